From an optimization exercise on the open Yosys and OpenROAD flow, aimed at small area; shortcuts taken in it are not production practice. RTL that was checked went through simulation tests only; none was proved equivalent to the original. Runs are listed by start time; runs that overlapped did not see each other's results, and the first one shown may already differ from the original design. The series may have gaps, and a smaller design here may also do less where the tests do not look. For run 2, only the layout was checked, not whether the RTL still works. The clock cells of runs 10 and 11 come from the design's own scripts or RTL, not from TritonCTS. The clock port is modelled as an ideal driver, which makes a skipped or thinned clock tree look cheaper than it is; a real chip needs a root buffer or a tree. No activity file was given, so power comes from the tool's default toggle rates.

--- flow/config.mk ---
export PLATFORM = sky130hd
export DESIGN_NAME = top_level
export DESIGN_NICKNAME = top_level
export VERILOG_FILES = /design/flow/design.v
export SDC_FILE = /design/flow/constraint.sdc
export NUM_CORES = 4
export LEC_CHECK = 0
export CAP_MARGIN = 20
export CORE_MARGIN = 2
export CORE_UTILIZATION = 40
export SLEW_MARGIN = 20
--- flow/constraint.sdc ---
create_clock -name core_clock -period 10.0 [get_ports {clk_100mhz}]
set_input_delay 2.0000 -clock core_clock [delete_from_list [all_inputs] [get_ports {clk_100mhz}]]
set_output_delay 2.0000 -clock core_clock [all_outputs]
set_load 0.01 [all_outputs]
--- flow/design.v ---
`timescale 1ns/1ps
`default_nettype none
module spi_controller #(
    parameter int unsigned CLK_HZ = 100_000_000,
    parameter int SCLK_CYCLES = 10                   
)(
    input wire clk,
    input wire rst,
    input wire start,
    input wire [7:0] data_in,
    output logic busy,
    output logic done,
    output logic sclk,
    output logic copi
);
    localparam int unsigned HALF_PERIOD = SCLK_CYCLES >> 1;
    localparam int unsigned FULL_PERIOD = HALF_PERIOD << 1;
    logic [$clog2(FULL_PERIOD)-1 : 0] div_count;
    logic [7:0] shreg;
    logic [3:0] bits_left;
    logic running;
    always_ff @(posedge clk) begin
        if (rst) begin
            div_count <= '0;
            sclk <= 1'b0;
            shreg <= 8'b0;
            bits_left <= 4'b0;
            running <= 1'b0;
            busy <= 1'b0;
            done <= 1'b0;
            copi <= 1'b0;
        end
        else begin 
            done <= 1'b0;
            if (start && !running) begin
                running <= 1'b1;
                busy <= 1'b1;
                sclk <= 1'b0;
                div_count <= '0;
                shreg <= data_in;
                bits_left <= 4'd8;
                copi <= data_in[7];   
            end
            if (running) begin
                if (HALF_PERIOD == 1 || div_count == HALF_PERIOD-1) begin
                    div_count <= '0;
                    sclk <= ~sclk;
                    if (sclk == 1'b1) begin
                        if (bits_left != 0) begin
                            shreg <= {shreg[6:0], 1'b0};
                            bits_left <= bits_left - 1'b1;
                            copi <= shreg[6];  
                        end
                        if (bits_left == 1) begin
                            running <= 1'b0;
                            busy <= 1'b0;
                            done <= 1'b1;
                            sclk <= 1'b0;  
                        end
                    end
                end else begin
                    div_count <= div_count + 1'b1;
                end
            end
        end
    end
endmodule  
`default_nettype wire
`timescale 1ns/1ps
`default_nettype none
module st7735_init_rom #(
    parameter int unsigned N = 22
)(
    input  wire [$clog2(N)-1:0] idx,
    output logic                 is_data,
    output logic [7:0]           byte_out
);
    always_comb begin
        is_data  = 1'b0;
        byte_out = 8'h00;
        unique case (idx)
            0:  begin is_data=1'b0; byte_out=8'h01; end
            1:  begin is_data=1'b0; byte_out=8'h11; end
            2:  begin is_data=1'b0; byte_out=8'h3A; end
            3:  begin is_data=1'b1; byte_out=8'h05; end
            4:  begin is_data=1'b0; byte_out=8'h36; end
            5:  begin is_data=1'b1; byte_out=8'h00; end
            6:  begin is_data=1'b0; byte_out=8'h2A; end
            7:  begin is_data=1'b1; byte_out=8'h00; end
            8:  begin is_data=1'b1; byte_out=8'h00; end
            9:  begin is_data=1'b1; byte_out=8'h00; end
            10: begin is_data=1'b1; byte_out=8'h7F; end
            11: begin is_data=1'b0; byte_out=8'h2B; end
            12: begin is_data=1'b1; byte_out=8'h00; end
            13: begin is_data=1'b1; byte_out=8'h00; end
            14: begin is_data=1'b1; byte_out=8'h00; end
            15: begin is_data=1'b1; byte_out=8'h9F; end
            16: begin is_data=1'b0; byte_out=8'h13; end
            17: begin is_data=1'b0; byte_out=8'h29; end
            18: begin is_data=1'b0; byte_out=8'h2C; end
            default: begin is_data=1'b0; byte_out=8'h00; end
        endcase
    end
endmodule
`default_nettype wire
`timescale 1ns/1ps
`default_nettype none
module st7735_controller #(
    parameter int unsigned CLK_HZ = 100_000_000,
    parameter int unsigned RESET_LOW_CYCLES   = 2_000_000,
    parameter int unsigned RESET_HIGH_CYCLES  = 2_000_000,
    parameter int unsigned SLPOUT_WAIT_CYCLES = 12_000_000,
    parameter int unsigned TEST_PIXELS        = 20480   
)(
    input  wire        clk,
    input  wire        rst,
    input  wire [3:0]  pattern,    
    output logic       spi_start,
    output logic [7:0] spi_data,
    input  wire        spi_busy,
    input  wire        spi_done,
    output logic       tft_cs,
    output logic       tft_dc,
    output logic       tft_rst
);
    localparam int unsigned INIT_N = 22;
    logic [$clog2(INIT_N)-1:0] init_idx;
    logic rom_is_data;
    logic [7:0] rom_byte;
    st7735_init_rom #(.N(INIT_N)) u_init_rom (
        .idx     (init_idx),
        .is_data (rom_is_data),
        .byte_out(rom_byte)
    );
    logic [15:0] pix_color;
    logic [$clog2(TEST_PIXELS)-1:0] pix_count;
    logic [7:0] x;
    logic [7:0] y;
    always_comb begin
        x = pix_count % 128;
        y = pix_count / 128;
        unique case (pattern)
            4'h0: pix_color = 16'hF800;  
            4'h1: pix_color = 16'h07E0;  
            4'h2: pix_color = 16'h001F;  
            4'h3: pix_color = 16'hFFFF;  
            4'h4: pix_color = (x[4] ^ y[4]) ? 16'hFFFF : 16'h0000;  
            4'h5: pix_color = {x[7:3], 6'b0, 5'b0};  
            4'h6: pix_color = {5'b0, y[7:2], 5'b0};  
            4'h7: pix_color = {5'b0, 6'b0, x[7:3]};  
            4'h8: pix_color = (x < 43) ? 16'hF800 : (x < 86) ? 16'h07E0 : 16'h001F;  
            default: pix_color = {x[7:3], y[7:2], x[7:3]};  
        endcase
    end
    typedef enum logic [4:0] {
        S_RESET_LOW,
        S_RESET_HIGH,
        S_INIT_SEND,
        S_INIT_WAIT,
        S_SLPOUT_DELAY,
        S_RAMWR_CMD_SEND,
        S_RAMWR_CMD_WAIT,
        S_PIX_HI_SEND,
        S_PIX_HI_WAIT,
        S_PIX_LO_SEND,
        S_PIX_LO_WAIT,
        S_IDLE
    } state_t;
    state_t st;
    logic [31:0] delay_cnt;
    logic [3:0] pattern_q;
    always_ff @(posedge clk) begin
        if (rst) begin
            st        <= S_RESET_LOW;
            delay_cnt <= 32'd0;
            init_idx  <= '0;
            spi_start <= 1'b0;
            spi_data  <= 8'h00;
            tft_cs    <= 1'b1;
            tft_dc    <= 1'b1;
            tft_rst   <= 1'b0;
            pix_count <= '0;
            pattern_q <= 4'h0;
        end else begin
            spi_start <= 1'b0;
            pattern_q <= pattern_q;  
            if (pattern != pattern_q) begin
                pattern_q <= pattern;
                if (st == S_IDLE) begin
                    st <= S_RAMWR_CMD_SEND;
                end
            end
            unique case (st)
                S_RESET_LOW: begin
                    tft_cs  <= 1'b1;
                    tft_dc  <= 1'b1;
                    tft_rst <= 1'b0;
                    delay_cnt <= delay_cnt + 1'b1;
                    if (delay_cnt == RESET_LOW_CYCLES-1) begin
                        delay_cnt <= 32'd0;
                        st <= S_RESET_HIGH;
                    end
                end
                S_RESET_HIGH: begin
                    tft_rst <= 1'b1;
                    delay_cnt <= delay_cnt + 1'b1;
                    if (delay_cnt == RESET_HIGH_CYCLES-1) begin
                        delay_cnt <= 32'd0;
                        init_idx  <= '0;
                        st <= S_INIT_SEND;
                    end
                end
                S_INIT_SEND: begin
                    if (!spi_busy) begin
                        tft_cs   <= 1'b0;
                        tft_dc   <= rom_is_data;
                        spi_data <= rom_byte;
                        spi_start<= 1'b1;
                        st <= S_INIT_WAIT;
                    end
                end
                S_INIT_WAIT: begin
                    if (spi_done) begin
                        tft_cs <= 1'b1;
                        if (init_idx == 1) begin
                            delay_cnt <= 32'd0;
                            init_idx  <= init_idx + 1'b1;
                            st <= S_SLPOUT_DELAY;
                        end else if (init_idx == INIT_N-1) begin
                            pix_count <= '0;
                            pattern_q <= pattern;  
                            st <= S_RAMWR_CMD_SEND;
                        end else begin
                            init_idx <= init_idx + 1'b1;
                            st <= S_INIT_SEND;
                        end
                    end
                end
                S_SLPOUT_DELAY: begin
                    delay_cnt <= delay_cnt + 1'b1;
                    if (delay_cnt == SLPOUT_WAIT_CYCLES-1) begin
                        delay_cnt <= 32'd0;
                        st <= S_INIT_SEND;
                    end
                end
                S_RAMWR_CMD_SEND: begin
                    if (!spi_busy) begin
                        tft_cs   <= 1'b0;
                        tft_dc   <= 1'b0;    
                        spi_data <= 8'h2C;   
                        spi_start<= 1'b1;
                        st <= S_RAMWR_CMD_WAIT;
                    end
                end
                S_RAMWR_CMD_WAIT: begin
                    if (spi_done) begin
                        tft_cs    <= 1'b0;  
                        tft_dc    <= 1'b1;  
                        pix_count <= '0;
                        st <= S_PIX_HI_SEND;
                    end
                end
                S_PIX_HI_SEND: begin
                    if (!spi_busy) begin
                        spi_data  <= pix_color[15:8];
                        spi_start <= 1'b1;
                        st <= S_PIX_HI_WAIT;
                    end
                end
                S_PIX_HI_WAIT: begin
                    if (spi_done) begin
                        st <= S_PIX_LO_SEND;
                    end
                end
                S_PIX_LO_SEND: begin
                    if (!spi_busy) begin
                        spi_data  <= pix_color[7:0];
                        spi_start <= 1'b1;
                        st <= S_PIX_LO_WAIT;
                    end
                end
                S_PIX_LO_WAIT: begin
                    if (spi_done) begin
                        if (pix_count == TEST_PIXELS-1) begin
                            tft_cs <= 1'b1;
                            st <= S_IDLE;
                        end else begin
                            pix_count <= pix_count + 1'b1;
                            st <= S_PIX_HI_SEND;
                        end
                    end
                end
                S_IDLE: begin
                    tft_cs <= 1'b1;
                end
                default: st <= S_RESET_LOW;
            endcase
        end
    end
endmodule
`default_nettype wire
`timescale 1ns/1ps
`default_nettype none
module top_level (
    input  wire        clk_100mhz,
    input  wire        btnC,
    input  wire [15:0] sw,
    output logic       tft_sclk,
    output logic       tft_copi,
    output logic       tft_cs,
    output logic       tft_rs,
    output logic       tft_rst,
    output logic       tft_bl
);
    logic rst;
    always_ff @(posedge clk_100mhz) rst <= btnC;
    logic        spi_start;
    logic [7:0]  spi_data;
    logic        spi_busy;
    logic        spi_done;
    assign tft_bl = 1'b1;
    spi_controller #(
        .CLK_HZ(100_000_000),
        .SCLK_CYCLES(10)
    ) u_spi_controller (
        .clk     (clk_100mhz),
        .rst     (rst),
        .start   (spi_start),
        .data_in (spi_data),
        .busy    (spi_busy),
        .done    (spi_done),
        .sclk    (tft_sclk),
        .copi    (tft_copi)
    );
    st7735_controller #(
        .CLK_HZ(100_000_000),
        .RESET_LOW_CYCLES   (2_000_000),
        .RESET_HIGH_CYCLES  (2_000_000),
        .SLPOUT_WAIT_CYCLES (12_000_000),
        .TEST_PIXELS        (20480)  
    ) u_st7735_controller (
        .clk      (clk_100mhz),
        .rst      (rst),
        .pattern  (sw[3:0]),
        .spi_start(spi_start),
        .spi_data (spi_data),
        .spi_busy (spi_busy),
        .spi_done (spi_done),
        .tft_cs   (tft_cs),
        .tft_dc   (tft_rs),
        .tft_rst  (tft_rst)
    );
endmodule
`default_nettype wire
--- flow/run.sh ---
#!/bin/bash
# synth_recipe.tcl (not shown) runs the flow's synth.tcl, then flattens the netlist and writes it again
# the make line also repeats each setting of config.mk as NAME=value (left out here)
make -C /OpenROAD-flow-scripts/flow DESIGN_CONFIG=/design/flow/config.mk WORK_HOME=/design/flow/orfs CLKGATE_MAP_FILE= SYNTH_SCRIPT=/design/flow/synth_recipe.tcl finish
==> results.json, run 1 <==
{
  "status": "timing/DRC/antenna clean",
  "grt_max_degree": 44,
  "min_to": "u_st7735_controller.spi_data[6]",
  "p_leak_nw": 2.24,
  "synthCells": 721,
  "cp-start-kind": "register",
  "hp-class": "register to register",
  "slew_viol_final": 0,
  "initial_core_util_pct": 40.5,
  "dp_hpwl_um": 9430,
  "r2r_slack_ns": 6.05,
  "path_cells": "nor2b_1 > nand2_1 > a31oi_1 > nand2_1 > a31oi_1 > ha_1 > nor2_1 > or3_1 > a22oi_1",
  "drc": 0,
  "fp.dieW_um": 125,
  "p_per_area_mw_per_mm2": 124,
  "cts_sinks": 103,
  "post_cts_buffers": 0,
  "gp_congestion": 0.894,
  "r2r_end": "u_st7735_controller.rom_byte[1]",
  "io_pins": 24,
  "setup_tns_ns": 0,
  "yosys.area.top_type": "dfxtp_1",
  "cp-end-kind": "register",
  "fp.dieH_um": 125,
  "critPathKind": "register to register",
  "fmax_mhz": 253,
  "setup_viol": 0,
  "hold_start": "u_st7735_controller.spi_data[6]",
  "drt_iter0_drc": 374,
  "grt_pass1_wl_um": 22900,
  "area_delta_synth_final_pct": 8.79,
  "io_buffer_count": 10,
  "dieArea_mm2": 0.0155,
  "synth.area.top_cells": "dfxtp_1 35%, nor2_1 6.9%, xor2_1 4.5%, a21oi_1 4.3%, nand2_1 3.9%",
  "r2r_cells": 9,
  "cts_inserted_buffers": 9,
  "finalNetCount": 739,
  "finalCriticalPeriod_ns": 3.95,
  "r2r-start": "u_st7735_controller.st[0]",
  "ys_seq_area_share_pct": 35.4,
  "hold_buffers": 0,
  "top_usage_layer": "met2",
  "viasPerCell": 5.67,
  "final_cells": 899,
  "grt_usage_pct": 17.5,
  "synthDistinctLibCells": 88,
  "cp_top_family": "simple AND/OR/NAND/NOR gates",
  "use_met1_pct": 21.7,
  "cts_resized": 0,
  "firstDrtPassIters": 5,
  "synth_area_mm2": 0.00582,
  "path_max_fanout": 25,
  "slowest_stage": "dfxtp_1",
  "num_rows": 44,
  "clockRootBuffer": "clkbuf_16",
  "worstSkewPairLatency_ns": 0.36,
  "tritoncts": "yes",
  "vias": 5096,
  "arrival_ns": 4.23,
  "fill_cells": 1441,
  "wl_um": 13400,
  "postSynthAreaPerCell_um2": 8.08,
  "slew_headroom_pct": 38.3,
  "grt_pass1_vias": 4851,
  "min_period_over_period_pct": 39.5,
  "grt_antenna_before_repair": 0,
  "final_common_cell": "nor2_1",
  "synth_top_area_share_pct": 35.4,
  "cp_slowest_stage_delay_ns": 0.83,
  "wl_per_cell_um": 14.9,
  "clk_pin_slew_worst_paths_ns": 0.07,
  "syn-num-nets": 750,
  "min_path_cells": 2,
  "htree_levels": 3,
  "worst_slew_pin_slew_ns": 0.921,
  "met2_usage_pct": 29.5,
  "vdd_drop_max_mv": 0.131,
  "gr-total-overflow": 0,
  "async_flop_share_pct": 0,
  "required_ns": 10.28,
  "synth_ff_type": "dfxtp_1",
  "drive_above_1_share_pct": 6.99,
  "cts_buffer_depth": 2,
  "timing.critical_path.buf_inv": 0,
  "yosysWarnings": 4,
  "numPlacedInstances": 883,
  "coreArea_mm2": 0.0144,
  "clock_skew_ns": 0.00732,
  "ant_nets": 0,
  "drv_cap": 0,
  "met3_usage_pct": 3.82,
  "diodes": 0,
  "grt_setup_unrepaired": "no",
  "final_cell_mix": "107 x nor2_1, 103 x dfxtp_1, 61 x nand2_1",
  "utilization_pct": 44.1,
  "ys_ff_latch": 103,
  "timing_hold_violations_final": 0,
  "synth_edf_count": 0
}
## synthesized netlist by cell type, drive strengths merged (17+ instances only)
cell type	count
o21ai	25
nand2	61
a21oi	51
nor2	107
nand3	36
xnor2	22
and3	17
inv	18
dfxtp	103
nor3	18
xor2	30
clkbuf	25
## through the flow
step	cell area [um^2]	setup slack (ns)	total power, W	hold WS (ns)
finish	6330	6.05	0.000785	0.475
global route	6330	5.73	0.000819	0.514
CTS	6330	6.14	0.000798	0.477
detailed placement	6040	5.77	0.000450	0.466
global placement	6040	5.88	0.000449	0.464
floorplan	5820	6.54	0.000442	0.446
## final cells by class
type	count	area, um^2	area share [%]
Sequential cell	103	2060	32.5
Clock buffer	10	239	3.77
Timing Repair Buffer	15	138	2.17
Clock inverter	6	51.3	0.810
Multi-Input combinational cell	562	3540	55.9
Tap cell	184	230	3.63
Inverter	19	71.3	1.13
## worst min-delay path: stages, from the launching register on
cell and delay, ns:
dfxtp_1 0.31, nand2b_1 0.06, a21oi_1 0.06
## metal layers
metal  share of wire [%]  routed length (um)
met1                  46                6110
met2                  48                6410
met3                 4.0                 540
met4                 2.3                 306
met5                   0                   0
## worst max-delay path by stage
stage | from | endpoint | slack (ns) | depth (start not counted)
6_report | u_st7735_controller.st[0] | u_st7735_controller.rom_byte[1] | 6.05 | 9
5_1_grt | u_st7735_controller.st[0] | u_st7735_controller.rom_byte[1] | 5.73 | 9
4_1_cts | sw[3] | u_st7735_controller.spi_data[5] | 6.14 | 6
3_5_place_dp | sw[3] | u_st7735_controller.spi_data[5] | 5.77 | 6
3_3_place_gp | sw[3] | u_st7735_controller.spi_data[1] | 5.88 | 6
2_1_floorplan | sw[0] | u_st7735_controller.spi_data[5] | 6.54 | 6
## state kept, by name (all words and copies together) (netlist names), 4 cells and up
name and count:
u_spi_controller.bits_left 4, u_spi_controller.shreg 7, u_spi_controller.div_count 4, u_st7735_controller.delay_cnt 32, u_st7735_controller.rom_byte 8, u_st7735_controller.pattern_q 4
u_st7735_controller.st 5, u_st7735_controller.spi_data 8, u_st7735_controller.pix_count 15, u_st7735_controller.init_idx 5
## report_power, final
group | internal [W] | leakage [nW] | switching, W
clock | 0.000179 | 0.134 | 0.000166
sequential | 0.000412 | 0.832 | 0.00000135
combinational | 0.00000931 | 1.27 | 0.0000171
total | 0.000601 | 2.24 | 0.000185
## cell families (layout without fill, tap and decap cells)
logic type	Yosys count	after routing	share of synthesized area [%]
other cells	2	2	0.129
compound gates	153	153	18.2
xor+xnor	52	52	7.82
flops	103	103	35.4
mux	15	15	2.60
fa+ha+maj	11	11	2.36
buf+inv	56	50	4.00
simple gates	329	329	29.5
==> run 2, diff against run 1 <==
==> flow/design.v (replaced) <==
`timescale 1ns/1ps
`default_nettype none
module top_level (
    input  wire        clk_100mhz,
    input  wire        btnC,
    input  wire [15:0] sw,
    output logic       tft_sclk,
    output logic       tft_copi,
    output logic       tft_cs,
    output logic       tft_rs,
    output logic       tft_rst,
    output logic       tft_bl
);
    localparam logic [24:0] C_RST   = 25'h0a1e41a;
    localparam logic [24:0] C_RSTHI = 25'h0d0f44c;
    localparam logic [24:0] C_B01   = 25'h1000485;
    localparam logic [24:0] C_B01E  = 25'h1000585;
    localparam logic [24:0] C_DLYE  = 25'h01a66a3;
    localparam logic [24:0] C_INIT2 = 25'h1fff586;
    localparam logic [24:0] C_RAMWR = 25'h1ffff86;
    localparam logic [24:0] C_END   = 25'h0500005;
    logic rst;
    always_ff @(posedge clk_100mhz) rst <= btnC;
    logic [24:0] cnt;
    logic        act;
    logic        dc;
    logic        rsth;
    logic [3:0]  pq;
    wire [2:0]  dv = cnt[2:0];
    wire        hf = cnt[3];
    wire [2:0]  bi = cnt[6:4];
    wire [17:0] U  = cnt[24:7];
    wire run   = (dv <= 3'd4);
    wire s_done = (dv == 3'd5);
    wire s_send = (dv == 3'd6);
    wire initr = U[17];
    logic [8:0] rom;
    always_comb begin
        rom = 9'h000;
        case (U[4:0])
            5'd9: rom = 9'h001;
            5'd10: rom = 9'h011;
            5'd11: rom = 9'h03a;
            5'd12: rom = 9'h105;
            5'd13: rom = 9'h036;
            5'd14: rom = 9'h100;
            5'd15: rom = 9'h02a;
            5'd16: rom = 9'h100;
            5'd17: rom = 9'h100;
            5'd18: rom = 9'h100;
            5'd19: rom = 9'h17f;
            5'd20: rom = 9'h02b;
            5'd21: rom = 9'h100;
            5'd22: rom = 9'h100;
            5'd23: rom = 9'h100;
            5'd24: rom = 9'h19f;
            5'd25: rom = 9'h013;
            5'd26: rom = 9'h029;
            5'd27: rom = 9'h02c;
            5'd28: rom = 9'h000;
            5'd29: rom = 9'h000;
            5'd30: rom = 9'h000;
            5'd31: rom = 9'h02c;
            default: rom = 9'h000;
        endcase
    end
    wire [6:0] x = U[7:1];
    wire [7:0] y = U[15:8];
    logic [15:0] col;
    always_comb begin
        case (pq)
            4'h0: col = 16'hF800;
            4'h1: col = 16'h07E0;
            4'h2: col = 16'h001F;
            4'h3: col = 16'hFFFF;
            4'h4: col = (x[4] ^ y[4]) ? 16'hFFFF : 16'h0000;
            4'h5: col = {1'b0, x[6:3], 11'b0};
            4'h6: col = {5'b0, y[7:2], 5'b0};
            4'h7: col = {11'b0, 1'b0, x[6:3]};
            4'h8: col = (x < 7'd43) ? 16'hF800 : (x < 7'd86) ? 16'h07E0 : 16'h001F;
            default: col = {1'b0, x[6:3], y[7:2], 1'b0, x[6:3]};
        endcase
    end
    wire [7:0] pbyte = U[0] ? col[7:0] : col[15:8];
    wire [7:0] byt = initr ? rom[7:0] : pbyte;
    wire       bit_o = byt[~bi];
    wire at_end = (cnt == C_END);
    wire chg    = (sw[3:0] != pq);
    wire e_dly  = !act && (cnt == C_DLYE);
    wire e_redr = !act && at_end && chg;
    always_ff @(posedge clk_100mhz) begin
        if (rst) begin
            cnt  <= C_RST;
            act  <= 1'b0;
            dc   <= 1'b1;
            rsth <= 1'b0;
        end else begin
            if (cnt == C_RSTHI) rsth <= 1'b1;
            if (e_dly) cnt <= C_INIT2;
            else if (e_redr) cnt <= C_RAMWR;
            else if (!at_end) begin
                if (dv == 3'd4) begin
                    cnt[3] <= !hf;
                    if (hf) begin
                        cnt[6:4] <= bi + 1'b1;
                        if (bi == 3'd7) begin
                            cnt[2:0] <= 3'd5;
                            cnt[24:7] <= U + 1'b1;
                        end else cnt[2:0] <= 3'd0;
                    end else cnt[2:0] <= 3'd0;
                end else cnt[2:0] <= dv + 1'b1;
            end
            if (cnt == C_B01 || e_dly || e_redr) act <= 1'b1;
            else if (cnt == C_B01E || at_end) act <= 1'b0;
            if (act && s_send && initr) dc <= rom[8];
            else if (act && s_done && !initr) dc <= 1'b1;
        end
    end
    always_ff @(posedge clk_100mhz)
        if (!act || s_done || s_send) pq <= sw[3:0];
    assign tft_sclk = act && run && hf;
    assign tft_copi = act && run && bit_o;
    assign tft_cs   = !act || (s_send && initr);
    assign tft_rs   = dc;
    assign tft_rst  = rsth;
    assign tft_bl   = 1'b1;
endmodule
`default_nettype wire
==> results.json, run 2 <==
{
  "status": "timing/DRC/antenna clean",
  "clk_pin_slew_worst_paths_ns": 0.07,
  "hp-class": "register to register",
  "postSynthAreaPerCell_um2": 8.02,
  "grt_antenna_before_repair": 0,
  "grt_usage_pct": 18.8,
  "ys_seq_area_share_pct": 26.9,
  "setup_viol": 0,
  "largest_register": "cnt",
  "synthCells": 325,
  "fill_cells": 626,
  "synth_area_mm2": 0.00260,
  "cp-start-kind": "register",
  "fp.dieW_um": 84.7,
  "final_common_cell": "nor2_1",
  "p_leak_nw": 0.996,
  "vias": 2349,
  "cts_resized": 0,
  "fin_total_pwr_w": 0.000282,
  "clockRootBuffer": "clkbuf_8",
  "synthDistinctLibCells": 64,
  "slew_viol_final": 0,
  "htree_levels": 2,
  "cp-end-kind": "primary output",
  "synth.area.top_cells": "dfxtp_1 22%, ha_1 6.7%, xnor2_1 5.4%, a21oi_1 4.6%, edfxtp_1 4.6%",
  "hold_buffers": 0,
  "multi_input_area_mm2": 0.00171,
  "p_per_area_mw_per_mm2": 102,
  "cts_inserted_buffers": 5,
  "wl_per_cell_um": 16.7,
  "critPathKind": "register to primary output",
  "setup_tns_ns": 0,
  "ant_nets": 0,
  "reg.largest.list": "cnt x25, pq x4",
  "largest_reg_flops": 25,
  "seq_area_um2": 701,
  "dp_hpwl_um": 4650,
  "cts_sinks": 33,
  "syn-num-nets": 357,
  "num_rows": 29,
  "drt_iter0_drc": 321,
  "yosysWarnings": 1,
  "initial_core_util_pct": 41.3,
  "ys_ff_latch": 33,
  "r2r_cells": 9,
  "path_max_fanout": 9,
  "area_delta_synth_final_pct": 5.86,
  "wl_um": 6600,
  "grt_pass1_vias": 2008,
  "gr-total-overflow": 0,
  "min_period_over_period_pct": 56.1,
  "synth_ff_type": "dfxtp_1",
  "cts_buffer_depth": 2,
  "grt_setup_unrepaired": "no",
  "fmax_mhz": 178,
  "io_buffer_count": 10,
  "drive_above_1_share_pct": 8.52,
  "io_pins": 24,
  "yosys.area.top_type": "dfxtp_1",
  "slew_headroom_pct": 46.0,
  "async_flop_share_pct": 0,
  "tritoncts": "yes",
  "viasPerCell": 5.96,
  "grt_pass1_wl_um": 10800,
  "vdd_drop_max_mv": 0.0657,
  "fp.dieH_um": 84.7,
  "diodes": 0,
  "required_ns": 8.00,
  "worstSkewPairLatency_ns": 0.28,
  "final_cell_mix": "30 x nor2_1, 29 x dfxtp_1, 28 x nand2_1",
  "post_cts_buffers": 0,
  "finalCriticalPeriod_ns": 5.61,
  "min_path_cells": 2,
  "dieArea_mm2": 0.00717,
  "timing_hold_violations_final": 0,
  "synth_top_area_share_pct": 22.3,
  "drc": 0,
  "finalNetCount": 348,
  "synth_most_common_cell": "nor2_1",
  "worst_slew_pin_slew_ns": 0.809,
  "arrival_ns": 3.61,
  "grt_max_degree": 24,
  "gp_congestion": 0.890,
  "clock_skew_ns": 0.00828,
  "synth_common_cells": "30 x nor2_1, 29 x dfxtp_1, 28 x nand2_1, 24 x a21oi_1, 17 x buf_2",
  "firstDrtPassIters": 5,
  "drv_cap": 0,
  "coreArea_mm2": 0.00631,
  "synth_edf_count": 4
}
[run 2: cells by family after synthesis]
logic type,after synthesis,share of synthesized area [%]
fa+ha+maj,15,7.11
other cells,1,0.144
xor+xnor,23,7.73
simple gates,123,26.6
compound gates,83,20.8
buf+inv,39,7.44
flops,33,26.9
mux,8,3.27
[run 2: layer usage]
| metal | GRT usage [%] | part of all wire [%] | up-vias |
|---|---|---|---|
| met3 | 3.44 | 6.1 | 9 |
| met2 | 27.3 | 45 | 97 |
| met4 | 5.19 | 1.1 | 0 |
| met5 | 0 | 0 | - |
| li1 | - | - | 1145 |
| met1 | 28.2 | 48 | 1098 |
[run 2: critical path, cell delays in order (launching register included)]
cell and delay, ns:
dfxtp_1 0.59, clkinv_1 0.37, ha_1 0.44, o211ai_1 0.18
a31oi_1 0.14, a211o_1 0.35, a211o_1 0.27, a221oi_1 0.38
clkdlybuf4s50_1 0.60
[run 2: stage by stage]
step | area (um^2) | hold WS, ns | setup WS [ns] | util [%] | cells
3_5_place_dp | 2660 | 0.472 | 4.80 | 42.1 | 386
6_report | 2760 | 0.484 | 4.39 | 43.7 | 394
3_3_place_gp | 2660 | 0.462 | 4.79 | 42.1 | 386
5_1_grt | 2760 | 0.551 | 4.24 | 43.7 | 394
2_1_floorplan | 2610 | 0.494 | 5.77 | - | 325
4_1_cts | 2760 | 0.492 | 4.49 | 43.7 | 394
[run 2: report_power, final]
group          switching (W)  internal, W
Combinational      0.0000130    0.0000119
Clock              0.0000506    0.0000623
Sequential        0.00000711     0.000137
Total              0.0000707     0.000211
[run 2: worst paths after layout]
path	slack, ns	startpoint	end
hold / removal	0.48	rsth	rsth
setup / recovery	4.39	cnt[7]	tft_copi
hold reg to reg	0.48	rsth	rsth
setup reg to reg	7.22	cnt[4]	cnt[1]
[run 2: layout make-up]
cell class	count	share of cell area (%)
tap	77	3.49
inverter	13	1.77
sequential	33	25.4
multi-input combinational	253	62.0
clock inverter	1	0.181
timing repair buffer	10	3.63
clock buffer	7	3.49
==> run 3, diff against run 2 <==
--- a/flow/design.v
+++ b/flow/design.v
@@ -13,29 +13,23 @@
 );
     localparam logic [24:0] C_RST   = 25'h0a1e41a;
-    localparam logic [24:0] C_RSTHI = 25'h0d0f44c;
-    localparam logic [24:0] C_B01   = 25'h1000485;
-    localparam logic [24:0] C_B01E  = 25'h1000585;
-    localparam logic [24:0] C_DLYE  = 25'h01a66a3;
     localparam logic [24:0] C_INIT2 = 25'h1fff586;
     localparam logic [24:0] C_RAMWR = 25'h1ffff86;
-    localparam logic [24:0] C_END   = 25'h0500005;
     logic rst;
     always_ff @(posedge clk_100mhz) rst <= btnC;
     logic [24:0] cnt;
-    logic        act;
+    logic        act;      
     logic        dc;
     logic        rsth;
-    logic [3:0]  pq;
+    logic [3:0]  pq;       
     wire [2:0]  dv = cnt[2:0];
     wire        hf = cnt[3];
     wire [2:0]  bi = cnt[6:4];
     wire [17:0] U  = cnt[24:7];
-    wire run   = (dv <= 3'd4);
+    wire run    = (dv <= 3'd4);
     wire s_done = (dv == 3'd5);
     wire s_send = (dv == 3'd6);
-    wire initr = U[17];
+    wire initr  = U[17];
     logic [8:0] rom;
     always_comb begin
-        rom = 9'h000;
         case (U[4:0])
             5'd9: rom = 9'h001;
@@ -65,28 +59,53 @@
         endcase
     end
+    wire [3:0] pos = {U[0], bi};
     wire [6:0] x = U[7:1];
     wire [7:0] y = U[15:8];
-    logic [15:0] col;
+    wire ch_r = (pos <= 4'd4);
+    wire ch_b = (pos >= 4'd11);
+    wire ch_g = !ch_r && !ch_b;
+    logic g;
+    always_comb begin
+        case (pos)
+            4'd1, 4'd12: g = x[6];
+            4'd2, 4'd13: g = x[5];
+            4'd3, 4'd14: g = x[4];
+            4'd4, 4'd15: g = x[3];
+            4'd5: g = y[7];
+            4'd6: g = y[6];
+            4'd7: g = y[5];
+            4'd8: g = y[4];
+            4'd9: g = y[3];
+            4'd10: g = y[2];
+            default: g = 1'b0;
+        endcase
+    end
+    wire bar_r = (x < 7'd43);
+    wire bar_g = !bar_r && (x < 7'd86);
+    wire bar_b = !bar_r && !bar_g;
+    logic pbit;
     always_comb begin
         case (pq)
-            4'h0: col = 16'hF800;
-            4'h1: col = 16'h07E0;
-            4'h2: col = 16'h001F;
-            4'h3: col = 16'hFFFF;
-            4'h4: col = (x[4] ^ y[4]) ? 16'hFFFF : 16'h0000;
-            4'h5: col = {1'b0, x[6:3], 11'b0};
-            4'h6: col = {5'b0, y[7:2], 5'b0};
-            4'h7: col = {11'b0, 1'b0, x[6:3]};
-            4'h8: col = (x < 7'd43) ? 16'hF800 : (x < 7'd86) ? 16'h07E0 : 16'h001F;
-            default: col = {1'b0, x[6:3], y[7:2], 1'b0, x[6:3]};
+            4'h0: pbit = ch_r;
+            4'h1: pbit = ch_g;
+            4'h2: pbit = ch_b;
+            4'h3: pbit = 1'b1;
+            4'h4: pbit = x[4] ^ y[4];
+            4'h5: pbit = ch_r & g;
+            4'h6: pbit = ch_g & g;
+            4'h7: pbit = ch_b & g;
+            4'h8: pbit = (bar_r & ch_r) | (bar_g & ch_g) | (bar_b & ch_b);
+            default: pbit = g;
         endcase
     end
-    wire [7:0] pbyte = U[0] ? col[7:0] : col[15:8];
-    wire [7:0] byt = initr ? rom[7:0] : pbyte;
-    wire       bit_o = byt[~bi];
-    wire at_end = (cnt == C_END);
-    wire chg    = (sw[3:0] != pq);
-    wire e_dly  = !act && (cnt == C_DLYE);
-    wire e_redr = !act && at_end && chg;
+    wire [7:0] rrev = {rom[0], rom[1], rom[2], rom[3], rom[4], rom[5], rom[6], rom[7]};
+    wire rbit = rrev[bi];
+    wire bit_o = initr ? rbit : pbit;
+    wire m_rsthi = cnt[2] & cnt[3] & cnt[6] & cnt[10] & cnt[12] & cnt[13] & cnt[14] & cnt[15] & cnt[20] & cnt[22];
+    wire m_b01   = dc && !act && cnt[7] & cnt[10] & cnt[24];
+    wire m_b01e  = cnt[7] & cnt[8] & !cnt[23] & cnt[24];
+    wire m_dlye  = !dc && !act && cnt[0] & cnt[1] & cnt[5] & cnt[7] & cnt[9] & cnt[10] & cnt[13] & cnt[14] & cnt[17] & cnt[19] & cnt[20] & !cnt[24];
+    wire at_end  = dc && cnt[20] & cnt[22] & !cnt[23];
+    wire e_redr  = !act && at_end && (sw[3:0] != pq);
     always_ff @(posedge clk_100mhz) begin
         if (rst) begin
@@ -96,6 +115,6 @@
             rsth <= 1'b0;
         end else begin
-            if (cnt == C_RSTHI) rsth <= 1'b1;
-            if (e_dly) cnt <= C_INIT2;
+            if (m_rsthi) rsth <= 1'b1;
+            if (m_dlye) cnt <= C_INIT2;
             else if (e_redr) cnt <= C_RAMWR;
             else if (!at_end) begin
@@ -111,6 +130,6 @@
                 end else cnt[2:0] <= dv + 1'b1;
             end
-            if (cnt == C_B01 || e_dly || e_redr) act <= 1'b1;
-            else if (cnt == C_B01E || at_end) act <= 1'b0;
+            if (m_b01 || m_dlye || e_redr) act <= 1'b1;
+            else if (m_b01e || at_end) act <= 1'b0;
             if (act && s_send && initr) dc <= rom[8];
             else if (act && s_done && !initr) dc <= 1'b1;
--- a/flow/config.mk
+++ b/flow/config.mk
@@ -9,3 +9,6 @@
 export CORE_MARGIN = 2
 export CORE_UTILIZATION = 40
+export CTS_BUF_LIST = sky130_fd_sc_hd__clkbuf_8
+export CTS_CLUSTER_DIAMETER = 500
+export CTS_CLUSTER_SIZE = 60
 export SLEW_MARGIN = 20
==> results.json, run 3 <==
{
  "drive_above_1_share_pct": 6.50,
  "area_delta_synth_final_pct": 7.09,
  "ys_seq_area_share_pct": 27.2,
  "seq_area_um2": 701,
  "setup_viol": 0,
  "largest_register": "cnt",
  "dp_hpwl_um": 4620,
  "cts_resized": 0,
  "vdd_drop_max_mv": 0.0725,
  "status": "timing/DRC/antenna clean",
  "critPathKind": "register to primary output",
  "worst_slew_pin_slew_ns": 0.981,
  "cts_sinks": 33,
  "postSynthAreaPerCell_um2": 7.86,
  "synth_edf_count": 4,
  "synth_ff_type": "dfxtp_1",
  "post_cts_buffers": 0,
  "gr-total-overflow": 0,
  "timing.critical_path.buf_inv": 2,
  "r2r_cells": 8,
  "fp.dieW_um": 84.3,
  "reg.largest.list": "cnt x25, pq x4",
  "hp-class": "register to register",
  "clock_skew_ns": 0.00997,
  "setup_tns_ns": 0,
  "drc": 0,
  "required_ns": 8.00,
  "min_to": "rsth",
  "gp_congestion": 0.862,
  "r2r_slack_ns": 7.14,
  "cp_slowest_stage_delay_ns": 0.58,
  "coreArea_mm2": 0.00628,
  "syn-num-nets": 364,
  "timing.critical_path.mode_cell": "nor3_1",
  "hold_start": "rsth",
  "io_buffer_count": 10,
  "finish.instance_area_mm2": 0.00276,
  "vias": 2260,
  "arrival_ns": 3.26,
  "grt_antenna_before_repair": 0,
  "synth_area_mm2": 0.00258,
  "synth_common_cells": "37 x nand2_1, 29 x dfxtp_1",
  "min_path_cells": 2,
  "cp_top_family": "buffers and inverters",
  "holdWs_ns": 0.480,
  "grt_setup_unrepaired": "no",
  "grt_usage_pct": 18.6,
  "viasPerCell": 5.65,
  "wl_per_cell_um": 16.0,
  "finalNetCount": 358,
  "cts_buffer_depth": 2,
  "worstSkewPairLatency_ns": 0.29,
  "initial_core_util_pct": 41.1,
  "grt_max_degree": 22,
  "largest_reg_flops": 25,
  "slowest_stage": "clkdlybuf4s50_1",
  "dieArea_mm2": 0.00710,
  "yosysWarnings": 1,
  "htree_levels": 2,
  "async_flop_share_pct": 0,
  "multi_input_area_mm2": 0.00172,
  "yosys.area.top_type": "dfxtp_1",
  "io_pins": 24,
  "fill_cells": 634,
  "final_cell_mix": "37 x nand2_1, 29 x dfxtp_1, 18 x nor2_1, 18 x a21oi_1, 18 x ha_1",
  "fmax_mhz": 190,
  "fin_total_pwr_w": 0.000262,
  "firstDrtPassIters": 4,
  "drt_iter0_drc": 191,
  "synth_top_area_share_pct": 22.5,
  "ys_ff_latch": 33,
  "cts_inserted_buffers": 5,
  "synth.area.top_cells": "dfxtp_1 23%, ha_1 8.7%, nand2_1 5.4%, edfxtp_1 4.7%, xnor2_1 4.1%",
  "synthDistinctLibCells": 59,
  "grt_pass1_wl_um": 10700,
  "tritoncts": "yes",
  "hold_buffers": 0,
  "cp-end-kind": "primary output",
  "num_rows": 29,
  "grt_pass1_vias": 2172,
  "ant_nets": 0,
  "synthCells": 328,
  "finalCriticalPeriod_ns": 5.26,
  "synth_most_common_cell": "nand2_1",
  "cp-start-kind": "register",
  "p_leak_nw": 0.995,
  "r2r_end": "cnt[17]",
  "slew_headroom_pct": 34.4,
  "fp.dieH_um": 84.3,
  "path_cells": "inv_1 > ha_1 > or4b_1 > a21oi_1 > nor3_1 > nor3_1 > o32ai_1 > a211oi_1 > clkdlybuf4s50_1",
  "clk_pin_slew_worst_paths_ns": 0.07,
  "min_period_over_period_pct": 52.6,
  "timing_hold_violations_final": 0,
  "r2r-start": "cnt[5]",
  "clockRootBuffer": "clkbuf_8",
  "path_max_fanout": 10,
  "place_area_mm2": 0.00268,
  "final_common_cell": "nand2_1",
  "p_per_area_mw_per_mm2": 94.8,
  "drv_cap": 0,
  "wl_um": 6390,
  "diodes": 0,
  "slew_viol_final": 0
}
[run 3: cells by family after synthesis]
logic type,synth area share (%)
other,0.145
AO/OA/AOI/OAI,18.3
multiplexers,3.93
AND/OR/NAND/NOR,27.9
adder cells (fa/ha/maj),8.74
buffers and inverters,5.97
XOR/XNOR,7.82
flip-flops,27.2
[run 3: worst max path at each step]
stage / from / to / cells past startpoint
3_3_place_gp: cnt[5] / tft_copi / 9
2_1_floorplan: cnt[5] / tft_copi / 8
5_1_grt: cnt[5] / tft_copi / 9
3_5_place_dp: cnt[5] / tft_copi / 9
6_report: cnt[5] / tft_copi / 9
4_1_cts: cnt[5] / tft_copi / 9
[run 3: stage by stage]
| stage | util [%] | instances | setup slack [ns] |
|---|---|---|---|
| after floorplan | - | 328 | 5.83 |
| after global placement | 42.6 | 392 | 5.04 |
| after detailed placement | 42.6 | 392 | 5.04 |
| after CTS | 44.0 | 400 | 4.74 |
| after global routing | 44.0 | 400 | 4.53 |
| final | 44.0 | 400 | 4.74 |
[run 3: area by class of cell]
type / count / share of cell area, %
repair buffers: 11 / 3.90
clock buffers: 5 / 2.49
flip-flops and latches: 33 / 25.4
inverters: 13 / 1.77
clock inverters: 3 / 0.544
well taps: 77 / 3.49
multi-input cells: 258 / 62.4
[run 3: metal layers]
metal  vias to the layer above  global-route usage [%]  share of wire (%)
li1                       1154                       -                  -
met1                      1060                    25.8                 49
met2                        40                    30.8                 46
met3                         6                    2.65                4.4
met4                         0                    4.40                1.0
met5                         -                       0                  0
[run 3: where the power goes]
part / switching (W) / internal [W]
logic: 0.0000112 / 0.0000108
registers: 0.00000616 / 0.000137
clock network: 0.0000495 / 0.0000472
[run 3: tightest hold or removal path, cell delays in order (launching register included)]
cell     delay [ns]
dfxtp_1        0.33
a31oi_1        0.05
nor2_1         0.07
==> run 4, diff against run 3 <==
==> flow/flow/run.sh (new file) <==
#!/bin/bash
bash standard.sh > standard.log 2>&1
==> flow/standard.sh (new file) <==
#!/bin/bash
# synth_recipe.tcl (not shown) runs the flow's synth.tcl, then flattens the netlist and writes it again
# the make line also repeats each setting of config.mk as NAME=value (left out here)
make -C /OpenROAD-flow-scripts/flow DESIGN_CONFIG=/design/flow/config.mk WORK_HOME=/design/flow/orfs CLKGATE_MAP_FILE= SYNTH_SCRIPT=/design/flow/synth_recipe.tcl "${@:-finish}"
--- a/flow/config.mk
+++ b/flow/config.mk
@@ -9,6 +9,6 @@
 export CORE_MARGIN = 2
 export CORE_UTILIZATION = 40
-export CTS_BUF_LIST = sky130_fd_sc_hd__clkbuf_8
-export CTS_CLUSTER_DIAMETER = 500
-export CTS_CLUSTER_SIZE = 60
+export CTS_BUF_LIST = sky130_fd_sc_hd__clkbuf_4
+export CTS_CLUSTER_DIAMETER = 300
+export CTS_CLUSTER_SIZE = 40
 export SLEW_MARGIN = 20
removed: flow/run.sh
==> results.json, run 4 <==
{
  "min_period_over_period_pct": 53.2,
  "viasPerCell": 5.65,
  "largest_register": "cnt",
  "diodes": 0,
  "setup_viol": 0,
  "ant_nets": 0,
  "reg.largest.list": "cnt x25, pq x4",
  "yosys.area.top_type": "dfxtp_1",
  "cts_buffer_depth": 2,
  "finalNetCount": 358,
  "grt_usage_pct": 18.6,
  "htree_levels": 2,
  "ys_ff_latch": 33,
  "final_common_cell": "nand2_1",
  "grt_setup_unrepaired": "no",
  "clock_skew_ns": 0.0150,
  "fin_total_pwr_w": 0.000246,
  "gp_congestion": 0.862,
  "final_cell_mix": "37 x nand2_1, 29 x dfxtp_1, 18 x nor2_1, 18 x a21oi_1, 18 x ha_1",
  "place_area_mm2": 0.00268,
  "finalCriticalPeriod_ns": 5.32,
  "firstDrtPassIters": 4,
  "synth_edf_count": 4,
  "grt_max_degree": 22,
  "clk_pin_slew_worst_paths_ns": 0.10,
  "cts_resized": 0,
  "p_per_area_mw_per_mm2": 89.8,
  "wl_per_cell_um": 15.9,
  "drive_above_1_share_pct": 7.12,
  "cp_top_family": "buffers and inverters",
  "worst_slack_ns": 4.68,
  "synthCells": 328,
  "dieArea_mm2": 0.00710,
  "dp_hpwl_um": 4620,
  "async_flop_share_pct": 0,
  "vdd_drop_max_mv": 0.0711,
  "io_buffer_count": 10,
  "io_pins": 24,
  "finish.instance_area_mm2": 0.00274,
  "gr-total-overflow": 0,
  "initial_core_util_pct": 41.1,
  "worstSkewPairLatency_ns": 0.34,
  "tritoncts": "yes",
  "utilization_pct": 43.6,
  "cp-start-kind": "register",
  "yosysWarnings": 1,
  "worst_slew_pin_slew_ns": 1.00,
  "fp.dieW_um": 84.3,
  "drv_cap": 0,
  "synthDistinctLibCells": 59,
  "setup_tns_ns": 0,
  "timing_hold_violations_final": 0,
  "synth_common_cells": "37 x nand2_1, 29 x dfxtp_1",
  "required_ns": 8.00,
  "cts_inserted_buffers": 5,
  "cts_sinks": 33,
  "grt_pass1_wl_um": 10800,
  "vias": 2261,
  "post_cts_buffers": 0,
  "cp-end-kind": "primary output",
  "dp_slack_ns": 5.04,
  "hold_buffers": 0,
  "timing.critical_path.mode_cell": "nor3_1",
  "wl_um": 6360,
  "synth.area.top_cells": "dfxtp_1 23%, ha_1 8.7%, nand2_1 5.4%, edfxtp_1 4.7%, xnor2_1 4.1%",
  "grt_antenna_before_repair": 0,
  "timing.critical_path.buf_inv": 2,
  "ys_seq_area_share_pct": 27.2,
  "cp_slowest_stage_delay_ns": 0.58,
  "postSynthAreaPerCell_um2": 7.86,
  "synth_top_area_share_pct": 22.5,
  "path_max_fanout": 10,
  "synth_most_common_cell": "nand2_1",
  "grt_pass1_vias": 2195,
  "drt_iter0_drc": 147,
  "area_delta_synth_final_pct": 6.16,
  "arrival_ns": 3.32,
  "coreArea_mm2": 0.00628,
  "status": "timing/DRC/antenna clean",
  "num_rows": 29,
  "slowest_stage": "clkdlybuf4s50_1",
  "slew_headroom_pct": 33.0,
  "critPathKind": "register to primary output",
  "path_cells": "inv_1 > ha_1 > or4b_1 > a21oi_1 > nor3_1 > nor3_1 > o32ai_1 > a211oi_1 > clkdlybuf4s50_1",
  "fmax_mhz": 188,
  "clockRootBuffer": "clkbuf_4",
  "slew_viol_final": 0,
  "synth_area_mm2": 0.00258,
  "largest_reg_flops": 25,
  "syn-num-nets": 364,
  "drc": 0,
  "hp-class": "register to register",
  "p_leak_nw": 0.980,
  "fp.dieH_um": 84.3,
  "synth_ff_type": "dfxtp_1"
}
==> run 4: cell types whose count changed in the layout (fill, tap and decap cells not counted) <==
| cell | previous run | this run |
|---|---|---|
| inv_1 | 15 | 13 |
| clkbuf_8 | 5 | 0 |
| clkbuf_4 | 0 | 7 |
==> run 4: final cells by class <==
type                       count  area (um^2)
inverter                      13         48.8
clock inverter                 1         7.51
fill                         641         3540
timing repair buffer          11          108
clock buffer                   7         52.6
tap                           77         96.3
multi-input combinational    258         1720
sequential                    33          701
==> run 4: worst register-to-register path, cell delays in order (launching register included) <==
cell,delay (ns)
dfxtp_1,0.56
ha_1,0.46
ha_1,0.25
nand2_1,0.13
or4b_1,0.57
or3_4,0.42
nor2_4,0.12
xnor2_1,0.14
a21oi_2,0.07
==> run 4: metal layers <==
metal  vias up  wire [um]  global-route usage (%)
li1       1151          -                       -
met1      1060       3090                    25.8
met2        40       2930                    30.0
met3        10        243                    2.85
met4         0         94                    5.72
met5         -          0                       0
==> run 4: path summary, 6_finish.rpt <==
path	startpoint	slack, ns	endpoint	cells after the start
worst min-delay path	rsth	0.49	rsth	2
worst max register to register	cnt[5]	7.15	cnt[17]	8
worst min register to register	rsth	0.49	rsth	2
worst max-delay path	cnt[5]	4.68	tft_copi	9
==> run 4: power breakdown <==
| part | leakage [nW] | internal (W) | switching (W) |
|---|---|---|---|
| logic | 0.671 | 0.0000108 | 0.0000112 |
| clock network | 0.0324 | 0.0000332 | 0.0000476 |
| registers | 0.278 | 0.000137 | 0.00000605 |
| total | 0.980 | 0.000181 | 0.0000649 |
==> run 4: metrics by stage <==
step	instances	hold slack, ns
after global placement	392	0.470
after floorplan	328	0.481
after detailed placement	392	0.461
final	400	0.492
after global routing	400	0.562
after CTS	400	0.494
==> run 4: logic make-up (layout without fill, tap and decap cells) <==
| logic type | count (synthesis) | count (layout) | share of synthesized area, % |
|---|---|---|---|
| mux | 10 | 10 | 3.93 |
| buf+inv | 37 | 32 | 5.97 |
| simple gates | 132 | 132 | 27.9 |
| xor+xnor | 23 | 23 | 7.82 |
| flops | 33 | 33 | 27.2 |
| other cells | 1 | 1 | 0.145 |
| compound gates | 74 | 74 | 18.3 |
| fa+ha+maj | 18 | 18 | 8.74 |
==> run 5, diff against run 4 <==
==> flow/run.sh (new file) <==
#!/bin/bash
# synth_recipe.tcl (not shown) runs the flow's synth.tcl, then flattens the netlist and writes it again
# the make line also repeats each setting of config.mk as NAME=value (left out here)
make -C /OpenROAD-flow-scripts/flow DESIGN_CONFIG=/design/flow/config.mk WORK_HOME=/design/flow/orfs CLKGATE_MAP_FILE= SYNTH_SCRIPT=/design/flow/synth_recipe.tcl finish
removed: flow/flow/run.sh
removed: flow/standard.sh
==> results.json, run 5 <==
{
  "area_delta_synth_final_pct": 6.16,
  "viasPerCell": 5.65,
  "critPathKind": "register to primary output",
  "largest_reg_flops": 25,
  "grt_max_degree": 22,
  "final_cells": 400,
  "grt_pass1_wl_um": 10800,
  "synth.area.top_cells": "dfxtp_1 23%, ha_1 8.7%, nand2_1 5.4%, edfxtp_1 4.7%, xnor2_1 4.1%",
  "finalNetCount": 358,
  "hp-class": "register to register",
  "final_cell_mix": "37 x nand2_1, 29 x dfxtp_1, 18 x nor2_1, 18 x a21oi_1, 18 x ha_1",
  "drv_cap": 0,
  "vdd_drop_max_mv": 0.0711,
  "cts_sinks": 33,
  "wl_um": 6360,
  "fp.dieH_um": 84.3,
  "io_pins": 24,
  "place_area_mm2": 0.00268,
  "worstSkewPairLatency_ns": 0.34,
  "min_path_cells": 2,
  "hold_buffers": 0,
  "clk_pin_slew_worst_paths_ns": 0.10,
  "initial_core_util_pct": 41.1,
  "r2r_slack_ns": 7.15,
  "grt_setup_unrepaired": "no",
  "ys_seq_area_share_pct": 27.2,
  "post_cts_buffers": 0,
  "grt_antenna_before_repair": 0,
  "dieArea_mm2": 0.00710,
  "firstDrtPassIters": 4,
  "vias": 2261,
  "htree_levels": 2,
  "drive_above_1_share_pct": 7.12,
  "setup_tns_ns": 0,
  "synthCells": 328,
  "tritoncts": "yes",
  "worst_slack_ns": 4.68,
  "cp-end-kind": "primary output",
  "timing_hold_violations_final": 0,
  "wl_per_cell_um": 15.9,
  "slew_viol_final": 0,
  "p_per_area_mw_per_mm2": 89.8,
  "synthDistinctLibCells": 59,
  "worst_slew_pin_slew_ns": 1.00,
  "finish.instance_area_mm2": 0.00274,
  "synth_area_mm2": 0.00258,
  "fp.dieW_um": 84.3,
  "synth_edf_count": 4,
  "drc": 0,
  "synth_common_cells": "37 x nand2_1, 29 x dfxtp_1",
  "postSynthAreaPerCell_um2": 7.86,
  "slew_headroom_pct": 33.0,
  "largest_register": "cnt",
  "setup_viol": 0,
  "path_max_fanout": 10,
  "coreArea_mm2": 0.00628,
  "syn-num-nets": 364,
  "ant_nets": 0,
  "r2r_end": "cnt[17]",
  "gp_congestion": 0.862,
  "min_to": "rsth",
  "diodes": 0,
  "clock_skew_ns": 0.0150,
  "holdWs_ns": 0.492,
  "clockRootBuffer": "clkbuf_4",
  "r2r-start": "cnt[5]",
  "numPlacedInstances": 392,
  "cts_inserted_buffers": 5,
  "yosysWarnings": 1,
  "drt_iter0_drc": 147,
  "p_leak_nw": 0.980,
  "grt_usage_pct": 18.6,
  "io_buffer_count": 10,
  "status": "timing/DRC/antenna clean",
  "fill_cells": 641,
  "arrival_ns": 3.32,
  "synth_ff_type": "dfxtp_1",
  "ys_ff_latch": 33,
  "dp_hpwl_um": 4620,
  "gr-total-overflow": 0,
  "finalCriticalPeriod_ns": 5.32,
  "synth_most_common_cell": "nand2_1",
  "yosys.area.top_type": "dfxtp_1",
  "final_common_cell": "nand2_1",
  "dp_slack_ns": 5.04,
  "r2r_cells": 8,
  "required_ns": 8.00,
  "cts_resized": 0,
  "fmax_mhz": 188,
  "num_rows": 29,
  "cp-start-kind": "register",
  "reg.largest.list": "cnt x25, pq x4",
  "async_flop_share_pct": 0,
  "grt_pass1_vias": 2195,
  "synth_top_area_share_pct": 22.5,
  "cts_buffer_depth": 2,
  "hold_start": "rsth",
  "min_period_over_period_pct": 53.2
}
==> run 5: cell counts after synthesis <==
Identical to the previous run, type by type.
==> run 5: layer usage <==
layer,GRT usage (%),vias up,share of wire (%)
met3,2.85,10,3.8
li1,-,1151,-
met4,5.72,0,1.5
met2,30.0,40,46
met1,25.8,1060,49
met5,0,-,0
==> run 5: final cells by class <==
cell class              count  area, um^2  area share (%)
flip-flops and latches     33         701            25.6
clock inverters             1        7.51           0.274
multi-input cells         258        1720            63.0
well taps                  77        96.3            3.52
inverters                  13        48.8            1.78
clock buffers               7        52.6            1.92
repair buffers             11         108            3.93
==> run 5: worst max-delay path by stage <==
stage / startpoint / end / slack (ns) / depth (start not counted)
final: cnt[5] / tft_copi / 4.68 / 9
after global routing: cnt[5] / tft_copi / 4.46 / 9
after CTS: cnt[5] / tft_copi / 4.67 / 9
after detailed placement: cnt[5] / tft_copi / 5.04 / 9
after global placement: cnt[5] / tft_copi / 5.04 / 9
after floorplan: cnt[5] / tft_copi / 5.83 / 8
==> run 5: cell families after synthesis <==
logic type	Yosys count	share of synthesized area, %
simple gates	132	27.9
compound gates	74	18.3
buf+inv	37	5.97
flops	33	27.2
xor+xnor	23	7.82
fa+ha+maj	18	8.74
mux	10	3.93
other cells	1	0.145
==> run 5: through the flow <==
stage               power, W  util (%)
detailed placement  0.000168      42.6
global route        0.000256      43.6
floorplan           0.000161         -
finish              0.000246      43.6
global placement    0.000168      42.6
CTS                 0.000247      43.6
==> run 5: report_power, final <==
group	switching (W)	internal [W]	total (W)
combinational	0.0000112	0.0000108	0.0000220
clock	0.0000476	0.0000332	0.0000808
sequential	0.00000605	0.000137	0.000143
==> run 5: critical path, cell delays in order (launching register included) <==
cell	delay [ns]
dfxtp_1	0.56
inv_1	0.20
ha_1	0.32
or4b_1	0.53
a21oi_1	0.21
nor3_1	0.08
nor3_1	0.14
o32ai_1	0.10
a211oi_1	0.26
clkdlybuf4s50_1	0.58
==> run 6, diff against run 5 <==
==> flow/flow/run.sh (new file) <==
#!/bin/bash
# Standard ORFS flow; only the ABC mapping script of synthesis is replaced by an
# area-oriented one, the adder extraction is skipped, and the port buffers are buf_1.
set -euo pipefail
rm -rf scripts_own
cp -r "$FLOW_HOME/scripts" scripts_own
cp flow/abc_area.script scripts_own/abc_speed.script
bash standard.sh SCRIPTS_DIR="$PWD/scripts_own" ADDER_MAP_FILE= \
    BUFFER_PORTS_ARGS="-buffer_cell sky130_fd_sc_hd__buf_1" finish > flow_make.log 2>&1
==> flow/flow/abc_area.script (new file) <==
strash
&get -n
&st
&dch -f
&nf -R 1000
&put
strash
&get -n
&dch -f
&nf -R 1000
&put
==> flow/standard.sh (new file) <==
#!/bin/bash
# synth_recipe.tcl (not shown) runs the flow's synth.tcl, then flattens the netlist and writes it again
# the make line also repeats each setting of config.mk as NAME=value (left out here)
make -C /OpenROAD-flow-scripts/flow DESIGN_CONFIG=/design/flow/config.mk WORK_HOME=/design/flow/orfs CLKGATE_MAP_FILE= SYNTH_SCRIPT=/design/flow/synth_recipe.tcl "${@:-finish}"
removed: flow/run.sh
==> results.json, run 6 <==
{
  "slew_headroom_pct": 41.4,
  "yosysWarnings": 1,
  "ys_seq_area_share_pct": 35.1,
  "r2r_slack_ns": 7.00,
  "setup_viol": 0,
  "clock_skew_ns": 0.0120,
  "finalNetCount": 305,
  "cts_buffer_depth": 2,
  "status": "timing/DRC/antenna clean",
  "arrival_ns": 2.89,
  "drv_cap": 0,
  "vias": 2062,
  "grt_usage_pct": 21.3,
  "drt_iter0_drc": 214,
  "p_per_area_mw_per_mm2": 107,
  "dp_hpwl_um": 3840,
  "tritoncts": "yes",
  "hp-class": "register to register",
  "reg.largest.list": "cnt x25, pq x4",
  "htree_levels": 2,
  "async_flop_share_pct": 0,
  "path_max_fanout": 17,
  "gr-total-overflow": 0,
  "synth_top_area_share_pct": 29.1,
  "syn-num-nets": 289,
  "slew_viol_final": 0,
  "cts_resized": 0,
  "min_period_over_period_pct": 48.9,
  "holdWs_ns": 0.493,
  "synthCells": 271,
  "io_buffer_count": 10,
  "grt_pass1_vias": 1872,
  "cp-start-kind": "register",
  "timing_hold_violations_final": 0,
  "largest_reg_flops": 25,
  "setup_tns_ns": 0,
  "wl_um": 5330,
  "synth_ff_type": "dfxtp_1",
  "hold_buffers": 0,
  "cts_inserted_buffers": 5,
  "synth.area.top_cells": "dfxtp_1 29%, nand2_1 7.5%, nor2_1 7.3%, a21oi_1 6.3%, edfxtp_1 6.0%",
  "yosys.area.top_type": "dfxtp_1",
  "coreArea_mm2": 0.00479,
  "initial_core_util_pct": 41.8,
  "area_delta_synth_final_pct": 8.45,
  "final_common_cell": "nand2_1",
  "ys_ff_latch": 33,
  "largest_register": "cnt",
  "synth_common_cells": "40 x nand2_1, 39 x nor2_1, 29 x dfxtp_1, 25 x a21oi_1, 21 x o21ai_0",
  "fp.dieH_um": 74.7,
  "critPathKind": "register to primary output",
  "grt_setup_unrepaired": "no",
  "dieArea_mm2": 0.00558,
  "clk_pin_slew_worst_paths_ns": 0.10,
  "synth_edf_count": 4,
  "num_rows": 25,
  "grt_pass1_wl_um": 8970,
  "required_ns": 8.00,
  "wl_per_cell_um": 15.0,
  "cp-end-kind": "primary output",
  "postSynthAreaPerCell_um2": 7.37,
  "grt_antenna_before_repair": 0,
  "ant_nets": 0,
  "vdd_drop_max_mv": 0.0661,
  "synth_most_common_cell": "nand2_1",
  "grt_max_degree": 23,
  "final_cell_mix": "40 x nand2_1, 39 x nor2_1, 29 x dfxtp_1",
  "cts_sinks": 33,
  "viasPerCell": 5.81,
  "synthDistinctLibCells": 42,
  "diodes": 0,
  "firstDrtPassIters": 5,
  "synth_area_mm2": 0.00200,
  "drive_above_1_share_pct": 2.78,
  "clockRootBuffer": "clkbuf_4",
  "post_cts_buffers": 0,
  "fill_cells": 525,
  "worst_slew_pin_slew_ns": 0.875,
  "fp.dieW_um": 74.7,
  "worstSkewPairLatency_ns": 0.35,
  "gp_congestion": 0.862,
  "p_leak_nw": 0.691,
  "finalCriticalPeriod_ns": 4.89,
  "drc": 0,
  "fmax_mhz": 204,
  "io_pins": 24
}
## run 6: cell types whose count changed in the layout (fill, tap and decap cells not counted), moves of 6 or more
cell	before	now
buf_1	0	10
mux2i_1	9	1
xnor2_1	12	4
ha_1	18	0
nor2_1	18	39
inv_1	13	0
nand3_1	12	6
a21oi_1	18	25
clkdlybuf4s50_1	10	0
## run 6: final cells by class
class	instances	area (um^2)	area share (%)
flip-flops and latches	33	701	32.3
clock buffers	6	45.0	2.08
multi-input cells	234	1280	59.0
well taps	67	83.8	3.87
inverters	3	11.3	0.520
repair buffers	10	37.5	1.73
clock inverters	2	10.0	0.462
## run 6: stage by stage
step | cells | util (%) | setup slack [ns] | total power (W) | cell area, um^2
after floorplan | 271 | - | 5.96 | 0.000154 | 2000
after global placement | 347 | 44.1 | 5.58 | 0.000159 | 2110
after detailed placement | 347 | 44.1 | 5.56 | 0.000159 | 2110
after CTS | 355 | 45.3 | 5.16 | 0.000234 | 2170
after global routing | 355 | 45.3 | 4.96 | 0.000243 | 2170
final | 355 | 45.3 | 5.11 | 0.000232 | 2170
## run 6: kinds of logic (layout without fill, tap and decap cells)
| kind of cell | Yosys count | count (layout) | synth area share [%] |
|---|---|---|---|
| XOR/XNOR | 13 | 13 | 5.70 |
| flip-flops | 33 | 33 | 35.1 |
| multiplexers | 1 | 1 | 0.501 |
| other | 1 | 1 | 0.188 |
| buffers and inverters | 4 | 21 | 0.939 |
| AO/OA/AOI/OAI | 87 | 87 | 26.8 |
| AND/OR/NAND/NOR | 132 | 132 | 30.8 |
## run 6: routing by layer
layer | global-route usage (%) | vias up | wire [um]
met3 | 4.15 | 8 | 298
met4 | 7.14 | 0 | 75
li1 | - | 1035 | -
met2 | 34.6 | 79 | 2410
met5 | 0 | - | 0
met1 | 28.4 | 940 | 2550
## run 6: path summary, 6_finish.rpt
| check | from | end | cells after the start |
|---|---|---|---|
| worst max-delay path | cnt[7] | tft_copi | 9 |
| worst min-delay path | rsth | rsth | 2 |
| worst max register to register | cnt[20] | cnt[21] | 15 |
| worst min register to register | rsth | rsth | 2 |
## run 6: where the power goes
part / switching [W] / total [W] / internal, W
registers: 0.00000627 / 0.000143 / 0.000137
clock network: 0.0000466 / 0.0000760 / 0.0000294
logic: 0.00000726 / 0.0000135 / 0.00000628
## run 6: worst max-delay path, stage by stage, from the launching register on
cell and delay, ns:
dfxtp_1 0.65, nand2_1 0.18, o21bai_1 0.28, a21oi_1 0.13, a21o_1 0.24, a31oi_1 0.17
o21ai_0 0.09, or3_1 0.33, a311oi_1 0.29, buf_1 0.19
==> run 7, diff against run 6 <==
==> flow/flow/abc_area.script (replaced) <==
strash
&get -n
&deepsyn -T 60
&dch -f
&nf -R 1000
&put
strash
&get -n
&dch -f
&nf -R 1000
&put
--- a/flow/config.mk
+++ b/flow/config.mk
@@ -9,6 +9,6 @@
 export CORE_MARGIN = 2
 export CORE_UTILIZATION = 40
-export CTS_BUF_LIST = sky130_fd_sc_hd__clkbuf_4
-export CTS_CLUSTER_DIAMETER = 300
+export CTS_BUF_LIST = sky130_fd_sc_hd__clkbuf_8
+export CTS_CLUSTER_DIAMETER = 500
 export CTS_CLUSTER_SIZE = 40
 export SLEW_MARGIN = 20
==> results.json, run 7 <==
{
  "status": "timing/DRC/antenna clean",
  "dp_hpwl_um": 3260,
  "io_pins": 24,
  "met3_usage_pct": 4.70,
  "r2r_end": "cnt[24]",
  "worst_slack_ns": 5.33,
  "vias": 1758,
  "drv_cap": 0,
  "wl_per_cell_um": 16.1,
  "drive_above_1_share_pct": 3.70,
  "num_rows": 24,
  "critPathLaunch": "cnt[6]",
  "cts_resized": 0,
  "fp.dieW_um": 71.1,
  "vdd_drop_max_mv": 0.0922,
  "drt_iter0_drc": 173,
  "clk_pin_slew_worst_paths_ns": 0.07,
  "drc": 0,
  "tritoncts": "yes",
  "area_delta_synth_final_pct": 11.2,
  "grt_usage_pct": 19.8,
  "worst_slew_pin_slew_ns": 0.936,
  "met2_usage_pct": 29.4,
  "diodes": 0,
  "grt_antenna_before_repair": 0,
  "synth_area_mm2": 0.00180,
  "firstDrtPassIters": 4,
  "clock_skew_ns": 0.00416,
  "setup_viol": 0,
  "min_period_over_period_pct": 46.7,
  "path_max_fanout": 9,
  "ant_nets": 0,
  "ys_seq_area_share_pct": 38.9,
  "postSynthAreaPerCell_um2": 7.97,
  "use_met1_pct": 28.1,
  "r2r_cells": 15,
  "slew_headroom_pct": 37.0,
  "cp-start-kind": "register",
  "final_common_cell": "nand2_1",
  "async_flop_share_pct": 0,
  "r2r-start": "cnt[23]",
  "wl_um": 4740,
  "htree_levels": 2,
  "yosysWarnings": 1,
  "largest_register": "cnt",
  "fp.dieH_um": 71.1,
  "min_to": "rsth",
  "ys_ff_latch": 33,
  "reg.largest.list": "cnt x25, pq x4",
  "cts_buffer_depth": 2,
  "r2r_slack_ns": 6.12,
  "final_cell_mix": "31 x nand2_1, 29 x nor2_1, 29 x dfxtp_1",
  "grt_pass1_vias": 1625,
  "gp_congestion": 0.915,
  "hp-class": "register to register",
  "slew_viol_final": 0,
  "fmax_mhz": 214,
  "syn-num-nets": 244,
  "synthCells": 226,
  "cts_sinks": 33,
  "finalNetCount": 260,
  "dp_slack_ns": 5.68,
  "initial_core_util_pct": 41.4,
  "post_cts_buffers": 0,
  "fill_cells": 460,
  "synth_edf_count": 4,
  "grt_pass1_wl_um": 7920,
  "grt_setup_unrepaired": "no",
  "worstSkewPairLatency_ns": 0.29,
  "dieArea_mm2": 0.00505,
  "p_per_area_mw_per_mm2": 134,
  "clockRootBuffer": "clkbuf_8",
  "synth_top_area_share_pct": 32.2,
  "timing_hold_violations_final": 0,
  "cts_inserted_buffers": 5,
  "cp-end-kind": "primary output",
  "p_leak_nw": 0.690,
  "setup_tns_ns": 0,
  "coreArea_mm2": 0.00435,
  "arrival_ns": 2.67,
  "yosys.area.top_type": "dfxtp_1",
  "critPathKind": "register to primary output",
  "synth_common_cells": "31 x nand2_1, 29 x dfxtp_1, 29 x nor2_1, 19 x a21oi_1, 12 x o21ai_0",
  "required_ns": 8.00,
  "hold_start": "rsth",
  "finalCriticalPeriod_ns": 4.67,
  "min_path_cells": 2,
  "synthDistinctLibCells": 40,
  "gr-total-overflow": 0,
  "synth_most_common_cell": "nand2_1",
  "viasPerCell": 5.96,
  "top_usage_layer": "met2",
  "largest_reg_flops": 25,
  "synth.area.top_cells": "dfxtp_1 32%, edfxtp_1 6.7%, nand2_1 6.5%, nor2_1 6.0%, xor2_1 5.4%",
  "grt_max_degree": 19,
  "synth_ff_type": "dfxtp_1",
  "io_buffer_count": 10,
  "hold_buffers": 0
}
## run 7: cell count changes after synthesis, moves of 5 or more
cell     change
a21oi_1      -6
a22oi_1      +5
a31oi_1      -6
nand2_1      -9
nor2_1      -10
o21ai_0      -9
## run 7: layout make-up
type,count,area (um^2),share of cell area [%]
multi-input cells,191,1090,54.6
flip-flops and latches,33,701,35.0
clock buffers,7,96.3,4.81
well taps,52,65.1,3.25
repair buffers,10,37.5,1.88
clock inverters,1,5.00,0.250
inverters,1,3.75,0.188
## run 7: worst max path at each step
| stage | to | slack, ns |
|---|---|---|
| floorplan | tft_copi | 6.05 |
| global placement | tft_copi | 5.66 |
| detailed placement | tft_copi | 5.68 |
| CTS | tft_copi | 5.34 |
| global route | tft_copi | 5.11 |
| finish | tft_copi | 5.33 |
## run 7: cell families (layout without fill, tap and decap cells)
| logic type | count (synthesis) | count (layout) | synth area share (%) |
|---|---|---|---|
| simple gates | 106 | 106 | 27.7 |
| compound gates | 67 | 67 | 24.3 |
| flops | 33 | 33 | 38.9 |
| xor+xnor | 16 | 16 | 7.78 |
| buf+inv | 2 | 19 | 0.625 |
| other cells | 1 | 1 | 0.208 |
| mux | 1 | 1 | 0.556 |
## run 7: power breakdown
part	internal [W]	switching (W)	total (W)	leakage [nW]
logic	0.00000617	0.00000732	0.0000135	0.358
registers	0.000137	0.00000626	0.000143	0.278
clock network	0.0000622	0.0000487	0.000111	0.0542
total	0.000205	0.0000623	0.000268	0.690
## run 7: worst max-delay path, stage by stage, from the launching register on
cell and delay (ns):
dfxtp_1 0.39, and2_0 0.38, a211o_1 0.37, nor2_1 0.16, mux2i_1 0.11, nor4_1 0.24
a211oi_1 0.08, a211oi_1 0.25, o31ai_1 0.10, nor2_1 0.14, buf_1 0.17
## run 7: through the flow
| step | std cells | hold slack (ns) | cell area (um^2) | total power (W) | utilization (%) |
|---|---|---|---|---|---|
| 4_1_cts | 295 | 0.484 | 2000 | 0.000269 | 46.0 |
| 6_report | 295 | 0.474 | 2000 | 0.000268 | 46.0 |
| 3_5_place_dp | 287 | 0.467 | 1900 | 0.000160 | 43.6 |
| 3_3_place_gp | 287 | 0.458 | 1900 | 0.000159 | 43.5 |
| 2_1_floorplan | 226 | 0.477 | 1800 | 0.000155 | - |
| 5_1_grt | 295 | 0.508 | 2000 | 0.000278 | 46.0 |
## run 7: per-layer routing
metal,up-vias,wire length [um]
met1,803,2200
met3,11,304
met4,0,89
li1,881,-
met5,-,0
met2,63,2150
==> run 8, diff against run 7 <==
==> flow/flow/run.sh (replaced) <==
#!/bin/bash
# Standard ORFS flow; only the ABC mapping script of synthesis is replaced by an
# area-oriented one, the adder extraction is skipped, the port buffers are buf_1,
# and clock tree synthesis gets its own arguments (flow/cts_args.txt).
set -euo pipefail
rm -rf scripts_own
cp -r "$FLOW_HOME/scripts" scripts_own
cp flow/abc_area.script scripts_own/abc_speed.script
bash standard.sh SCRIPTS_DIR="$PWD/scripts_own" ADDER_MAP_FILE= \
    BUFFER_PORTS_ARGS="-buffer_cell sky130_fd_sc_hd__buf_1" \
    CTS_ARGS="$(cat flow/cts_args.txt)" finish > flow_make.log 2>&1
==> flow/flow/cts_args.txt (new file) <==
-root_buf sky130_fd_sc_hd__clkbuf_8 -buf_list sky130_fd_sc_hd__clkbuf_8 -sink_clustering_enable -sink_clustering_size 40 -sink_clustering_max_diameter 1000 -sink_clustering_levels 1 -dont_use_dummy_load -repair_clock_nets
==> results.json, run 8 <==
{
  "slew_headroom_pct": 38.5,
  "ys_seq_area_share_pct": 38.9,
  "synthCells": 226,
  "gp_congestion": 0.915,
  "num_rows": 24,
  "cp-start-kind": "register",
  "path_max_fanout": 9,
  "grt_pass1_vias": 1611,
  "tritoncts": "yes",
  "required_ns": 8.00,
  "cts_sinks": 33,
  "gr-total-overflow": 0,
  "synth_ff_type": "dfxtp_1",
  "synth_edf_count": 4,
  "viasPerCell": 5.90,
  "wl_met3_um": 284,
  "drv_cap": 0,
  "clk_pin_slew_worst_paths_ns": 0.07,
  "slew_viol_final": 0,
  "final_common_cell": "nand2_1",
  "cts_inserted_buffers": 5,
  "yosysWarnings": 1,
  "hold_buffers": 0,
  "largest_register": "cnt",
  "cts_buffer_depth": 2,
  "largest_reg_flops": 25,
  "finalNetCount": 260,
  "cts_resized": 0,
  "worst_slew_pin_slew_ns": 0.914,
  "min_period_over_period_pct": 46.8,
  "cp-end-kind": "primary output",
  "p_leak_nw": 0.671,
  "vdd_drop_max_mv": 0.0733,
  "coreArea_mm2": 0.00435,
  "initial_core_util_pct": 41.4,
  "grt_antenna_before_repair": 0,
  "ys_ff_latch": 33,
  "worstSkewPairLatency_ns": 0.28,
  "io_pins": 24,
  "area_delta_synth_final_pct": 9.38,
  "synth_area_mm2": 0.00180,
  "final_cell_mix": "31 x nand2_1, 29 x nor2_1, 29 x dfxtp_1",
  "fill_cells": 462,
  "drc": 0,
  "syn-num-nets": 244,
  "wl_per_cell_um": 16.0,
  "yosys.area.top_type": "dfxtp_1",
  "utilization_pct": 45.2,
  "synth.area.top_cells": "dfxtp_1 32%, edfxtp_1 6.7%, nand2_1 6.5%, nor2_1 6.0%, xor2_1 5.4%",
  "fp.dieH_um": 71.1,
  "finalCriticalPeriod_ns": 4.68,
  "synthDistinctLibCells": 40,
  "firstDrtPassIters": 4,
  "grt_pass1_wl_um": 7880,
  "fmax_mhz": 214,
  "wl_met1_um": 2220,
  "reg.largest.list": "cnt x25, pq x4",
  "setup_viol": 0,
  "grt_setup_unrepaired": "no",
  "wl_met2_um": 2060,
  "async_flop_share_pct": 0,
  "diodes": 0,
  "synth_common_cells": "31 x nand2_1, 29 x dfxtp_1, 29 x nor2_1, 19 x a21oi_1, 12 x o21ai_0",
  "clockRootBuffer": "clkbuf_8",
  "synth_top_area_share_pct": 32.2,
  "hp-class": "register to register",
  "critPathKind": "register to primary output",
  "wl_um": 4660,
  "synth_most_common_cell": "nand2_1",
  "vias": 1723,
  "htree_levels": 2,
  "ant_nets": 0,
  "fp.dieW_um": 71.1,
  "dp_hpwl_um": 3260,
  "clock_skew_ns": 0.00910,
  "io_buffer_count": 10,
  "grt_usage_pct": 19.7,
  "postSynthAreaPerCell_um2": 7.97,
  "top_layer_used": "met4",
  "dieArea_mm2": 0.00505,
  "arrival_ns": 2.68,
  "drive_above_1_share_pct": 2.50,
  "grt_max_degree": 19,
  "p_per_area_mw_per_mm2": 124,
  "status": "timing/DRC/antenna clean",
  "post_cts_buffers": 0,
  "drt_iter0_drc": 164,
  "timing_hold_violations_final": 0,
  "setup_tns_ns": 0
}
run 8: area by class of cell:
cell class / count / area [um^2] / area share, %
Sequential cell: 33 / 701 / 35.6
Timing Repair Buffer: 10 / 37.5 / 1.91
Clock buffer: 5 / 68.8 / 3.49
Multi-Input combinational cell: 191 / 1090 / 55.5
Inverter: 1 / 3.75 / 0.191
Tap cell: 52 / 65.1 / 3.30
run 8: power by group:
group / switching [W] / total (W) / internal (W)
clock: 0.0000431 / 0.0000878 / 0.0000447
sequential: 0.00000633 / 0.000144 / 0.000137
combinational: 0.00000721 / 0.0000134 / 0.00000617
total: 0.0000567 / 0.000245 / 0.000188
run 8: stage by stage:
stage	worst slack, ns	total power [W]	area [um^2]	hold WS (ns)	instances
finish	5.32	0.000245	1970	0.474	292
global route	5.11	0.000256	1970	0.508	292
CTS	5.34	0.000247	1970	0.484	292
detailed placement	5.68	0.000160	1900	0.467	287
global placement	5.66	0.000159	1900	0.458	287
floorplan	6.05	0.000155	1800	0.477	226
run 8: final timing paths:
| check | startpoint | to | slack, ns | cells past startpoint |
|---|---|---|---|---|
| min | rsth | rsth | 0.47 | 2 |
| max reg2reg | cnt[23] | cnt[24] | 6.12 | 15 |
| max | cnt[6] | tft_copi | 5.32 | 10 |
| min reg2reg | rsth | rsth | 0.47 | 2 |
run 8: cell families (layout without fill, tap and decap cells):
family,count (synthesis),count (layout),share of synthesized area [%]
AND/OR/NAND/NOR,106,106,27.7
AO/OA/AOI/OAI,67,67,24.3
flip-flops,33,33,38.9
XOR/XNOR,16,16,7.78
buffers and inverters,2,16,0.625
other,1,1,0.208
multiplexers,1,1,0.556
run 8: worst max-delay path, stage by stage, from the launching register on:
cell	delay, ns
dfxtp_1	0.40
and2_0	0.38
a211o_1	0.37
nor2_1	0.15
mux2i_1	0.24
nor4_1	0.07
a211oi_1	0.23
a211oi_1	0.08
o31ai_1	0.24
nor2_1	0.09
buf_1	0.13
run 8: per-layer routing:
layer | up-vias | track usage, %
li1 | 878 | -
met1 | 791 | 28.1
met2 | 44 | 29.1
met3 | 10 | 4.70
met4 | 0 | 7.34
met5 | - | 0
==> run 9, diff against run 8 <==
==> flow/flow/cts_args.txt (replaced) <==
-root_buf sky130_fd_sc_hd__clkbuf_16 -buf_list sky130_fd_sc_hd__clkbuf_16 -dont_use_dummy_load
==> results.json, run 9 <==
{
  "cp-start-kind": "register",
  "synth_top_area_share_pct": 32.2,
  "r2r-start": "cnt[23]",
  "r2r_end": "cnt[24]",
  "drt_iter0_drc": 143,
  "reg.largest.list": "cnt x25, pq x4",
  "post_cts_buffers": 0,
  "finalCriticalPeriod_ns": 4.65,
  "coreArea_mm2": 0.00435,
  "fp.dieH_um": 71.1,
  "postSynthAreaPerCell_um2": 7.97,
  "min_period_over_period_pct": 46.5,
  "grt_pass1_vias": 1612,
  "r2r_slack_ns": 6.12,
  "finalNetCount": 260,
  "numPlacedInstances": 287,
  "vdd_drop_max_mv": 0.0909,
  "cp_slowest_stage_delay_ns": 0.39,
  "gr-total-overflow": 0,
  "synth_ff_type": "dfxtp_1",
  "grt_antenna_before_repair": 0,
  "largest_register": "cnt",
  "final_cell_mix": "31 x nand2_1, 29 x nor2_1, 29 x dfxtp_1",
  "slowest_stage": "dfxtp_1",
  "diodes": 0,
  "grt_pass1_wl_um": 7860,
  "timing_hold_violations_final": 0,
  "cts_buffer_depth": 2,
  "min_path_cells": 2,
  "firstDrtPassIters": 4,
  "final_common_cell": "nand2_1",
  "largest_reg_flops": 25,
  "clk_pin_slew_worst_paths_ns": 0.05,
  "num_rows": 24,
  "hold_start": "rsth",
  "wl_um": 4680,
  "fill_cells": 449,
  "slew_viol_final": 0,
  "clock_skew_ns": 0.00604,
  "p_per_area_mw_per_mm2": 145,
  "synth.area.top_cells": "dfxtp_1 32%, edfxtp_1 6.7%, nand2_1 6.5%, nor2_1 6.0%, xor2_1 5.4%",
  "worst_slew_pin_slew_ns": 0.953,
  "drive_above_1_share_pct": 2.50,
  "slew_headroom_pct": 35.9,
  "required_ns": 8.00,
  "ys_ff_latch": 33,
  "cts_resized": 0,
  "p_leak_nw": 0.697,
  "min_to": "rsth",
  "drc": 0,
  "hold_buffers": 0,
  "synthDistinctLibCells": 40,
  "final_cells": 292,
  "critPathLaunch": "cnt[6]",
  "syn-num-nets": 244,
  "fin_total_pwr_w": 0.000293,
  "vias": 1767,
  "grt_setup_unrepaired": "no",
  "gp_congestion": 0.915,
  "holdWs_ns": 0.469,
  "cts_inserted_buffers": 5,
  "path_max_fanout": 9,
  "dp_hpwl_um": 3260,
  "fp.dieW_um": 71.1,
  "grt_max_degree": 19,
  "initial_core_util_pct": 41.4,
  "arrival_ns": 2.65,
  "drv_cap": 0,
  "async_flop_share_pct": 0,
  "grt_usage_pct": 19.8,
  "worstSkewPairLatency_ns": 0.27,
  "io_buffer_count": 10,
  "htree_levels": 2,
  "io_pins": 24,
  "setup_tns_ns": 0,
  "synth_common_cells": "31 x nand2_1, 29 x dfxtp_1, 29 x nor2_1, 19 x a21oi_1, 12 x o21ai_0",
  "tritoncts": "yes",
  "timing.critical_path.buf_inv": 1,
  "ant_nets": 0,
  "r2r_cells": 15,
  "synthCells": 226,
  "critPathKind": "register to primary output",
  "yosysWarnings": 1,
  "synth_edf_count": 4,
  "synth_area_mm2": 0.00180,
  "clockRootBuffer": "clkbuf_16",
  "setup_viol": 0,
  "status": "timing/DRC/antenna clean",
  "viasPerCell": 6.05,
  "cp-end-kind": "primary output",
  "cp_top_family": "simple AND/OR/NAND/NOR gates",
  "area_delta_synth_final_pct": 12.5,
  "synth_most_common_cell": "nand2_1",
  "wl_per_cell_um": 16.0,
  "path_cells": "and2_0 > a211o_1 > nor2_1 > mux2i_1 > nor4_1 > a211oi_1 > a211oi_1 > o31ai_1 > nor2_1 > buf_1",
  "fmax_mhz": 215,
  "hp-class": "register to register",
  "dieArea_mm2": 0.00505,
  "ys_seq_area_share_pct": 38.9,
  "cts_sinks": 33,
  "yosys.area.top_type": "dfxtp_1"
}
## run 9: cell types whose count changed in the layout (fill, tap and decap cells not counted)
cell	change
clkbuf_16	+5
clkbuf_8	-5
## run 9: how the worst max path moves through the flow
stage	end	slack, ns	cells past startpoint
finish	tft_copi	5.35	10
global placement	tft_copi	5.66	10
CTS	tft_copi	5.36	10
floorplan	tft_copi	6.05	9
detailed placement	tft_copi	5.68	10
global route	tft_copi	5.13	10
## run 9: where the power goes
| group | internal [W] | switching [W] | leakage [nW] |
|---|---|---|---|
| clock network | 0.0000875 | 0.0000485 | 0.0616 |
| logic | 0.00000617 | 0.00000727 | 0.358 |
| registers | 0.000138 | 0.00000628 | 0.278 |
## run 9: kinds of logic after synthesis
logic type / after synthesis / synth area share [%]
compound gates: 67 / 24.3
other cells: 1 / 0.208
mux: 1 / 0.556
buf+inv: 2 / 0.625
xor+xnor: 16 / 7.78
simple gates: 106 / 27.7
flops: 33 / 38.9
## run 9: layout make-up
type | instances | area (um^2) | area share [%]
sequential | 33 | 701 | 34.6
inverter | 1 | 3.75 | 0.185
tap | 52 | 65.1 | 3.21
timing repair buffer | 10 | 37.5 | 1.85
multi-input combinational | 191 | 1090 | 54.0
clock buffer | 5 | 125 | 6.18
## run 9: layer usage
metal / track usage (%) / share of wire (%) / vias up
met5: 0 / 0 / -
met4: 6.92 / 1.8 / 0
met3: 5.98 / 7.6 / 10
met2: 28.2 / 45 / 70
met1: 28.4 / 46 / 809
li1: - / - / 878
## run 9: metrics by stage
step | area (um^2) | setup slack [ns] | utilization, %
2_1_floorplan | 1800 | 6.05 | -
3_3_place_gp | 1900 | 5.66 | 43.5
3_5_place_dp | 1900 | 5.68 | 43.6
4_1_cts | 2030 | 5.36 | 46.5
5_1_grt | 2030 | 5.13 | 46.5
6_report | 2030 | 5.35 | 46.5
## run 9: worst min-delay path, delay by kind of cell, from the launching register on
family | cells | cell delay (ns)
and+or+nand+nor | 2 | 0.12
DFF | 1 | 0.32
==> run 10, diff against run 9 <==
==> flow/flow/run.sh (replaced) <==
#!/bin/bash
# Standard ORFS flow with three changes: synthesis maps with an area-oriented
# ABC script (flow/abc_area.script) and skips the adder extraction; the port
# buffers are buf_1; clock tree synthesis is one clock buffer (flow/onebuf.tcl).
set -euo pipefail
CLKBUF=sky130_fd_sc_hd__clkbuf_16
rm -rf scripts_own
cp -r "$FLOW_HOME/scripts" scripts_own
cp flow/abc_area.script scripts_own/abc_speed.script
sed -i "s#^log_cmd clock_tree_synthesis .*#source $PWD/flow/onebuf.tcl\none_clock_buffer $CLKBUF\nset_propagated_clock [all_clocks]#" scripts_own/cts.tcl
grep -q one_clock_buffer scripts_own/cts.tcl
bash standard.sh SCRIPTS_DIR="$PWD/scripts_own" ADDER_MAP_FILE= \
    BUFFER_PORTS_ARGS="-buffer_cell sky130_fd_sc_hd__buf_1" finish > flow_make.log 2>&1
==> flow/flow/onebuf.tcl (new file) <==
# Clock tree of one buffer: the clock port drives one clock buffer placed at
# the centre of the flip-flops, and that buffer drives every clock pin.
proc one_clock_buffer { cell } {
  set block [ord::get_db_block]
  set net [[$block findBTerm clk_100mhz] getNet]
  set master [[ord::get_db] findMaster $cell]
  set inst [odb::dbInst_create $block $master clkbuf_root]
  set onet [odb::dbNet_create $block clknet_root]
  $onet setSigType CLOCK
  set sx 0
  set sy 0
  set n 0
  foreach it [$net getITerms] {
    set loc [[$it getInst] getLocation]
    set sx [expr { $sx + [lindex $loc 0] }]
    set sy [expr { $sy + [lindex $loc 1] }]
    incr n
    $it disconnect
    $it connect $onet
  }
  [$inst findITerm A] connect $net
  [$inst findITerm X] connect $onet
  $inst setLocation [expr { $sx / $n }] [expr { $sy / $n }]
  $inst setPlacementStatus PLACED
  puts "one_clock_buffer: $cell drives $n clock pins"
}
removed: flow/flow/cts_args.txt
==> results.json, run 10 <==
{
  "status": "timing/DRC/antenna clean",
  "p_per_area_mw_per_mm2": 109,
  "reg.largest.list": "cnt x25, pq x4",
  "drc": 0,
  "dp_slack_ns": 5.68,
  "dp_hpwl_um": 3260,
  "grt_usage_pct": 18.3,
  "synth_top_area_share_pct": 32.2,
  "vias": 1725,
  "grt_setup_unrepaired": "no",
  "utilization_pct": 44.2,
  "synth-compound-area-share_pct": 24.3,
  "async_flop_share_pct": 0,
  "gp_congestion": 0.915,
  "yosys.area.top_type": "dfxtp_1",
  "synthDistinctLibCells": 40,
  "r2r_slack_ns": 6.11,
  "worst_slew_pin_slew_ns": 0.933,
  "arrival_ns": 2.59,
  "fp.dieW_um": 71.1,
  "synth.area.top_cells": "dfxtp_1 32%, edfxtp_1 6.7%, nand2_1 6.5%, nor2_1 6.0%, xor2_1 5.4%",
  "fill_cells": 461,
  "yosysWarnings": 1,
  "viasPerCell": 5.99,
  "ys_seq_area_share_pct": 38.9,
  "r2r_end": "cnt[24]",
  "synth-xor-area-share_pct": 7.78,
  "finalNetCount": 256,
  "initial_core_util_pct": 41.4,
  "wl_per_cell_um": 15.8,
  "grt_max_degree": 34,
  "fp.dieH_um": 71.1,
  "setup_tns_ns": 0,
  "post_cts_buffers": 0,
  "dieArea_mm2": 0.00505,
  "synth_mux_area_share_pct": 0.556,
  "timing_hold_violations_final": 0,
  "min_path_cells": 2,
  "ant_nets": 0,
  "fmax_mhz": 218,
  "synth_edf_count": 4,
  "min_period_over_period_pct": 45.9,
  "largest_reg_flops": 25,
  "synth_top_family_by_area": "simple AND/OR/NAND/NOR gates",
  "clk_pin_slew_worst_paths_ns": 0.12,
  "final_cell_mix": "31 x nand2_1, 29 x nor2_1, 29 x dfxtp_1",
  "slew_viol_final": 0,
  "drv_cap": 0,
  "diodes": 0,
  "cp-end-kind": "primary output",
  "cts_resized": 0,
  "hold_start": "rsth",
  "cp-start-kind": "register",
  "synth_ff_type": "dfxtp_1",
  "largest_register": "cnt",
  "hp-class": "register to register",
  "area_delta_synth_final_pct": 6.95,
  "finalCriticalPeriod_ns": 4.59,
  "synth_area_mm2": 0.00180,
  "r2r_cells": 15,
  "num_rows": 24,
  "synth-simple-area-share_pct": 27.7,
  "worst_slack_ns": 5.41,
  "coreArea_mm2": 0.00435,
  "postSynthAreaPerCell_um2": 7.97,
  "gr-total-overflow": 0,
  "worstSkewPairLatency_ns": 0.18,
  "grt_antenna_before_repair": 0,
  "synth_most_common_cell": "nand2_1",
  "io_pins": 24,
  "r2r-start": "cnt[23]",
  "final_common_cell": "nand2_1",
  "drive_above_1_share_pct": 0.847,
  "critPathKind": "register to primary output",
  "hold_buffers": 0,
  "grt_pass1_vias": 1571,
  "syn-num-nets": 244,
  "slew_headroom_pct": 37.2,
  "synthAdderAreaFrac_pct": 0,
  "synthCells": 226,
  "synth_common_cells": "31 x nand2_1, 29 x dfxtp_1, 29 x nor2_1, 19 x a21oi_1, 12 x o21ai_0",
  "drt_iter0_drc": 141,
  "grt_pass1_wl_um": 7710,
  "wl_um": 4560,
  "ys_ff_latch": 33,
  "vdd_drop_max_mv": 0.0819,
  "firstDrtPassIters": 4,
  "io_buffer_count": 10,
  "path_max_fanout": 9,
  "min_to": "rsth",
  "setup_viol": 0,
  "required_ns": 8.00,
  "p_leak_nw": 0.648,
  "clock_skew_ns": 0.00701
}
[run 10: layer usage]
layer / vias up / GRT usage [%] / share of wire (%)
met2: 57 / 27.5 / 44
met5: - / 0 / 0
met3: 10 / 1.71 / 5.0
li1: 869 / - / -
met1: 789 / 28.5 / 49
met4: 0 / 3.77 / 2.3
[run 10: final cells by class]
type                       count  area, um^2  area share [%]
buffer                         1        25.0            1.30
inverter                       1        3.75           0.195
multi-input combinational    191        1090            56.8
sequential                    33         701            36.4
tap                           52        65.1            3.38
timing repair buffer          10        37.5            1.95
[run 10: cells by family after synthesis]
group,after synthesis
xor gates and xnor gates,16
other,1
DFF,33
AOI/OAI and AO/OA,67
muxes,1
buffers and inverters,2
and+or+nand+nor,106
[run 10: worst max-delay path: stages (launching register included)]
cell and delay, ns:
dfxtp_1 0.42, and2_0 0.38, a211o_1 0.37, nor2_1 0.16, mux2i_1 0.11, nor4_1 0.24, a211oi_1 0.08, a211oi_1 0.25
o31ai_1 0.10, nor2_1 0.14, buf_1 0.16
[run 10: how the worst max path moves through the flow]
| stage | start | slack (ns) | depth (start not counted) | endpoint |
|---|---|---|---|---|
| 2_1_floorplan | cnt[6] | 6.05 | 9 | tft_copi |
| 3_3_place_gp | cnt[6] | 5.66 | 10 | tft_copi |
| 3_5_place_dp | cnt[6] | 5.68 | 10 | tft_copi |
| 4_1_cts | cnt[6] | 5.43 | 10 | tft_copi |
| 5_1_grt | cnt[6] | 5.18 | 10 | tft_copi |
| 6_report | cnt[6] | 5.41 | 10 | tft_copi |
[run 10: through the flow]
stage                     hold WS, ns  std cells  total power [W]  area [um^2]
after floorplan                 0.477        226         0.000155         1800
after CTS                       0.496        288         0.000212         1930
after detailed placement        0.467        287         0.000160         1900
final                           0.487        288         0.000210         1930
after global routing            0.520        288         0.000220         1930
after global placement          0.458        287         0.000159         1900
[run 10: report_power, final]
| part | internal, W | leakage (nW) | switching, W |
|---|---|---|---|
| logic | 0.00000617 | 0.358 | 0.00000723 |
| registers | 0.000137 | 0.278 | 0.00000632 |
| clock network | 0.0000188 | 0.0123 | 0.0000342 |
| total | 0.000162 | 0.648 | 0.0000478 |
==> run 11, diff against run 10 <==
--- a/flow/design.v
+++ b/flow/design.v
@@ -12,10 +12,10 @@
     output logic       tft_bl
 );
-    localparam logic [24:0] C_RST   = 25'h0a1e41a;
-    localparam logic [24:0] C_INIT2 = 25'h1fff586;
-    localparam logic [24:0] C_RAMWR = 25'h1ffff86;
+    localparam logic [23:0] C_RST   = 24'h62fb86;
+    localparam logic [23:0] C_INIT2 = 24'hfff586;
+    localparam logic [23:0] C_RAMWR = 24'hffff86;
     logic rst;
     always_ff @(posedge clk_100mhz) rst <= btnC;
-    logic [24:0] cnt;
+    logic [23:0] cnt;
     logic        act;      
     logic        dc;
@@ -25,9 +25,9 @@
     wire        hf = cnt[3];
     wire [2:0]  bi = cnt[6:4];
-    wire [17:0] U  = cnt[24:7];
+    wire [16:0] U  = cnt[23:7];
     wire run    = (dv <= 3'd4);
     wire s_done = (dv == 3'd5);
     wire s_send = (dv == 3'd6);
-    wire initr  = U[17];
+    wire initr  = U[16];
     logic [8:0] rom;
     always_comb begin
@@ -102,9 +102,9 @@
     wire rbit = rrev[bi];
     wire bit_o = initr ? rbit : pbit;
-    wire m_rsthi = cnt[2] & cnt[3] & cnt[6] & cnt[10] & cnt[12] & cnt[13] & cnt[14] & cnt[15] & cnt[20] & cnt[22];
-    wire m_b01   = dc && !act && cnt[7] & cnt[10] & cnt[24];
-    wire m_b01e  = cnt[7] & cnt[8] & !cnt[23] & cnt[24];
-    wire m_dlye  = !dc && !act && cnt[0] & cnt[1] & cnt[5] & cnt[7] & cnt[9] & cnt[10] & cnt[13] & cnt[14] & cnt[17] & cnt[19] & cnt[20] & !cnt[24];
-    wire at_end  = dc && cnt[20] & cnt[22] & !cnt[23];
+    wire m_rsthi = cnt[1] & cnt[2] & cnt[15] & cnt[16] & cnt[23];
+    wire m_b01   = dc && !act && cnt[0] & cnt[2] & cnt[7] & cnt[10] & cnt[21] & cnt[23];
+    wire m_b01e  = cnt[7] & cnt[8] & !cnt[22] & cnt[23];
+    wire m_dlye  = !dc && !act && cnt[0] & cnt[2] & cnt[7] & cnt[13] & cnt[16] & cnt[17] & cnt[18] & cnt[20] & cnt[22] & !cnt[23];
+    wire at_end  = dc && cnt[20] & !cnt[21] & cnt[22];
     wire e_redr  = !act && at_end && (sw[3:0] != pq);
     always_ff @(posedge clk_100mhz) begin
@@ -118,5 +118,7 @@
             if (m_dlye) cnt <= C_INIT2;
             else if (e_redr) cnt <= C_RAMWR;
-            else if (!at_end) begin
+            else if (at_end) ;
+            else if (!act) cnt <= cnt + 1'b1;
+            else begin
                 if (dv == 3'd4) begin
                     cnt[3] <= !hf;
@@ -125,5 +127,5 @@
                         if (bi == 3'd7) begin
                             cnt[2:0] <= 3'd5;
-                            cnt[24:7] <= U + 1'b1;
+                            cnt[23:7] <= U + 1'b1;
                         end else cnt[2:0] <= 3'd0;
                     end else cnt[2:0] <= 3'd0;
==> results.json, run 11 <==
{
  "synth_ff_type": "dfxtp_1",
  "wl_um": 4130,
  "wl_per_cell_um": 14.4,
  "initial_core_util_pct": 40.9,
  "synthDistinctLibCells": 39,
  "drc": 0,
  "yosysWarnings": 1,
  "worstSkewPairLatency_ns": 0.18,
  "ys_seq_area_share_pct": 38.8,
  "r2r_end": "cnt[23]",
  "setup_tns_ns": 0,
  "p_per_area_mw_per_mm2": 118,
  "coreArea_mm2": 0.00429,
  "clock_skew_ns": 0.00663,
  "worst_slew_pin_slew_ns": 0.642,
  "cp-start-kind": "register",
  "synth_area_mm2": 0.00176,
  "drive_above_1_share_pct": 0.851,
  "hp-class": "register to register",
  "drv_cap": 0,
  "syn-num-nets": 242,
  "arrival_ns": 2.22,
  "finish.instance_area_mm2": 0.00188,
  "setup_viol": 0,
  "required_ns": 8.00,
  "ant_nets": 0,
  "fill_cells": 442,
  "slew_headroom_pct": 56.8,
  "io_buffer_count": 10,
  "gr-total-overflow": 0,
  "grt_usage_pct": 16.8,
  "dp_hpwl_um": 3030,
  "slew_viol_final": 0,
  "io_pins": 24,
  "grt_pass1_wl_um": 6960,
  "num_rows": 24,
  "async_flop_share_pct": 0,
  "status": "timing/DRC/antenna clean",
  "diodes": 0,
  "r2r_slack_ns": 6.06,
  "drt_iter0_drc": 179,
  "synth.area.top_cells": "dfxtp_1 32%, edfxtp_1 6.8%, nor2_1 6.4%, a21oi_1 6.3%, nand2_1 6.2%",
  "finalNetCount": 255,
  "ys_ff_latch": 32,
  "min_period_over_period_pct": 42.2,
  "fp.dieH_um": 70.2,
  "vdd_drop_max_mv": 0.0894,
  "r2r_cells": 16,
  "critPathKind": "register to primary output",
  "fp.dieW_um": 70.2,
  "synth_most_common_cell": "nor2_1",
  "clk_pin_slew_worst_paths_ns": 0.12,
  "dieArea_mm2": 0.00493,
  "grt_pass1_vias": 1442,
  "firstDrtPassIters": 4,
  "viasPerCell": 5.84,
  "reg.largest.list": "cnt x24, pq x4",
  "area_delta_synth_final_pct": 7.27,
  "gp_congestion": 0.812,
  "synthCells": 224,
  "vias": 1677,
  "numPlacedInstances": 286,
  "largest_register": "cnt",
  "yosys.area.top_type": "dfxtp_1",
  "synth_top_area_share_pct": 31.9,
  "cts_resized": 0,
  "finalCriticalPeriod_ns": 4.22,
  "grt_setup_unrepaired": "no",
  "multi_input_area_mm2": 0.00106,
  "p_leak_nw": 0.690,
  "largest_reg_flops": 24,
  "final_cell_mix": "30 x nor2_1, 29 x nand2_1, 28 x dfxtp_1",
  "r2r-start": "cnt[1]",
  "cp-end-kind": "primary output",
  "holdWs_ns": 0.507,
  "synth_common_cells": "30 x nor2_1, 29 x nand2_1, 28 x dfxtp_1, 22 x a21oi_1, 13 x o21ai_0",
  "path_max_fanout": 15,
  "synth_edf_count": 4,
  "postSynthAreaPerCell_um2": 7.84,
  "final_cells": 287,
  "final_common_cell": "nor2_1",
  "cp-endpoint": "tft_copi",
  "timing_hold_violations_final": 0,
  "critPathLaunch": "cnt[7]",
  "post_cts_buffers": 0,
  "seq_area_um2": 681,
  "hold_buffers": 0,
  "place_area_mm2": 0.00186,
  "grt_max_degree": 33,
  "fmax_mhz": 237,
  "grt_antenna_before_repair": 0
}
-- run 11: final cells by class --
| class | count | area share (%) |
|---|---|---|
| buffer | 1 | 1.33 |
| timing repair buffer | 11 | 2.39 |
| sequential | 32 | 36.1 |
| multi-input combinational | 188 | 56.1 |
| tap | 52 | 3.46 |
| inverter | 3 | 0.598 |
-- run 11: critical path, cell delays in order, from the launching register on --
cell and delay, ns:
dfxtp_1 0.66, and2_0 0.26, a31oi_1 0.07, nor2_1 0.11
o22ai_1 0.08, a22oi_1 0.17, o21ai_0 0.11, o22ai_1 0.15
nand3_1 0.09, a21boi_0 0.18, buf_1 0.18
-- run 11: cells by family after synthesis --
kind of cell | Yosys count | share of synthesized area [%]
and+or+nand+nor | 102 | 27.1
AOI/OAI and AO/OA | 69 | 24.8
DFF | 32 | 38.8
xor gates and xnor gates | 15 | 7.48
buffers and inverters | 4 | 1.07
muxes | 1 | 0.570
other | 1 | 0.214
-- run 11: per-layer routing --
metal  routed length [um]  vias to the layer above  part of all wire [%]  track usage (%)
met1                 2090                      778                    51             26.1
met4                   68                        0                   1.6             2.14
met3                  156                        5                   3.8            0.577
met5                    0                        -                     0                0
li1                     -                      849                     -                -
met2                 1820                       45                    44             26.7
-- run 11: report_power, final --
group / leakage [nW] / internal, W / switching (W)
logic: 0.408 / 0.0000104 / 0.0000155
clock network: 0.0123 / 0.0000188 / 0.0000331
registers: 0.270 / 0.000136 / 0.00000829
total: 0.690 / 0.000165 / 0.0000569
-- run 11: worst min path at each step --
| stage | startpoint | to | slack, ns | depth (start not counted) |
|---|---|---|---|---|
| floorplan | cnt[3] | cnt[3] | 0.48 | 1 |
| global placement | rsth | rsth | 0.45 | 2 |
| detailed placement | rsth | rsth | 0.46 | 2 |
| CTS | rsth | rsth | 0.50 | 2 |
| global route | rsth | rsth | 0.51 | 2 |
| finish | rsth | rsth | 0.51 | 2 |
-- run 11: stage by stage --
step / utilization, % / setup slack (ns) / total power (W)
final: 43.9 / 5.78 / 0.000222
after CTS: 43.9 / 5.74 / 0.000224
after global routing: 43.9 / 5.40 / 0.000233
after floorplan: - / 6.31 / 0.000165
after global placement: 43.3 / 5.95 / 0.000172
after detailed placement: 43.3 / 5.96 / 0.000172

-- separate check: timing with driven ports --
Ports are ideal in the flow. The routed layouts listed here were re-timed in OpenROAD.
Step 1 (the two cells are an assumption about what drives the block):
set clk [get_ports {clk_100mhz}]
set_driving_cell -lib_cell sky130_fd_sc_hd__clkbuf_16 $clk
set_driving_cell -lib_cell sky130_fd_sc_hd__buf_2 [delete_from_list [all_inputs] $clk]
Step 2 adds t to the input delays and takes it off the output delays; t is the mean of the earliest and latest rising clock arrival at the registers after step 1. Input paths then give back, and output paths get back, about the clock's delay inside the block.
a / b / c = ideal / step 1 / step 2; a / b = the first two.
run	t, ns	slack for setup (ns)	slew at the worst register clock pin (ns)
run 1	0.396	6.051 / 6.051 / 5.759	0.07 / 0.07
run 2	0.308	4.390 / 4.362 / 4.671	0.07 / 0.07
run 3	0.314	4.739 / 4.710 / 5.024	0.07 / 0.07
run 4	0.364	4.677 / 4.649 / 5.013	0.11 / 0.11
run 5	0.364	4.677 / 4.649 / 5.013	0.11 / 0.11
run 6	0.367	5.109 / 5.086 / 5.453	0.11 / 0.11
run 7	0.310	5.325 / 5.298 / 5.609	0.07 / 0.07
run 8	0.307	5.319 / 5.292 / 5.599	0.07 / 0.07
run 9	0.301	5.346 / 5.316 / 5.617	0.05 / 0.05
run 10	0.208	5.405 / 5.375 / 5.584	0.12 / 0.12
run 11	0.207	5.777 / 5.745 / 5.952	0.12 / 0.12
After both steps setup and hold are still met in every run listed. The setup slack of run 1, which loses most, moves by 0.000 ns with the drivers and by -0.292 ns with both steps.
